Context: an optimization exercise on an open-source flow, tuned for small area and a short achievable clock period. The choices shown serve that exercise and are no tape-out recipe.
RTL that was checked went through simulation tests only; none was proved equivalent to the original.
Order is by start time. A run may have started before the one above it ended, and the first run may already hold edits.
The series may have gaps, and a smaller design here may also do less where the tests do not look.
Only the layout flow was run in run 1; the RTL was not checked for function there.
No driver is modelled on the clock port, so clocking that relies on it looks cheaper here than on a real chip.
Power and IR drop assume default switching activity.

**flow/config.mk**
```make
export PLATFORM = sky130hd
export DESIGN_NAME = aes_ops_top
export DESIGN_NICKNAME = aes_ops_top
export VERILOG_FILES = /design/flow/design.v
export SDC_FILE = /design/flow/constraint.sdc
export NUM_CORES = 4
export LEC_CHECK = 0
export CAP_MARGIN = 20
export CELL_PAD_IN_SITES_DETAIL_PLACEMENT = 2
export CELL_PAD_IN_SITES_GLOBAL_PLACEMENT = 4
export CORE_MARGIN = 2
export CORE_UTILIZATION = 25
export SLEW_MARGIN = 20
```
**flow/constraint.sdc**
```tcl
create_clock -name core_clock -period 4.0 [get_ports {clk}]
set_input_delay 0.8000 -clock core_clock [delete_from_list [all_inputs] [get_ports {clk}]]
set_output_delay 0.8000 -clock core_clock [all_outputs]
set_load 0.01 [all_outputs]
```
**flow/design.v**
```verilog
module xor_32bit (
    input logic [31:0] a,       
    input logic [31:0] b,       
    output logic [31:0] result   
);
    always_comb begin
        result = a ^ b;  
    end
endmodule
module add_round_key #(parameter vecSize = 4) (
    input logic [vecSize-1:0][31:0] state,         
    input logic [vecSize-1:0][31:0] round_key,     
    output logic [vecSize-1:0][31:0] new_state      
);
    genvar i;  
    generate
        for (i = 0; i < vecSize; i++) begin : xor_inst
            xor_32bit xor_inst_i (
                .a(state[i]),
                .b(round_key[i]),
                .result(new_state[i])
            );
        end
    endgenerate
endmodule
module s_box (
    input logic [7:0] addr,   
    output logic [7:0] data   
);
    always_comb begin
        case (addr)
            8'h00: data = 8'h63;
            8'h01: data = 8'h7c;
            8'h02: data = 8'h77;
            8'h03: data = 8'h7b;
            8'h04: data = 8'hf2;
            8'h05: data = 8'h6b;
            8'h06: data = 8'h6f;
            8'h07: data = 8'hc5;
            8'h08: data = 8'h30;
            8'h09: data = 8'h01;
            8'h0a: data = 8'h67;
            8'h0b: data = 8'h2b;
            8'h0c: data = 8'hfe;
            8'h0d: data = 8'hd7;
            8'h0e: data = 8'hab;
            8'h0f: data = 8'h76;
            8'h10: data = 8'hca;
            8'h11: data = 8'h82;
            8'h12: data = 8'hc9;
            8'h13: data = 8'h7d;
            8'h14: data = 8'hfa;
            8'h15: data = 8'h59;
            8'h16: data = 8'h47;
            8'h17: data = 8'hf0;
            8'h18: data = 8'had;
            8'h19: data = 8'hd4;
            8'h1a: data = 8'ha2;
            8'h1b: data = 8'haf;
            8'h1c: data = 8'h9c;
            8'h1d: data = 8'ha4;
            8'h1e: data = 8'h72;
            8'h1f: data = 8'hc0;
            8'h20: data = 8'hb7;
            8'h21: data = 8'hfd;
            8'h22: data = 8'h93;
            8'h23: data = 8'h26;
            8'h24: data = 8'h36;
            8'h25: data = 8'h3f;
            8'h26: data = 8'hf7;
            8'h27: data = 8'hcc;
            8'h28: data = 8'h34;
            8'h29: data = 8'ha5;
            8'h2a: data = 8'he5;
            8'h2b: data = 8'hf1;
            8'h2c: data = 8'h71;
            8'h2d: data = 8'hd8;
            8'h2e: data = 8'h31;
            8'h2f: data = 8'h15;
            8'h30: data = 8'h04;
            8'h31: data = 8'hc7;
            8'h32: data = 8'h23;
            8'h33: data = 8'hc3;
            8'h34: data = 8'h18;
            8'h35: data = 8'h96;
            8'h36: data = 8'h05;
            8'h37: data = 8'h9a;
            8'h38: data = 8'h07;
            8'h39: data = 8'h12;
            8'h3a: data = 8'h80;
            8'h3b: data = 8'he2;
            8'h3c: data = 8'heb;
            8'h3d: data = 8'h27;
            8'h3e: data = 8'hb2;
            8'h3f: data = 8'h75;
            8'h40: data = 8'h09;
            8'h41: data = 8'h83;
            8'h42: data = 8'h2c;
            8'h43: data = 8'h1a;
            8'h44: data = 8'h1b;
            8'h45: data = 8'h6e;
            8'h46: data = 8'h5a;
            8'h47: data = 8'ha0;
            8'h48: data = 8'h52;
            8'h49: data = 8'h3b;
            8'h4a: data = 8'hd6;
            8'h4b: data = 8'hb3;
            8'h4c: data = 8'h29;
            8'h4d: data = 8'he3;
            8'h4e: data = 8'h2f;
            8'h4f: data = 8'h84;
            8'h50: data = 8'h53;
            8'h51: data = 8'hd1;
            8'h52: data = 8'h00;
            8'h53: data = 8'hed;
            8'h54: data = 8'h20;
            8'h55: data = 8'hfc;
            8'h56: data = 8'hb1;
            8'h57: data = 8'h5b;
            8'h58: data = 8'h6a;
            8'h59: data = 8'hcb;
            8'h5a: data = 8'hbe;
            8'h5b: data = 8'h39;
            8'h5c: data = 8'h4a;
            8'h5d: data = 8'h4c;
            8'h5e: data = 8'h58;
            8'h5f: data = 8'hcf;
            8'h60: data = 8'hd0;
            8'h61: data = 8'hef;
            8'h62: data = 8'haa;
            8'h63: data = 8'hfb;
            8'h64: data = 8'h43;
            8'h65: data = 8'h4d;
            8'h66: data = 8'h33;
            8'h67: data = 8'h85;
            8'h68: data = 8'h45;
            8'h69: data = 8'hf9;
            8'h6a: data = 8'h02;
            8'h6b: data = 8'h7f;
            8'h6c: data = 8'h50;
            8'h6d: data = 8'h3c;
            8'h6e: data = 8'h9f;
            8'h6f: data = 8'ha8;
            8'h70: data = 8'h51;
            8'h71: data = 8'ha3;
            8'h72: data = 8'h40;
            8'h73: data = 8'h8f;
            8'h74: data = 8'h92;
            8'h75: data = 8'h9d;
            8'h76: data = 8'h38;
            8'h77: data = 8'hf5;
            8'h78: data = 8'hbc;
            8'h79: data = 8'hb6;
            8'h7a: data = 8'hda;
            8'h7b: data = 8'h21;
            8'h7c: data = 8'h10;
            8'h7d: data = 8'hff;
            8'h7e: data = 8'hf3;
            8'h7f: data = 8'hd2;
            8'h80: data = 8'hcd;
            8'h81: data = 8'h0c;
            8'h82: data = 8'h13;
            8'h83: data = 8'hec;
            8'h84: data = 8'h5f;
            8'h85: data = 8'h97;
            8'h86: data = 8'h44;
            8'h87: data = 8'h17;
            8'h88: data = 8'hc4;
            8'h89: data = 8'ha7;
            8'h8a: data = 8'h7e;
            8'h8b: data = 8'h3d;
            8'h8c: data = 8'h64;
            8'h8d: data = 8'h5d;
            8'h8e: data = 8'h19;
            8'h8f: data = 8'h73;
            8'h90: data = 8'h60;
            8'h91: data = 8'h81;
            8'h92: data = 8'h4f;
            8'h93: data = 8'hdc;
            8'h94: data = 8'h22;
            8'h95: data = 8'h2a;
            8'h96: data = 8'h90;
            8'h97: data = 8'h88;
            8'h98: data = 8'h46;
            8'h99: data = 8'hee;
            8'h9a: data = 8'hb8;
            8'h9b: data = 8'h14;
            8'h9c: data = 8'hde;
            8'h9d: data = 8'h5e;
            8'h9e: data = 8'h0b;
            8'h9f: data = 8'hdb;
            8'ha0: data = 8'he0;
            8'ha1: data = 8'h32;
            8'ha2: data = 8'h3a;
            8'ha3: data = 8'h0a;
            8'ha4: data = 8'h49;
            8'ha5: data = 8'h06;
            8'ha6: data = 8'h24;
            8'ha7: data = 8'h5c;
            8'ha8: data = 8'hc2;
            8'ha9: data = 8'hd3;
            8'haa: data = 8'hac;
            8'hab: data = 8'h62;
            8'hac: data = 8'h91;
            8'had: data = 8'h95;
            8'hae: data = 8'he4;
            8'haf: data = 8'h79;
            8'hb0: data = 8'he7;
            8'hb1: data = 8'hc8;
            8'hb2: data = 8'h37;
            8'hb3: data = 8'h6d;
            8'hb4: data = 8'h8d;
            8'hb5: data = 8'hd5;
            8'hb6: data = 8'h4e;
            8'hb7: data = 8'ha9;
            8'hb8: data = 8'h6c;
            8'hb9: data = 8'h56;
            8'hba: data = 8'hf4;
            8'hbb: data = 8'hea;
            8'hbc: data = 8'h65;
            8'hbd: data = 8'h7a;
            8'hbe: data = 8'hae;
            8'hbf: data = 8'h08;
            8'hc0: data = 8'hba;
            8'hc1: data = 8'h78;
            8'hc2: data = 8'h25;
            8'hc3: data = 8'h2e;
            8'hc4: data = 8'h1c;
            8'hc5: data = 8'ha6;
            8'hc6: data = 8'hb4;
            8'hc7: data = 8'hc6;
            8'hc8: data = 8'he8;
            8'hc9: data = 8'hdd;
            8'hca: data = 8'h74;
            8'hcb: data = 8'h1f;
            8'hcc: data = 8'h4b;
            8'hcd: data = 8'hbd;
            8'hce: data = 8'h8b;
            8'hcf: data = 8'h8a;
            8'hd0: data = 8'h70;
            8'hd1: data = 8'h3e;
            8'hd2: data = 8'hb5;
            8'hd3: data = 8'h66;
            8'hd4: data = 8'h48;
            8'hd5: data = 8'h03;
            8'hd6: data = 8'hf6;
            8'hd7: data = 8'h0e;
            8'hd8: data = 8'h61;
            8'hd9: data = 8'h35;
            8'hda: data = 8'h57;
            8'hdb: data = 8'hb9;
            8'hdc: data = 8'h86;
            8'hdd: data = 8'hc1;
            8'hde: data = 8'h1d;
            8'hdf: data = 8'h9e;
            8'he0: data = 8'he1;
            8'he1: data = 8'hf8;
            8'he2: data = 8'h98;
            8'he3: data = 8'h11;
            8'he4: data = 8'h69;
            8'he5: data = 8'hd9;
            8'he6: data = 8'h8e;
            8'he7: data = 8'h94;
            8'he8: data = 8'h9b;
            8'he9: data = 8'h1e;
            8'hea: data = 8'h87;
            8'heb: data = 8'he9;
            8'hec: data = 8'hce;
            8'hed: data = 8'h55;
            8'hee: data = 8'h28;
            8'hef: data = 8'hdf;
            8'hf0: data = 8'h8c;
            8'hf1: data = 8'ha1;
            8'hf2: data = 8'h89;
            8'hf3: data = 8'h0d;
            8'hf4: data = 8'hbf;
            8'hf5: data = 8'he6;
            8'hf6: data = 8'h42;
            8'hf7: data = 8'h68;
            8'hf8: data = 8'h41;
            8'hf9: data = 8'h99;
            8'hfa: data = 8'h2d;
            8'hfb: data = 8'h0f;
            8'hfc: data = 8'hb0;
            8'hfd: data = 8'h54;
            8'hfe: data = 8'hbb;
            8'hff: data = 8'h16;
            default: data = 8'h00;
        endcase
    end
endmodule
module sub_word #(
    parameter regSize = 32                
) (
    input logic [regSize-1:0] word_in,    
    output logic [regSize-1:0] word_out    
);
    logic [7:0] sbox_outputs[0:3];  
    s_box sbox_inst0 (
        .addr(word_in[31:24]),  
        .data(sbox_outputs[0])   
    );
    s_box sbox_inst1 (
        .addr(word_in[23:16]),  
        .data(sbox_outputs[1])   
    );
    s_box sbox_inst2 (
        .addr(word_in[15:8]),   
        .data(sbox_outputs[2])   
    );
    s_box sbox_inst3 (
        .addr(word_in[7:0]),    
        .data(sbox_outputs[3])   
    );
    always_comb begin
        word_out[31:24] = sbox_outputs[0];
        word_out[23:16] = sbox_outputs[1];
        word_out[15:8]  = sbox_outputs[2];
        word_out[7:0]   = sbox_outputs[3];
    end
endmodule
module sub_bytes #(
    parameter regSize = 32,   
    parameter vecSize = 4     
) (
    input logic [vecSize-1:0][regSize-1:0] state,      
    output logic [vecSize-1:0][regSize-1:0] new_state  
);
    genvar i;
    generate
        for (i = 0; i < vecSize; i++) begin : sub_word_loop
            sub_word sub_word_inst (
                .word_in(state[i]),
                .word_out(new_state[i])
            );
        end
    endgenerate
endmodule
module shift_rows #(
    parameter regSize = 32,         
    parameter vecSize = 4           
)(
    input logic [vecSize-1:0][regSize-1:0] vect_in,    
    output logic [vecSize-1:0][regSize-1:0] vect_out
);
    always_comb begin
        logic [regSize-1:0] transposed [vecSize-1:0];
        logic [regSize-1:0] shifted [vecSize-1:0];
        transposed[0] = {vect_in[0][31:24], vect_in[1][31:24], vect_in[2][31:24], vect_in[3][31:24]};  
        transposed[1] = {vect_in[0][23:16], vect_in[1][23:16], vect_in[2][23:16], vect_in[3][23:16]};  
        transposed[2] = {vect_in[0][15:8],  vect_in[1][15:8],  vect_in[2][15:8],  vect_in[3][15:8]};   
        transposed[3] = {vect_in[0][7:0],   vect_in[1][7:0],   vect_in[2][7:0],   vect_in[3][7:0]};    
        shifted[0] = transposed[0];   
        shifted[1] = {transposed[1][23:0], transposed[1][31:24]};  
        shifted[2] = {transposed[2][15:0], transposed[2][31:16]};  
        shifted[3] = {transposed[3][7:0], transposed[3][31:8]};    
        vect_out[0] = {shifted[0][31:24], shifted[1][31:24], shifted[2][31:24], shifted[3][31:24]};  
        vect_out[1] = {shifted[0][23:16], shifted[1][23:16], shifted[2][23:16], shifted[3][23:16]};  
        vect_out[2] = {shifted[0][15:8],  shifted[1][15:8],  shifted[2][15:8],  shifted[3][15:8]};   
        vect_out[3] = {shifted[0][7:0],   shifted[1][7:0],   shifted[2][7:0],   shifted[3][7:0]};    
    end
endmodule
module mix_column (
    input logic [31:0] col,               
    output logic [31:0] new_col           
);
    logic [7:0] b0, b1, b2, b3;
    logic [7:0] xtime_b0, xtime_b1, xtime_b2, xtime_b3;
    logic [7:0] mul_by_3_b0, mul_by_3_b1, mul_by_3_b2, mul_by_3_b3;
    always_comb begin
        b0 = col[31:24];   
        b1 = col[23:16];   
        b2 = col[15:8];    
        b3 = col[7:0];     
        xtime_b0 = (b0 << 1) ^ ((b0 & 8'h80) ? 8'h1B : 8'h00);
        xtime_b1 = (b1 << 1) ^ ((b1 & 8'h80) ? 8'h1B : 8'h00);
        xtime_b2 = (b2 << 1) ^ ((b2 & 8'h80) ? 8'h1B : 8'h00);
        xtime_b3 = (b3 << 1) ^ ((b3 & 8'h80) ? 8'h1B : 8'h00);
        mul_by_3_b0 = xtime_b0 ^ b0;
        mul_by_3_b1 = xtime_b1 ^ b1;
        mul_by_3_b2 = xtime_b2 ^ b2;
        mul_by_3_b3 = xtime_b3 ^ b3;
        new_col[31:24] = xtime_b0 ^ mul_by_3_b1 ^ b2 ^ b3;  
        new_col[23:16] = b0 ^ xtime_b1 ^ mul_by_3_b2 ^ b3;  
        new_col[15:8]  = b0 ^ b1 ^ xtime_b2 ^ mul_by_3_b3;  
        new_col[7:0]   = mul_by_3_b0 ^ b1 ^ b2 ^ xtime_b3;  
    end
endmodule
module mix_columns #(
    parameter regSize = 32,   
    parameter vecSize = 4     
) (
    input logic [vecSize-1:0][regSize-1:0] vect,   
    output logic [vecSize-1:0][regSize-1:0] new_vect   
);
    genvar i;  
    generate
        for (i = 0; i < vecSize; i++) begin : mix_column_gen
            mix_column mc (
                .col(vect[i]),                
                .new_col(new_vect[i])        
            );
        end
    endgenerate
endmodule
module key_expansion #(
    parameter regSize = 32,          
    parameter vecSize = 4            
)(
    input logic [vecSize-1:0][regSize-1:0] current_key,  
    input logic [vecSize-1:0][regSize-1:0] round,        
    output logic [vecSize-1:0][regSize-1:0] next_key     
);
    logic [regSize-1:0] temp_word;    
    logic [regSize-1:0] rot_word;      
    logic [regSize-1:0] sub_word_out;  
    logic [31:0] rcon;
    logic [3:0]  round_idx;   
    assign round_idx = round[0][3:0];
    always_comb begin
        case (round_idx)
            4'd0: rcon = 32'h01000000;  4'd1: rcon = 32'h02000000;
            4'd2: rcon = 32'h04000000;  4'd3: rcon = 32'h08000000;
            4'd4: rcon = 32'h10000000;  4'd5: rcon = 32'h20000000;
            4'd6: rcon = 32'h40000000;  4'd7: rcon = 32'h80000000;
            4'd8: rcon = 32'h1b000000;  4'd9: rcon = 32'h36000000;
            default: rcon = 32'h00000000;  
        endcase
    end
    assign rot_word = {current_key[vecSize-1][23:0], current_key[vecSize-1][31:24]};
    sub_word #(.regSize(regSize)) sub_word_inst (
        .word_in(rot_word),
        .word_out(sub_word_out)
    );
    always_comb begin
        temp_word = sub_word_out ^ rcon;
        next_key[0] = current_key[0] ^ temp_word;         
        next_key[1] = current_key[1] ^ next_key[0];       
        next_key[2] = current_key[2] ^ next_key[1];       
        next_key[3] = current_key[3] ^ next_key[2];       
    end
endmodule
module aes_operations_unit #(
    parameter regSize = 32,         
    parameter vecSize = 4           
) (
    input logic [vecSize-1:0][regSize-1:0] operand1, 
    input logic [vecSize-1:0][regSize-1:0] operand2, 
    input logic [2:0] operation_select,
    output logic [vecSize-1:0][regSize-1:0] result
);
    logic [vecSize-1:0][regSize-1:0] outputSubBytes;
    logic [vecSize-1:0][regSize-1:0] outputShiftRows;
    logic [vecSize-1:0][regSize-1:0] outputMixColumns;
    logic [vecSize-1:0][regSize-1:0] outputAddRoundKey;
    logic [vecSize-1:0][regSize-1:0] expandedKey;
    sub_bytes #(
        .regSize(regSize),
        .vecSize(vecSize)
    ) sub_bytes_inst (
        .state(operand1),    
        .new_state(outputSubBytes) 
    );
    shift_rows #(
        .regSize(regSize),
        .vecSize(vecSize)
    ) shift_rows_inst (
        .vect_in(operand1),  
        .vect_out(outputShiftRows)  
    );
    mix_columns #(
        .regSize(regSize),
        .vecSize(vecSize)
    ) mix_columns_inst (
        .vect(operand1),  
        .new_vect(outputMixColumns)  
    );
    add_round_key #(
        .vecSize(vecSize)
    ) add_round_key_inst (
        .state(operand1),         
        .round_key(operand2),     
        .new_state(outputAddRoundKey)  
    );
    key_expansion #(
        .regSize(regSize),
        .vecSize(vecSize)
    ) key_expansion_inst (
        .current_key(operand1), 
        .round(operand2),        
        .next_key(expandedKey)  
    );
		assign result = (operation_select == 3'b001) ? expandedKey :
						    (operation_select == 3'b010) ? outputSubBytes :
                      (operation_select == 3'b011) ? outputShiftRows :
                      (operation_select == 3'b100) ? outputMixColumns :
                      (operation_select == 3'b101) ? outputAddRoundKey :
                      '0;  
endmodule
module aes_ops_top (
    input  logic         clk,
    input  logic [2:0]   operation_select,
    input  logic [127:0] operand1,
    input  logic [127:0] operand2,
    output logic [127:0] result
);
    logic [2:0]   op_q;
    logic [127:0] operand1_q, operand2_q;
    logic [127:0] result_d;
    always_ff @(posedge clk) begin
        op_q       <= operation_select;
        operand1_q <= operand1;
        operand2_q <= operand2;
        result     <= result_d;
    end
    aes_operations_unit #(
        .regSize(32),
        .vecSize(4)
    ) unit (
        .operand1(operand1_q),
        .operand2(operand2_q),
        .operation_select(op_q),
        .result(result_d)
    );
endmodule
```
**flow/run.sh**
```bash
#!/bin/bash
# synth_recipe.tcl (not shown) runs the flow's synth.tcl, then flattens the netlist and writes it again
# the make line also repeats each setting of config.mk as NAME=value (left out here)
make -C /OpenROAD-flow-scripts/flow DESIGN_CONFIG=/design/flow/config.mk WORK_HOME=/design/flow/orfs CLKGATE_MAP_FILE= SYNTH_SCRIPT=/design/flow/synth_recipe.tcl finish
```
==> results.yml, run 1 <==
routing:
  vias: 95300
  drt_iter0_drc: 10300
  wirelength_um: 568000
  route.detailed.drc: 0
  viasPerCell: 6.36
  antenna_left: 0
  avgRoutedWirePerCell_um: 37.9
  drt-pass1-iter-count: 6
sta:
  setup_violations: 0
  finalCriticalPeriod_ps: 3480
  tightest_slew_ps: 1120
  period_share_pct: 87.0
  max_freq_ghz: 0.287
  finalSetupTns_ps: 0
  slew_headroom_pct: 24.9
  hold_viol: 0
  finClkSkew_ps: 35.6
  final_max_slew_viol_count: 0
  rsz0062_at_grt: "false"
yosys:
  synth_fp_nets: 11300
  synth_area_mm2: 0.0736
  synth_largest_area_cell: "dfxtp_1"
  yosysTopAreaCellShare_pct: 14.2
  ys_ff_latch: 523
  synthFlopType: "dfxtp_1"
  yosysUniqueCellTypes: 93
  synth-edff-count: 0
  ys_async_sr_fraction_pct: 0
  synthTopCellsByArea: "dfxtp_1 14%, a21oi_1 6.3%, o21ai_0 6.2%"
  ys_warn_count: 12
  syn_avg_cell_area_um2: 6.79
  synth_cells: 10800
  synth-seq-area-share_pct: 14.2
worst_setup_path:
  critPathRequiredTime_ps: 4510
  path_class: "input pin to register"
  critical_path.startpoint_type: "input pin"
  rrSetupSlack_ps: 950
  crit_path_cell_trace: "clkdlybuf4s50_1 > inv_1 > buf_4 > ha_1 > buf_4 > nor2_1 > a21oi_1 > a211oi_1 > a21oi_1 > o21ai_0 > o311ai_0"
  max_stage_delay_ps: 910
  rr_worst_depth: 5
  slowest_stage: "o311ai_0"
  crit_path_end_kind: "register"
  cp.arrival_ps: 3990
  r2r-end: "result[117]$_DFF_P_"
  worstPathMaxFanout: 7
cells_and_area:
  stdcell_count: 15000
  layout-drive-gt1-share_pct: 13.1
  layout.nets: 11500
  stdcell_area_mm2: 0.0878
  syn_to_final_growth_pct: 19.2
  final_util_pct: 29.9
worst_hold_path:
  min_path_cells: 3
  worstHoldStart: "operand1[76]"
  hp-class: "input pin to register"
floorplanning:
  rows: 199
  die_h_um: 547
  start_util_pct: 25.1
  die_area_mm2: 0.299
  core-area_mm2: 0.293
  die_w_um: 547
  io_pins: 388
clock_network:
  clk_pin_slew_ps: 70
  clock_sinks: 523
  clock_latency_ps: 740
  cts_buffer_depth: 3
  cts_made_buffers: 79
  cts_root_buf: "clkbuf_16"
  cts_tree: "built"
  cts_resized: 0
  ctsHoldBuffers: 0
  htree_levels: 3
  postCtsSetupBuffers: 0
pwr:
  power.total_uw: 27100
  irDropWorstVdd_mv: 0.299
  clkPwrFrac_pct: 28.2
  p_leak_uw: 0.0317
  sw_frac_of_total_pct: 46.3
  p_seq_share_pct: 25.6
  p_comb_share_pct: 46.2
  pwr_density_cell_mw_per_mm2: 308
  p_int_uw: 14500
  p_sw_uw: 12500
grt:
  grt_remaining_overflow: 0
  grt_pass1_wl_um: 795000
  grt_antenna_before_repair: 56
  track_usage_pct: 36.3
  grt_max_degree: 140
  grt_pass1_vias: 96800
outcome:
  outcome: "finished clean"
job:
  drv_cap: 0
place:
  place_hpwl_um: 433000
  dp_cells: 14800
  portBuffers: 387
  postPlaceCellArea_mm2: 0.0850
  gp_congestion: 1.03
==> layout make-up <==
class	count	area, µm²
Sequential cell	523	10500
Timing Repair Buffer	1398	11800
Multi-Input combinational cell	8844	57300
Clock buffer	95	2160
Fill cell	34600	206000
Antenna cell	14	35.0
Clock inverter	45	541
Inverter	155	582
Tap cell	3919	4900
==> power by group through the flow <==
stage	registers, µW	logic, µW	clock network (µW)
6_report	6930	12500	7620
5_1_grt	6890	13100	8000
4_1_cts	6880	12200	7790
3_5_place_dp	6990	12200	0
3_3_place_gp	7000	12100	0
2_1_floorplan	6120	6690	0
==> worst max-delay path by stage <==
| stage | startpoint | endpoint | slack, ps | cells past startpoint |
|---|---|---|---|---|
| after floorplan | operand1[32] | register | 560 | 12 |
| after global placement | operand1[72] | register | -90 | 9 |
| final | operand1[24] | register | 520 | 11 |
| after CTS | operand1[72] | register | 670 | 9 |
| after global routing | operand1[24] | register | 440 | 9 |
| after detailed placement | operand1[72] | register | -90 | 9 |
==> Yosys cell counts, types with 278 or more instances <==
cell and number:
a21oi_1 930, buf_2 280, clkbuf_1 869, dfxtp_1 523, nand2_1 845, nand2b_1 325, nand3_1 324, nor2_1 787
nor2b_1 278, nor3_1 415, o21ai_0 917, xnor2_1 520
==> layer usage <==
metal  track usage, %  routed length [µm]  up-vias
li1                 -                   -    40800
met1             47.6              242000    49200
met2             57.6              255000     4286
met3             5.57               38700      995
met4             18.1               32500       50
met5                0                 308        -
==> worst max-delay path, delay by kind of cell <==
kind	cells	cell delay [ps]
AO/OA/AOI/OAI	5	1710
buffers and inverters	4	1010
adder cells (fa/ha/maj)	1	320
AND/OR/NAND/NOR	1	130
==> cells by family (layout without fill, tap and decap cells) <==
| kind of cell | count (synthesis) | in the layout | synth area share, % |
|---|---|---|---|
| flip-flops | 523 | 523 | 14.2 |
| buffers and inverters | 1475 | 1693 | 8.08 |
| AO/OA/AOI/OAI | 4134 | 4134 | 37.6 |
| AND/OR/NAND/NOR | 3547 | 3547 | 23.7 |
| XOR/XNOR | 720 | 720 | 8.57 |
| adder cells (fa/ha/maj) | 241 | 241 | 4.09 |
| other | 0 | 14 | 0 |
| multiplexers | 202 | 202 | 3.80 |
==> cell usage in the layout (no fill, tap or decap), drive strengths merged, types with 58 or more instances in the layout <==
master and instances:
a2111oi 68, a211o 63, a211oi 246, a21oi 930, a221oi 110, a22oi 63
a311oi 162, a31oi 260, and2 106, and3 59, buf 1083, clkbuf 95
clkdlybuf4s50 315, dfxtp 523, ha 240, inv 140, mux2i 107, mux4 58
nand2 845, nand2b 326, nand3 324, nand4 63, nor2 788, nor2b 278
nor3 415, o211ai 264, o21ai 919, o221ai 109, o22ai 113, o311ai 146
o31ai 106, or2 85, or3 67, xnor2 520, xor2 200
==> stage by stage <==
| step | hold WS, ps | setup slack, ps |
|---|---|---|
| after detailed placement | 462 | -89.9 |
| final | 452 | 520 |
| after global routing | 469 | 437 |
| after CTS | 410 | 669 |
| after global placement | 462 | -85.4 |
| after floorplan | 413 | 560 |
==> run 2: too many edits to list; what changed since run 1 <==
flow/design.v: 525 -> 2014 lines; modules unchanged: 0
  g_a21o: new, 3 lines
  g_a221o: new, 3 lines
  g_a222oi: new, 3 lines
  g_a22o: new, 3 lines
  g_a311oi: new, 3 lines
  g_a31oi: new, 3 lines
  g_a32o: new, 3 lines
  g_a32oi: new, 3 lines
  g_and3: new, 3 lines
  g_inv: new, 3 lines
  g_mux2i: new, 3 lines
  g_nand2: new, 3 lines
  g_nand3: new, 3 lines
  g_nand4: new, 3 lines
  g_nor2: new, 3 lines
  g_o211a: new, 3 lines
  g_o21a: new, 3 lines
  g_o21ai: new, 3 lines
  g_o22ai: new, 3 lines
  g_o311a: new, 3 lines
  g_o311ai: new, 3 lines
  g_xnor2: new, 3 lines
  g_xor2: new, 3 lines
  s_box: edited, 266 -> 454 lines, not shown
  aes_ops_top: edited, 26 -> 1491 lines, shown in part
  removed: xor_32bit, add_round_key, sub_word, sub_bytes, shift_rows, mix_column, mix_columns, key_expansion, aes_operations_unit
==> module g_a21o as of run 2 <==
module g_a21o (input logic A1, A2, B1, output logic X);
    assign X = (A1&A2) | (B1);
endmodule
==> module g_a221o as of run 2 <==
module g_a221o (input logic A1, A2, B1, B2, C1, output logic X);
    assign X = (B1&B2) | (A1&A2) | (C1);
endmodule
==> module g_a222oi as of run 2 <==
module g_a222oi (input logic A1, A2, B1, B2, C1, C2, output logic Y);
    assign Y = (~A1&~B1&~C1) | (~A1&~B1&~C2) | (~A1&~B2&~C1) | (~A2&~B1&~C1) | (~A1&~B2&~C2) | (~A2&~B1&~C2) | (~A2&~B2&~C1) | (~A2&~B2&~C2);
endmodule
==> module g_a22o as of run 2 <==
module g_a22o (input logic A1, A2, B1, B2, output logic X);
    assign X = (B1&B2) | (A1&A2);
endmodule
==> module g_a311oi as of run 2 <==
module g_a311oi (input logic A1, A2, A3, B1, C1, output logic Y);
    assign Y = (~A1&~B1&~C1) | (~A2&~B1&~C1) | (~A3&~B1&~C1);
endmodule
==> module g_a31oi as of run 2 <==
module g_a31oi (input logic A1, A2, A3, B1, output logic Y);
    assign Y = (~A1&~B1) | (~A2&~B1) | (~A3&~B1);
endmodule
==> module g_a32o as of run 2 <==
module g_a32o (input logic A1, A2, A3, B1, B2, output logic X);
    assign X = (A1&A2&A3) | (B1&B2);
endmodule
==> module g_a32oi as of run 2 <==
module g_a32oi (input logic A1, A2, A3, B1, B2, output logic Y);
    assign Y = (~A1&~B1) | (~A1&~B2) | (~A2&~B1) | (~A3&~B1) | (~A2&~B2) | (~A3&~B2);
endmodule
==> module g_and3 as of run 2 <==
module g_and3 (input logic A, B, C, output logic X);
    assign X = (A&B&C);
endmodule
==> module g_inv as of run 2 <==
module g_inv (input logic A, output logic Y);
    assign Y = (~A);
endmodule
==> module g_mux2i as of run 2 <==
module g_mux2i (input logic A0, A1, S, output logic Y);
    assign Y = (~A0&~S) | (~A1&S);
endmodule
==> module g_nand2 as of run 2 <==
module g_nand2 (input logic A, B, output logic Y);
    assign Y = (~A) | (~B);
endmodule
==> module g_nand3 as of run 2 <==
module g_nand3 (input logic A, B, C, output logic Y);
    assign Y = (~A) | (~B) | (~C);
endmodule
==> module g_nand4 as of run 2 <==
module g_nand4 (input logic A, B, C, D, output logic Y);
    assign Y = (~A) | (~B) | (~C) | (~D);
endmodule
==> module g_nor2 as of run 2 <==
module g_nor2 (input logic A, B, output logic Y);
    assign Y = (~A&~B);
endmodule
==> module g_o211a as of run 2 <==
module g_o211a (input logic A1, A2, B1, C1, output logic X);
    assign X = (A1&B1&C1) | (A2&B1&C1);
endmodule
==> module g_o21a as of run 2 <==
module g_o21a (input logic A1, A2, B1, output logic X);
    assign X = (A1&B1) | (A2&B1);
endmodule
==> module g_o21ai as of run 2 <==
module g_o21ai (input logic A1, A2, B1, output logic Y);
    assign Y = (~A1&~A2) | (~B1);
endmodule
==> module g_o22ai as of run 2 <==
module g_o22ai (input logic A1, A2, B1, B2, output logic Y);
    assign Y = (~B1&~B2) | (~A1&~A2);
endmodule
==> module g_o311a as of run 2 <==
module g_o311a (input logic A1, A2, A3, B1, C1, output logic X);
    assign X = (A1&B1&C1) | (A2&B1&C1) | (A3&B1&C1);
endmodule
==> module g_o311ai as of run 2 <==
module g_o311ai (input logic A1, A2, A3, B1, C1, output logic Y);
    assign Y = (~A1&~A2&~A3) | (~B1) | (~C1);
endmodule
==> module g_xnor2 as of run 2 <==
module g_xnor2 (input logic A, B, output logic Y);
    assign Y = (~A&~B) | (A&B);
endmodule
==> module g_xor2 as of run 2 <==
module g_xor2 (input logic A, B, output logic X);
    assign X = (A&~B) | (~A&B);
endmodule
==> module aes_ops_top, changes in run 2, first 45 of 1503 lines <==
@@ -6,21 +6,1486 @@
     output logic [127:0] result
 );
-    logic [2:0]   op_q;
-    logic [127:0] operand1_q, operand2_q;
-    logic [127:0] result_d;
+    logic [127:0] x_q, x_d, r_d;
+    logic         s_sb, s_ke, s_x, s_xsr, s_mc, s_sr;
+    logic         e_ark, e_ke;
+    logic [7:0]   rc, rck;
+    logic [7:0]   sb00, sb01, sb02, sb03, sb10, sb11, sb12, sb13, sb20, sb21, sb22, sb23, sb30, sb31, sb32, sb33;
+    assign e_ark = (operation_select == 3'd5);
+    assign e_ke  = (operation_select == 3'd1);
+    always_comb begin
+        case (operand2[3:0])
+            4'd0: rc = 8'h01;  4'd1: rc = 8'h02;  4'd2: rc = 8'h04;  4'd3: rc = 8'h08;
+            4'd4: rc = 8'h10;  4'd5: rc = 8'h20;  4'd6: rc = 8'h40;  4'd7: rc = 8'h80;
+            4'd8: rc = 8'h1b;  4'd9: rc = 8'h36;
+            default: rc = 8'h00;
+        endcase
+    end
+    assign rck = e_ke ? rc : 8'h00;
     always_ff @(posedge clk) begin
-        op_q       <= operation_select;
-        operand1_q <= operand1;
-        operand2_q <= operand2;
-        result     <= result_d;
+        x_q    <= x_d;
+        s_sb   <= (operation_select == 3'd2);
+        s_ke   <= (operation_select == 3'd1);
+        s_x    <= (operation_select == 3'd1) || (operation_select == 3'd5);
+        s_xsr  <= (operation_select == 3'd1) || (operation_select == 3'd3) || (operation_select == 3'd5);
+        s_mc   <= (operation_select == 3'd4);
+        s_sr   <= (operation_select == 3'd3);
+        result <= r_d;
     end
-    aes_operations_unit #(
-        .regSize(32),
-        .vecSize(4)
-    ) unit (
-        .operand1(operand1_q),
-        .operand2(operand2_q),
-        .operation_select(op_q),
-        .result(result_d)
-    );
--- a/flow/config.mk
+++ b/flow/config.mk
@@ -7,7 +7,8 @@
 export LEC_CHECK = 0
 export CAP_MARGIN = 20
-export CELL_PAD_IN_SITES_DETAIL_PLACEMENT = 2
-export CELL_PAD_IN_SITES_GLOBAL_PLACEMENT = 4
+export CELL_PAD_IN_SITES_DETAIL_PLACEMENT = 1
+export CELL_PAD_IN_SITES_GLOBAL_PLACEMENT = 2
 export CORE_MARGIN = 2
-export CORE_UTILIZATION = 25
+export CORE_UTILIZATION = 45
 export SLEW_MARGIN = 20
+export SYNTH_HIERARCHICAL = 1
==> run 2 against run 1 <==
The run now fails in global placement. Synthesized cell count down 20%. Area after synthesis shrank 31%.
==> results.yml, run 2 <==
outcome:
  outcome: "aborted with a tool error"
  stop_stage: "global placement"
  error_line: "[ERROR GPL-0301] Utilization 101.064 % exceeds 100%."
yosys:
  ys_warn_count: 7
  synth_largest_area_cell: "nand2_1"
  synth_area_mm2: 0.0504
  synth_top_family_by_area: "simple AND/OR/NAND/NOR gates"
  syn_avg_cell_area_um2: 5.83
  yosysUniqueCellTypes: 41
  ys_ff_latch: 262
  synth_common_cells: "2408 x nand2_1, 1472 x nand3_1, 880 x o21ai_1"
  synthFlopType: "dfxtp_1"
  synth-edff-count: 0
  synth-seq-area-share_pct: 10.4
  ys_async_sr_fraction_pct: 0
  synthAdderAreaFrac_pct: 0
  synth_compound_area_share_pct: 33.6
  synth_mux_area_share_pct: 0.318
  synthTopCellsByArea: "nand2_1 18%, nand3_1 15%, xor2_1 11%"
  yosysTopAreaCellShare_pct: 17.9
  synth_fp_nets: 8913
  synth_cells: 8653
  synth_simple_gate_area_share_pct: 38.6
  yosysMostFrequentCell: "nand2_1"
  yosys.area_share.xor_xnor_pct: 13.4
floorplanning:
  rows: 122
  start_util_pct: 45.4
  die_w_um: 339
  io_pins: 388
  die_h_um: 339
place:
  portBuffers: 387
## run 2: cell types whose count changed after synthesis, sizes merged, moves of 367 or more
cell / delta
nand3: +1148
nor3: -411
nand2: +1563
a21oi: -927
buf: -443
xnor2: -383
a31oi: +380
xor2: +432
clkbuf: -872
inv: +367
## run 2: Yosys stat by module, one instance, submodules excluded, excerpt
module,area [µm²],flip-flops and latches,cells inside,copies in the design
g_a222oi,10.0,0,1,96
g_o311a,10.0,0,1,16
g_a32o,10.0,0,1,16
g_a311oi,8.76,0,1,16
g_xor2,8.76,0,1,632
g_o311ai,8.76,0,1,160
g_a22o,8.76,0,1,224
g_xnor2,8.76,0,1,136
g_a21o,7.51,0,1,40
g_o21a,7.51,0,1,16
g_nand4,6.26,0,1,64
g_and3,6.26,0,1,48
g_o22ai,6.26,0,1,128
g_o21ai,5.00,0,1,880
g_nand3,5.00,0,1,1472
g_nand2,3.75,0,1,2408
## run 2: cells by family after synthesis
logic type / Yosys count
buffers and inverters: 502
muxes: 16
and+or+nand+nor: 4594
xor gates and xnor gates: 769
AOI/OAI and AO/OA: 2510
DFF: 262
==> run 3, diff against run 2 <==
--- a/flow/config.mk
+++ b/flow/config.mk
@@ -8,7 +8,8 @@
 export CAP_MARGIN = 20
 export CELL_PAD_IN_SITES_DETAIL_PLACEMENT = 1
-export CELL_PAD_IN_SITES_GLOBAL_PLACEMENT = 2
+export CELL_PAD_IN_SITES_GLOBAL_PLACEMENT = 1
 export CORE_MARGIN = 2
-export CORE_UTILIZATION = 45
+export CORE_UTILIZATION = 40
+export SETUP_SLACK_MARGIN = 1.8
 export SLEW_MARGIN = 20
 export SYNTH_HIERARCHICAL = 1
==> run 3 against run 2 <==
The flow stops in global routing. Synthesized cell count did not move. Area after synthesis did not move.
==> results.yml, run 3 <==
place:
  gp_congestion: 1.25
  place_hpwl_um: 288000
  portBuffers: 387
  postPlaceCellArea_mm2: 0.0608
yosys:
  yosysMostFrequentCell: "nand2_1"
  synth_cells: 8653
  yosysTopAreaCellShare_pct: 17.9
  yosysUniqueCellTypes: 41
  synth_area_mm2: 0.0504
  synth-edff-count: 0
  synth_common_cells: "2408 x nand2_1, 1472 x nand3_1, 880 x o21ai_1"
  synth_largest_area_cell: "nand2_1"
  synth_fp_nets: 8913
  synthTopCellsByArea: "nand2_1 18%, nand3_1 15%, xor2_1 11%"
  ys_ff_latch: 262
  synth-seq-area-share_pct: 10.4
  ys_async_sr_fraction_pct: 0
  syn_avg_cell_area_um2: 5.83
  synthFlopType: "dfxtp_1"
  ys_warn_count: 7
floorplanning:
  die_h_um: 359
  rows: 130
  die_w_um: 359
  io_pins: 388
  start_util_pct: 40.2
clock_network:
  clock_sinks: 262
  cts_root_buf: "clkbuf_16"
  htree_levels: 2
  cts_buffer_depth: 3
  ctsHoldBuffers: 0
  cts_made_buffers: 41
grt:
  grt_max_degree: 67
outcome:
  stop_stage: "global routing"
  outcome: "aborted with a tool error"
  error_line: "[ERROR GRT-0116] Global routing finished with congestion. Check the congestion regions in the DRC Viewer."
run 3: cell counts after synthesis:
No cell type changed its count.
run 3: cells by family after synthesis:
family	count (synthesis)	share of synthesized area (%)
AO/OA/AOI/OAI	2510	33.6
XOR/XNOR	769	13.4
flip-flops	262	10.4
AND/OR/NAND/NOR	4594	38.6
buffers and inverters	502	3.77
multiplexers	16	0.318
run 3: worst max path at each step:
stage / from / cells after the start / slack, ps / endpoint
2_1_floorplan: x_q[116]$_DFF_P_ / 8 / 1440 / result[127]$_DFF_P_
3_3_place_gp: operand2[1] / 6 / 70 / x_q[90]$_DFF_P_
3_5_place_dp: operand2[1] / 6 / -8 / x_q[90]$_DFF_P_
4_1_cts: x_q[50]$_DFF_P_ / 8 / 1440 / result[51]$_DFF_P_
run 3: modules after synthesis, one instance, submodules excluded, excerpt:
module / flops+latches / area (µm²)
g_nand4: 0 / 6.26
g_xnor2: 0 / 8.76
g_nand2: 0 / 3.75
g_a31oi: 0 / 6.26
g_a32oi: 0 / 8.76
g_nor2: 0 / 3.75
g_o22ai: 0 / 6.26
g_xor2: 0 / 8.76
g_mux2i: 0 / 10.0
run 3: power by group through the flow:
stage	logic (µW)	clock network [µW]	registers (µW)
after CTS	18200	3930	3900
after detailed placement	15600	0	3990
after global placement	15500	0	3990
after floorplan	8180	0	4160
run 3: per-stage QoR:
step / utilization, % / std cells / TNS [ps] / total power (µW) / setup WS, ps
detailed placement: 48.4 / 11200 / -8.35 / 19600 / -8.35
global placement: 48.4 / 11200 / 0 / 19400 / 66.9
CTS: 59.2 / 11800 / 0 / 26000 / 1440
floorplan: - / 8653 / 0 / 12300 / 1440
run 3: timing repair:
| item | in CTS |
|---|---|
| pin swaps | 291 |
| gates resized for setup | 2020 |
| setup endpoints to repair | 372 |
| setup buffers | 482 |
| gates cloned | 28 |
==> run 4, diff against run 3 <==
==> flow/flow/run.sh (new file) <==
#!/bin/bash
# Layout flow: the standard ORFS flow (standard.sh) with
#  - buf_1 port buffers,
#  - the result registers' clock delayed by a few clock buffers after CTS
#    (useful skew for the paths from the stage-1 registers to the result registers),
#    planned from floorplan on as an ideal clock latency on those registers,
#  - timing repair after the skew is in place, and power (size) recovery after global route.
# Each tool's output goes to the ORFS logs (orfs/logs/...) and to standard.log here.
set -uo pipefail
HERE=$(pwd)
source "$HERE/flow/params.sh"
export BUFFER_PORTS_ARGS="-buffer_cell sky130_fd_sc_hd__buf_1"
export PRE_FLOORPLAN_TCL="$HERE/flow/pre_floorplan.tcl"
export POST_CTS_TCL="$HERE/flow/post_cts.tcl"
export SKIP_CTS_REPAIR_TIMING=1
bash standard.sh > "$HERE/standard.log" 2>&1
rc=$?
echo "standard.sh exit $rc"
exit $rc
==> flow/flow/params.sh (new file) <==
# Flow parameters (sourced by run.sh)
export SETUP_SLACK_MARGIN=1.35
export RECOVER_POWER=0
export SKEW_LATENCY=0.33
export SKEW_CELLS="sky130_fd_sc_hd__clkbuf_2 sky130_fd_sc_hd__clkbuf_2 sky130_fd_sc_hd__clkbuf_8"
==> flow/flow/post_cts.tcl (new file) <==
# Realise the planned skew: buffers between each clock-tree leaf net and the CLK
# pins of the result registers on it. Then repair setup and hold timing.
set_propagated_clock [all_clocks]
unset_clock_latency [get_pins -of_objects [get_cells {result*}] -filter "direction==input" -quiet]
set groups [dict create]
foreach c [get_cells {result*}] {
  foreach x [get_pins -of_objects $c -filter "direction==input"] {
    if {[string match "*/CLK" [get_full_name $x]]} {
      dict lappend groups [get_full_name [get_nets -of_objects $x]] $x
    }
  }
}
set i 0
foreach n [dict keys $groups] {
  set pins [dict get $groups $n]
  set sx 0; set sy 0
  foreach x $pins {
    set loc [[sta::sta_to_db_inst [get_cells -of_objects $x]] getLocation]
    set sx [expr {$sx + [lindex $loc 0]}]; set sy [expr {$sy + [lindex $loc 1]}]
  }
  set k [llength $pins]
  set loc [list [expr {double($sx) / $k / 1000.0}] [expr {double($sy) / $k / 1000.0}]]
  set net [get_nets $n]
  set s 0
  foreach cell $::env(SKEW_CELLS) {
    insert_buffer -buffer_cell $cell -net $net -load_pins $pins -location $loc -buffer_name skewbuf_${i}_$s -net_name skewnet_${i}_$s
    set net [get_nets -of_objects [lindex $pins 0]]
    incr s
  }
  incr i
}
puts "skew: $i groups of result registers, buffers $::env(SKEW_CELLS) each"
detailed_placement
estimate_parasitics -placement
report_clock_skew
repair_timing_helper -setup
repair_timing_helper -hold
detailed_placement
check_placement -verbose
estimate_parasitics -placement
report_worst_slack -max
report_worst_slack -min
report_checks -path_delay max -format end -group_path_count 3 -to [all_outputs]
report_checks -path_delay max -format end -group_path_count 3 -from [all_inputs]
report_checks -path_delay max -format end -group_path_count 3
==> flow/flow/pre_floorplan.tcl (new file) <==
# Plan the useful skew: the result registers' clock arrives SKEW_LATENCY later.
set_clock_latency $::env(SKEW_LATENCY) [get_pins -of_objects [get_cells {result*}] -filter "direction==input" -quiet]
puts "skew plan: clock latency $::env(SKEW_LATENCY) on the result registers"
==> flow/standard.sh (new file) <==
#!/bin/bash
# synth_recipe.tcl (not shown) runs the flow's synth.tcl, then flattens the netlist and writes it again
# the make line also repeats each setting of config.mk as NAME=value (left out here)
make -C /OpenROAD-flow-scripts/flow DESIGN_CONFIG=/design/flow/config.mk WORK_HOME=/design/flow/orfs CLKGATE_MAP_FILE= SYNTH_SCRIPT=/design/flow/synth_recipe.tcl "${@:-finish}"
--- a/flow/config.mk
+++ b/flow/config.mk
@@ -10,6 +10,5 @@
 export CELL_PAD_IN_SITES_GLOBAL_PLACEMENT = 1
 export CORE_MARGIN = 2
-export CORE_UTILIZATION = 40
-export SETUP_SLACK_MARGIN = 1.8
+export CORE_UTILIZATION = 35
 export SLEW_MARGIN = 20
 export SYNTH_HIERARCHICAL = 1
removed: flow/run.sh
==> run 4 against run 3 <==
Now clean on timing, DRC and antenna. Area after synthesis stayed put. Synthesized cell count unchanged.
==> results.yml, run 4 <==
clock_network:
  clk_pin_slew_ps: 60
  cts_tree: "built"
  clock_latency_ps: 1030
  clock_sinks: 262
pwr:
  p_int_uw: 11100
  clkPwrFrac_pct: 19.9
  p_sw_uw: 15400
  p_leak_uw: 0.0278
  p_comb_share_pct: 65.0
  sw_frac_of_total_pct: 58.0
  irDropWorstVdd_mv: 0.373
  pwr_density_cell_mw_per_mm2: 422
  p_seq_share_pct: 15.1
yosys:
  yosysUniqueCellTypes: 41
  synth_mux_area_share_pct: 0.318
  ys_warn_count: 7
  synth_cells: 8653
  synth_compound_area_share_pct: 33.6
  synth-edff-count: 0
  yosysMostFrequentCell: "nand2_1"
  ys_async_sr_fraction_pct: 0
  synth_fp_nets: 8913
  syn_avg_cell_area_um2: 5.83
  ys_ff_latch: 262
  synth_common_cells: "2408 x nand2_1, 1472 x nand3_1, 880 x o21ai_1"
  yosysTopAreaCellShare_pct: 17.9
  synth_largest_area_cell: "nand2_1"
  synthAdderAreaFrac_pct: 0
  synth-seq-area-share_pct: 10.4
  yosys.area_share.xor_xnor_pct: 13.4
  synthFlopType: "dfxtp_1"
  synth_top_family_by_area: "simple AND/OR/NAND/NOR gates"
  synthTopCellsByArea: "nand2_1 18%, nand3_1 15%, xor2_1 11%"
  synth_area_mm2: 0.0504
  synth_simple_gate_area_share_pct: 38.6
floorplanning:
  die_area_mm2: 0.147
  start_util_pct: 35.2
  die_w_um: 384
  rows: 139
  core-area_mm2: 0.143
  die_h_um: 384
  io_pins: 388
worst_setup_path:
  r2r-end: "result[84]$_DFF_P_"
  worstPathMaxFanout: 12
  critPathLaunch: "x_q[80]$_DFF_P_"
  max_stage_delay_ps: 640
  crit_path_cell_trace: "buf_4 > nand3_1 > a31oi_1 > nand2_1 > o21ai_1 > nand3_1 > nand3_1 > nand2_1 > a22o_1 > xnor2_1"
  rrSetupSlack_ps: 1060
  critPathMostFrequentCell: "nand3_1"
  critPathRequiredTime_ps: 4840
  rr_worst_depth: 10
  slowest_stage: "dfxtp_1"
  cp.arrival_ps: 3780
  path_class: "register to register"
  crit_path_end_kind: "register"
  critical_path.startpoint_type: "register"
  reg2reg_from: "x_q[80]$_DFF_P_"
routing:
  antenna_left: 0
  drt_iter0_drc: 18200
  drt-pass1-iter-count: 17
  wirelength_um: 405000
  route.detailed.drc: 0
  avgRoutedWirePerCell_um: 34.7
  viasPerCell: 7.43
  vias: 86700
sta:
  final_max_slew_viol_count: 0
  hold_viol: 0
  setup_slack_ps: 1060
  finClkSkew_ps: 405
  period_share_pct: 73.5
  rsz0062_at_grt: "true"
  max_freq_ghz: 0.340
  tightest_slew_ps: 1350
  finalCriticalPeriod_ps: 2940
  slew_headroom_pct: 9.77
  setup_violations: 0
grt:
  track_usage_pct: 51.1
  grt_max_degree: 75
  grt_pass1_vias: 82200
  grt_remaining_overflow: 0
  grt_antenna_before_repair: 22
  grt_pass1_wl_um: 570000
cells_and_area:
  stdcell_area_mm2: 0.0628
  layout-drive-gt1-share_pct: 11.8
  syn_to_final_growth_pct: 24.6
  mostFrequentLayoutCells: "2283 x nand2_1, 1443 x nand3_1, 869 x o21ai_1, 617 x a31oi_1, 611 x xor2_1"
  num-fill-cells: 19800
  layout_commonest_cell: "nand2_1"
  layout.nets: 9979
  top_regs: "result x128, x_q x128"
outcome:
  outcome: "finished clean"
worst_hold_path:
  worstHoldStart: "operand1[71]"
  hp-class: "input pin to register"
  hold_path_end: "x_q[71]$_DFF_P_"
  min_path_cells: 2
place:
  gp_congestion: 1.24
  post-place-ws_ps: 243
  portBuffers: 387
  postPlaceCellArea_mm2: 0.0578
  place_hpwl_um: 289000
job:
  drv_cap: 0
==> run 4: cell counts after synthesis <==
Identical to the previous run, type by type.
==> run 4: worst max-delay path by stage <==
stage / endpoint / slack (ps) / depth (start not counted)
2_1_floorplan: x_q[35]$_DFF_P_ / 1370 / 4
3_3_place_gp: x_q[80]$_DFF_P_ / -140 / 6
3_5_place_dp: x_q[81]$_DFF_P_ / 240 / 6
5_1_grt: result[86]$_DFF_P_ / 1230 / 9
6_report: result[84]$_DFF_P_ / 1060 / 10
==> run 4: kinds of logic after synthesis <==
logic type / count (synthesis)
multiplexers: 16
AO/OA/AOI/OAI: 2510
flip-flops: 262
buffers and inverters: 502
XOR/XNOR: 769
AND/OR/NAND/NOR: 4594
==> run 4: power by group through the flow <==
stage	registers [µW]	logic, µW	clock network (µW)
finish	3990	17200	5270
global route	3960	17500	5480
detailed placement	3870	15200	0
global placement	3880	15100	0
floorplan	4130	8160	0
==> run 4: Yosys stat by module, one instance, submodules excluded, excerpt <==
module	cells inside	copies in the design
g_o211a	1	16
g_mux2i	1	16
g_a32o	1	16
g_nand4	1	64
g_a31oi	1	640
aes_ops_top	301	1
g_a222oi	1	96
g_xnor2	1	136
g_o21ai	1	880
g_o21a	1	16
g_nand3	1	1472
g_a311oi	1	16
g_a22o	1	224
g_o22ai	1	128
g_o311ai	1	160
==> run 4: per-layer routing <==
layer	vias up	routed length, µm	track usage (%)
met5	-	179	0
li1	34400	-	-
met1	40900	143000	62.4
met4	30	37600	36.0
met3	2596	66800	21.9
met2	8761	157000	71.4
==> run 4: cell type report, without the clock buffers <==
| cell class | instances | area (µm²) | area share, % |
|---|---|---|---|
| diodes | 10 | 25.0 | 0.0398 |
| clock inverters | 26 | 240 | 0.382 |
| inverters | 497 | 2030 | 3.24 |
| multi-input cells | 7889 | 44800 | 71.4 |
| flip-flops and latches | 262 | 5400 | 8.59 |
| well taps | 1903 | 2380 | 3.79 |
| repair buffers | 928 | 6020 | 9.58 |
| repair inverters | 14 | 72.6 | 0.115 |
==> run 4: critical path: cells and delay by family (launching register included) <==
| family | cells | cell delay (ps) |
|---|---|---|
| AO/OA/AOI/OAI | 3 | 1000 |
| AND/OR/NAND/NOR | 5 | 980 |
| flip-flops | 1 | 640 |
| buffers and inverters | 1 | 370 |
| XOR/XNOR | 1 | 120 |
==> run 4: per-stage QoR <==
stage          total power (µW)  instances  hold WS, ps  TNS (ps)  utilization [%]
6_report                  26500      11700          317         0             43.8
5_1_grt                   26900      11700          334         0             43.8
3_5_place_dp              19000      11400          452         0             40.3
3_3_place_gp              19000      11400          446      -136             40.3
2_1_floorplan             12300       8653          438         0                -
==> run 5, diff against run 4 <==
==> flow/run.sh (new file) <==
#!/bin/bash
# synth_recipe.tcl (not shown) runs the flow's synth.tcl, then flattens the netlist and writes it again
# the make line also repeats each setting of config.mk as NAME=value (left out here)
make -C /OpenROAD-flow-scripts/flow DESIGN_CONFIG=/design/flow/config.mk WORK_HOME=/design/flow/orfs CLKGATE_MAP_FILE= SYNTH_SCRIPT=/design/flow/synth_recipe.tcl finish
--- a/flow/config.mk
+++ b/flow/config.mk
@@ -10,5 +10,6 @@
 export CELL_PAD_IN_SITES_GLOBAL_PLACEMENT = 1
 export CORE_MARGIN = 2
-export CORE_UTILIZATION = 35
+export CORE_UTILIZATION = 30
+export SETUP_SLACK_MARGIN = 1.4
 export SLEW_MARGIN = 20
 export SYNTH_HIERARCHICAL = 1
removed: flow/flow/run.sh
removed: flow/flow/params.sh
removed: flow/flow/post_cts.tcl
removed: flow/flow/pre_floorplan.tcl
removed: flow/standard.sh
==> run 5 against run 4 <==
Core utilization increased by 1.4 points. Clock skew decreased by 350 ps. Wire length increased by 7.9%. Via count increased by 1.8%. Cell count increased by 6.0%. Largest power group unchanged. Critical path type unchanged. Area after synthesis unchanged. Global-route usage decreased by 4.5 points. Flip-flop and latch count unchanged. Critical path depth increased by 2. Sequential share of layout area decreased by 1.2 points. Combinational power increased by 17%.
==> results.yml, run 5 <==
yosys:
  synth_cells: 8653
  synth_simple_gate_area_share_pct: 38.6
  synth_common_cells: "2408 x nand2_1, 1472 x nand3_1, 880 x o21ai_1"
  yosysMostFrequentCell: "nand2_1"
  synth_area_mm2: 0.0504
  synth-seq-area-share_pct: 10.4
  synth_fp_nets: 8913
  syn_avg_cell_area_um2: 5.83
  yosysUniqueCellTypes: 41
  synth-edff-count: 0
  synth_top_family_by_area: "simple AND/OR/NAND/NOR gates"
  synth_largest_area_cell: "nand2_1"
  yosysTopAreaCellShare_pct: 17.9
  synthTopCellsByArea: "nand2_1 18%, nand3_1 15%, xor2_1 11%"
  synth_compound_area_share_pct: 33.6
  ys_ff_latch: 262
  ys_async_sr_fraction_pct: 0
  synthAdderAreaFrac_pct: 0
  synthFlopType: "dfxtp_1"
  ys_warn_count: 7
  synth_mux_area_share_pct: 0.318
  yosys.area_share.xor_xnor_pct: 13.4
floorplanning:
  io_pins: 388
  start_util_pct: 30.2
  die_area_mm2: 0.171
  rows: 150
  die_h_um: 414
  die_w_um: 414
  core-area_mm2: 0.167
worst_setup_path:
  worstPathMaxFanout: 8
  critPathLaunch: "x_q[120]$_DFF_P_"
  crit_path_end_kind: "register"
  cp.arrival_ps: 3380
  critPathRequiredTime_ps: 4530
  critical_path.startpoint_type: "register"
  reg2reg_from: "x_q[120]$_DFF_P_"
  path_class: "register to register"
sta:
  hold_viol: 0
  setup_slack_ps: 1150
  tightest_slew_ps: 1210
  max_freq_ghz: 0.351
  period_share_pct: 71.3
  final_max_slew_viol_count: 0
  finClkSkew_ps: 51.9
  setup_violations: 0
  finalCriticalPeriod_ps: 2850
  slew_headroom_pct: 19.5
  holdWs_ps: 696
  rsz0062_at_grt: "true"
pwr:
  pwr_density_cell_mw_per_mm2: 375
  p_leak_uw: 0.0321
  p_comb_share_pct: 71.4
  p_sw_uw: 16100
  clkPwrFrac_pct: 14.4
  p_seq_share_pct: 14.2
  p_int_uw: 12200
  irDropWorstVdd_mv: 0.298
  sw_frac_of_total_pct: 56.9
cells_and_area:
  layout.nets: 10400
  multi_input_area_mm2: 0.0495
  layout_commonest_cell: "nand2_1"
  num-fill-cells: 21600
  layout-drive-gt1-share_pct: 23.0
  seq_area_mm2: 0.00560
  mostFrequentLayoutCells: "2080 x nand2_1, 1336 x nand3_1, 812 x o21ai_1, 736 x buf_4, 592 x xor2_1"
  syn_to_final_growth_pct: 49.8
  top_regs: "result x128, x_q x128"
routing:
  vias: 88200
  antenna_left: 0
  drt-pass1-iter-count: 17
  viasPerCell: 7.14
  wirelength_um: 437000
  drt_iter0_drc: 16500
  avgRoutedWirePerCell_um: 35.4
  route.detailed.drc: 0
outcome:
  outcome: "finished clean"
grt:
  grt_antenna_before_repair: 19
  grt_pass1_wl_um: 596000
  grt_max_degree: 83
  grt_remaining_overflow: 0
  track_usage_pct: 46.6
  grt_pass1_vias: 81700
clock_network:
  cts_tree: "built"
  cts_made_buffers: 41
  ctsHoldBuffers: 0
  htree_levels: 2
  cts_buffer_depth: 3
  clk_pin_slew_ps: 60
  clock_sinks: 262
  cts_root_buf: "clkbuf_16"
  clock_latency_ps: 680
place:
  portBuffers: 387
  place_hpwl_um: 306000
  gp_congestion: 1.12
  post-place-ws_ps: 5.05
worst_hold_path:
  hp-class: "input pin to register"
  worstHoldStart: "operand1[68]"
job:
  drv_cap: 0
[run 5: cell counts after synthesis]
No cell type changed its count.
[run 5: per-stage QoR]
stage | cells | util [%] | area [µm²] | power, µW | TNS, ps
finish | 12400 | 45.2 | 75500 | 28300 | 0
global route | 12400 | 45.2 | 75500 | 28800 | 0
CTS | 12100 | 40.9 | 68400 | 25400 | 0
detailed placement | 11800 | 37.1 | 61900 | 20100 | 0
global placement | 11800 | 37.0 | 61900 | 20200 | -1170
floorplan | 8653 | - | 50900 | 12300 | 0
[run 5: worst max-delay path, cell delays in order (launching register included)]
cell and delay [ps]:
dfxtp_4 420, nand2_4 200, buf_4 220, nand2_1 120, nand2_1 110, nand3_1 130, o22ai_2 340, a32oi_1 130
o21ai_1 220, nand2_2 100, buf_12 170, a22o_1 250, xnor2_2 290
[run 5: power groups by stage]
stage,Sequential (µW),Combinational (µW),Clock (µW)
after floorplan,4150,8160,0
after global placement,4020,16200,0
after detailed placement,4010,16100,0
after CTS,3910,17300,4120
after global routing,3980,20600,4230
final,4010,20200,4080
[run 5: per-module statistics from Yosys (local to each module, per instance), excerpt]
module    cells  cell area [µm²]
g_o311ai      1             8.76
g_nand3       1             5.00
g_a221o       1             10.0
g_a22o        1             8.76
g_o22ai       1             6.26
g_o21a        1             7.51
[run 5: path summary, 6_finish.rpt]
kind | slack (ps) | endpoint | depth (start not counted)
max | 1150 | result[4]$_DFF_P_ | 12
min | 700 | x_q[68]$_DFF_P_ | 2
max reg2reg | 1150 | result[4]$_DFF_P_ | 12
min reg2reg | 790 | result[116]$_DFF_P_ | 3
[run 5: layer usage]
| metal | GRT usage, % | part of all wire [%] |
|---|---|---|
| met1 | 58.5 | 36 |
| met2 | 66.9 | 40 |
| met3 | 15.6 | 14 |
| met5 | 0.612 | 0.022 |
| met4 | 31.6 | 9.2 |
[run 5: layout make-up]
type / instances / share of cell area [%]
clock buffers: 54 / 1.48
diodes: 23 / 0.0762
flip-flops and latches: 262 / 7.41
multi-input cells: 7891 / 65.5
clock inverters: 21 / 0.379
inverters: 497 / 2.96
repair buffers: 1408 / 18.5
repair inverters: 4 / 0.0298
well taps: 2204 / 3.65
[run 5: what timing repair did]
action                                 in CTS  in global routing
gates cloned                               12                 12
setup buffers                             188                244
gates resized for setup                   794               1043
setup endpoints to repair                 196                133
pin swaps                                  69                240
endpoints found under the hold margin       0                  0
[run 5: cells by family (layout without fill, tap and decap cells)]
| logic type | count (synthesis) | after routing |
|---|---|---|
| compound gates | 2510 | 2510 |
| xor+xnor | 769 | 769 |
| buf+inv | 502 | 1984 |
| flops | 262 | 262 |
| mux | 16 | 16 |
| other cells | 0 | 23 |
| simple gates | 4594 | 4596 |
==> run 6, diff against run 5 <==
==> flow/flow/run.sh (new file) <==
#!/bin/bash
# Layout flow: the standard ORFS flow (standard.sh) with
#  - buf_1 port buffers,
#  - the result registers' clock delayed by a few clock buffers after CTS
#    (useful skew for the paths from the stage-1 registers to the result registers),
#    planned from floorplan on as an ideal clock latency on those registers,
#  - timing repair after the skew is in place, and power (size) recovery after global route.
# Each tool's output goes to the ORFS logs (orfs/logs/...) and to standard.log here.
set -uo pipefail
HERE=$(pwd)
source "$HERE/flow/params.sh"
export BUFFER_PORTS_ARGS="-buffer_cell sky130_fd_sc_hd__buf_1"
export PRE_FLOORPLAN_TCL="$HERE/flow/pre_floorplan.tcl"
export POST_CTS_TCL="$HERE/flow/post_cts.tcl"
export SKIP_CTS_REPAIR_TIMING=1
bash standard.sh > "$HERE/standard.log" 2>&1
rc=$?
echo "standard.sh exit $rc"
exit $rc
==> flow/flow/params.sh (new file) <==
# Flow parameters (sourced by run.sh)
export SETUP_SLACK_MARGIN=1.35
export RECOVER_POWER=0
export SKEW_LATENCY=0.45
export SKEW_CELLS="sky130_fd_sc_hd__clkbuf_2 sky130_fd_sc_hd__clkbuf_2 sky130_fd_sc_hd__clkbuf_2 sky130_fd_sc_hd__clkbuf_8"
==> flow/flow/post_cts.tcl (new file) <==
# Realise the planned skew: buffers between each clock-tree leaf net and the CLK
# pins of the result registers on it. Then repair setup and hold timing.
set_propagated_clock [all_clocks]
unset_clock_latency [get_pins -of_objects [get_cells {result*}] -filter "direction==input" -quiet]
set groups [dict create]
foreach c [get_cells {result*}] {
  foreach x [get_pins -of_objects $c -filter "direction==input"] {
    if {[string match "*/CLK" [get_full_name $x]]} {
      dict lappend groups [get_full_name [get_nets -of_objects $x]] $x
    }
  }
}
set i 0
foreach n [dict keys $groups] {
  set pins [dict get $groups $n]
  set sx 0; set sy 0
  foreach x $pins {
    set loc [[sta::sta_to_db_inst [get_cells -of_objects $x]] getLocation]
    set sx [expr {$sx + [lindex $loc 0]}]; set sy [expr {$sy + [lindex $loc 1]}]
  }
  set k [llength $pins]
  set loc [list [expr {double($sx) / $k / 1000.0}] [expr {double($sy) / $k / 1000.0}]]
  set net [get_nets $n]
  set s 0
  foreach cell $::env(SKEW_CELLS) {
    insert_buffer -buffer_cell $cell -net $net -load_pins $pins -location $loc -buffer_name skewbuf_${i}_$s -net_name skewnet_${i}_$s
    set net [get_nets -of_objects [lindex $pins 0]]
    incr s
  }
  incr i
}
puts "skew: $i groups of result registers, buffers $::env(SKEW_CELLS) each"
detailed_placement
estimate_parasitics -placement
report_clock_skew
repair_timing_helper -setup
repair_timing_helper -hold
detailed_placement
check_placement -verbose
estimate_parasitics -placement
report_worst_slack -max
report_worst_slack -min
report_checks -path_delay max -format end -group_path_count 3 -to [all_outputs]
report_checks -path_delay max -format end -group_path_count 3 -from [all_inputs]
report_checks -path_delay max -format end -group_path_count 3
==> flow/flow/pre_floorplan.tcl (new file) <==
# Plan the useful skew: the result registers' clock arrives SKEW_LATENCY later.
set_clock_latency $::env(SKEW_LATENCY) [get_pins -of_objects [get_cells {result*}] -filter "direction==input" -quiet]
puts "skew plan: clock latency $::env(SKEW_LATENCY) on the result registers"
==> flow/standard.sh (new file) <==
#!/bin/bash
# synth_recipe.tcl (not shown) runs the flow's synth.tcl, then flattens the netlist and writes it again
# the make line also repeats each setting of config.mk as NAME=value (left out here)
make -C /OpenROAD-flow-scripts/flow DESIGN_CONFIG=/design/flow/config.mk WORK_HOME=/design/flow/orfs CLKGATE_MAP_FILE= SYNTH_SCRIPT=/design/flow/synth_recipe.tcl "${@:-finish}"
--- a/flow/config.mk
+++ b/flow/config.mk
@@ -10,6 +10,5 @@
 export CELL_PAD_IN_SITES_GLOBAL_PLACEMENT = 1
 export CORE_MARGIN = 2
-export CORE_UTILIZATION = 30
-export SETUP_SLACK_MARGIN = 1.4
+export CORE_UTILIZATION = 35
 export SLEW_MARGIN = 20
 export SYNTH_HIERARCHICAL = 1
removed: flow/run.sh
==> run 6 against run 5 <==
Area after synthesis stayed put. Critical path depth is 4 lower. Core utilization is 2.2 points lower. Critical endpoint is now result[41]$_DFF_P_. Highest routed layer unchanged.
==> results.yml, run 6 <==
worst_setup_path:
  critPathMostFrequentCell: "buf_4"
  crit_path_cell_trace: "buf_4 > clkinvlp_4 > buf_4 > o311ai_1 > nand3_1 > a32oi_1 > a22o_2 > xnor2_4"
  rrSetupSlack_ps: 1150
  worstPathMaxFanout: 34
  max_stage_delay_ps: 520
  r2r-end: "result[41]$_DFF_P_"
  cp.buffers_inverters: 3
  slowest_stage: "buf_4"
  critical_path.startpoint_type: "register"
  cp.arrival_ps: 3780
  crit_family: "buffers and inverters"
  path_class: "register to register"
  critPathRequiredTime_ps: 4940
  rr_worst_depth: 8
  reg2reg_from: "x_q[45]$_DFF_P_"
  crit_path_end_kind: "register"
routing:
  viasPerCell: 7.44
  drt_iter0_drc: 18500
  route.detailed.drc: 0
  drt-pass1-iter-count: 22
  avgRoutedWirePerCell_um: 34.6
  wirelength_um: 401000
  vias: 86300
  antenna_left: 0
clock_network:
  clock_latency_ps: 1170
  cts_tree: "built"
  clock_sinks: 262
  clk_pin_slew_ps: 60
floorplanning:
  die_w_um: 384
  rows: 139
  core-area_mm2: 0.143
  die_h_um: 384
  start_util_pct: 35.2
  die_area_mm2: 0.147
  io_pins: 388
sta:
  setup_violations: 0
  finalSetupTns_ps: 0
  max_freq_ghz: 0.351
  finClkSkew_ps: 544
  hold_viol: 0
  rsz0062_at_grt: "true"
  finalCriticalPeriod_ps: 2850
  slew_headroom_pct: 19.0
  tightest_slew_ps: 1210
  period_share_pct: 71.2
  final_max_slew_viol_count: 0
yosys:
  synth_fp_nets: 8913
  yosysUniqueCellTypes: 41
  syn_avg_cell_area_um2: 5.83
  synthFlopType: "dfxtp_1"
  synth-seq-area-share_pct: 10.4
  synth_common_cells: "2408 x nand2_1, 1472 x nand3_1, 880 x o21ai_1"
  ys_async_sr_fraction_pct: 0
  yosysMostFrequentCell: "nand2_1"
  synth-edff-count: 0
  synth_cells: 8653
  synth_area_mm2: 0.0504
  yosysTopAreaCellShare_pct: 17.9
  synth_largest_area_cell: "nand2_1"
  ys_warn_count: 7
  ys_ff_latch: 262
  synthTopCellsByArea: "nand2_1 18%, nand3_1 15%, xor2_1 11%"
pwr:
  power.total_uw: 26400
  p_leak_uw: 0.0273
  irDropWorstVdd_mv: 0.397
  pwr_density_cell_mw_per_mm2: 429
worst_hold_path:
  hp-class: "input pin to register"
  hold_path_end: "x_q[70]$_DFF_P_"
  min_path_cells: 2
  worstHoldStart: "operand1[70]"
grt:
  grt_pass1_wl_um: 568000
  grt_max_degree: 72
  track_usage_pct: 50.9
  grt_pass1_vias: 81800
  grt_antenna_before_repair: 19
  grt_remaining_overflow: 0
cells_and_area:
  top_regs: "result x128, x_q x128"
  layout-drive-gt1-share_pct: 10.4
  num-fill-cells: 19700
  syn_to_final_growth_pct: 22.2
  stdcell_count: 11600
  layout.nets: 9921
  mostFrequentLayoutCells: "2318 x nand2_1, 1450 x nand3_1, 871 x o21ai_1, 621 x xor2_1, 620 x a31oi_1"
  layout_commonest_cell: "nand2_1"
  stdcell_area_mm2: 0.0616
job:
  drv_cap: 0
place:
  place_hpwl_um: 285000
  portBuffers: 387
  postPlaceCellArea_mm2: 0.0575
  dp_cells: 11300
  gp_congestion: 1.16
outcome:
  outcome: "finished clean"
## run 6: cell counts after synthesis
Identical to the previous run, type by type.
## run 6: worst max-delay path by stage
stage / start / slack (ps) / to / cells past startpoint
after floorplan: operation_select[0] / 1370 / x_q[35]$_DFF_P_ / 4
after global placement: x_q[26]$_DFF_P_ / 720 / result[28]$_DFF_P_ / 12
after detailed placement: x_q[40]$_DFF_P_ / 700 / result[41]$_DFF_P_ / 10
after global routing: x_q[45]$_DFF_P_ / 1230 / result[41]$_DFF_P_ / 8
final: x_q[45]$_DFF_P_ / 1150 / result[41]$_DFF_P_ / 8
## run 6: per-stage QoR
step | util, % | hold WS [ps] | setup slack [ps]
finish | 43.0 | 288 | 1150
global route | 43.0 | 304 | 1230
detailed placement | 40.1 | 336 | 695
global placement | 40.1 | 323 | 719
floorplan | - | 318 | 1370
## run 6: logic make-up (layout without fill, tap and decap cells)
logic type / count (synthesis) / count (layout) / share of synthesized area, %
simple gates: 4594 / 4594 / 38.6
compound gates: 2510 / 2510 / 33.6
xor+xnor: 769 / 769 / 13.4
buf+inv: 502 / 1543 / 3.77
flops: 262 / 262 / 10.4
mux: 16 / 16 / 0.318
other cells: 0 / 7 / 0
## run 6: cell type report, without the clock buffers
| cell class | count | area, µm² | area share (%) |
|---|---|---|---|
| diodes | 7 | 17.5 | 0.0284 |
| clock inverters | 30 | 343 | 0.556 |
| inverters | 497 | 1990 | 3.22 |
| multi-input cells | 7889 | 44400 | 72.0 |
| flip-flops and latches | 262 | 5400 | 8.76 |
| well taps | 1903 | 2380 | 3.86 |
| repair buffers | 851 | 5250 | 8.51 |
| repair inverters | 15 | 82.6 | 0.134 |
## run 6: Yosys stat by module, one instance, submodules excluded, a selection
module       cell area [µm²]  copies in the design  flops+latches  cells inside
aes_ops_top             5530                     1            262           301
g_mux2i                 10.0                    16              0             1
g_a32o                  10.0                    16              0             1
g_o211a                 10.0                    16              0             1
g_a221o                 10.0                    48              0             1
g_o311a                 10.0                    16              0             1
g_o311ai                8.76                   160              0             1
g_o21a                  7.51                    16              0             1
g_o22ai                 6.26                   128              0             1
g_nand4                 6.26                    64              0             1
g_a31oi                 6.26                   640              0             1
g_nand3                 5.00                  1472              0             1
g_nor2                  3.75                   576              0             1
g_inv                   3.75                   496              0             1
## run 6: layer usage
metal | vias up | wire (µm) | global-route usage [%] | part of all wire [%]
li1 | 34300 | - | - | -
met3 | 2620 | 66400 | 21.9 | 17
met2 | 8787 | 156000 | 71.8 | 39
met5 | - | 490 | 0.520 | 0.12
met4 | 36 | 35900 | 33.7 | 8.9
met1 | 40600 | 142000 | 62.3 | 35
## run 6: power breakdown
group          switching (µW)  internal (µW)
Sequential                912           3070
Combinational           12200           4690
Clock                    2270           3290

[what the ideal ports hide]
The results above use ideal ports. As a check the final layouts listed here were re-extracted and re-timed, cells and wires unchanged. Step 1 sets driving cells, clkbuf_16 on the clock port and buf_2 on the other inputs (assumed; they add their load-dependent delay and slew). Step 2, shift: input delay + t, output delay - t, t = (earliest + latest rising clock arrival at the registers) / 2. This alone moves slack from input paths to output paths. a / b / c = no drivers / after step 1 / after step 2; a / b = the first two.
run	shift t [ns]	setup WS [ns]	clock arrival spread, ns	slew at the worst register clock pin (ns)	pins driven straight from the clock port
run 1	0.813	0.520 / 0.595 / -0.218	0.044 / 0.044	0.07 / 0.07	1
run 4	0.902	1.061 / 1.061 / 0.605	0.409 / 0.409	0.08 / 0.08	1
run 5	0.737	1.150 / 1.150 / 0.722	0.052 / 0.052	0.08 / 0.08	1
run 6	0.974	1.154 / 1.154 / 0.492	0.555 / 0.556	0.09 / 0.09	1
In run 4 and run 6 the clock reaches the registers at very different times; t lies between them, and the last value is a rough guide only. Met with ideal ports but missed after step 2: setup timing in run 1. The setup slack of run 1, which loses most, moves by +0.075 ns with the drivers and by -0.738 ns with both steps.
